What follows belongs to an exercise in optimizing a design on an open flow for small area; a production flow would make more cautious choices.
Function was checked by simulation only, so behaviour that the tests miss may differ from the original.
The runs stand in the order in which they began. Some may have run side by side, so a run need not build on the results above it, and the first need not be the original design.
The series may have gaps, and a smaller design here may also do less where the tests do not look.

==> design/flow/design.v <==
module program_counter (clk, reset, pc_in, pc_out);
	input clk, reset;
	input [31:0] pc_in;
	output [31:0] pc_out;
	reg [31:0] pc_out;
	always @ (posedge clk or posedge reset)
	begin
		if(reset==1'b1)
			pc_out<=32'h00000000;
		else
			pc_out<=pc_in;
	end
endmodule
module PCplus4 (fromPC, nextToPC);
	input [31:0] fromPC;
	output [31:0] nextToPC;
	assign nextToPC = fromPC +32'h00000004;
endmodule 
module register_file (clk, reset, Rs1, Rs2, Rd, Write_data, RegWrite, Read_data1, Read_data2);
	input clk, reset, RegWrite;  
	input [4:0] Rs1, Rs2, Rd;  
	input [31:0] Write_data;  
	output [31:0] Read_data1, Read_data2;
	reg [31:0] Registers [31:1];  
	integer k;
	always @(posedge clk)
	begin
			if (reset == 1'b1)
			begin
				for (k=1; k<32; k=k+1)
				begin
					Registers[k] <= 32'h0;
				end
			end
			else if (RegWrite == 1'b1 && Rd != 5'd0)
			begin
				Registers[Rd] <= Write_data;
			end
	end
	assign Read_data1 = (Rs1 == 5'd0) ? 32'h0 : Registers[Rs1];
	assign Read_data2 = (Rs2 == 5'd0) ? 32'h0 : Registers[Rs2];
endmodule
module alu(A, B, zero, ALUControl_in, ALU_result);
	input [31:0] A,B;
	input [3:0] ALUControl_in;
	output reg [31:0] ALU_result;
	output reg zero;
	always @ (ALUControl_in or A or B)
	begin
		case (ALUControl_in)
			4'b0000: begin zero<=0; ALU_result <= A & B; end
			4'b0001: begin zero<=0; ALU_result <= A | B; end
			4'b0010: begin zero<=0; ALU_result <= A + B; end
			4'b0110: begin if (A==B) zero<= 1; else zero<=0; ALU_result <= A - B; end
			default: begin zero<=0; ALU_result <= A; end
		endcase
	end
endmodule 
module Mux1(Sel , A1, B1, Mux1_out);
	input Sel;
	input [31:0] A1, B1;
	output [31:0] Mux1_out;
	assign Mux1_out = (Sel == 1'b0) ? A1: B1;
endmodule 
module ALUControl (ALUOp_in, func7, func3, ALUControl_out);
	input [1:0] ALUOp_in;
	input [31:25] func7;
	input [14:12] func3;
	output reg [3:0] ALUControl_out;
	always @ (*) 
	begin
		casez ({ALUOp_in, func7, func3})
			12'b00_???????_??? : ALUControl_out = 4'b0010;  
			12'b01_???????_??? : ALUControl_out = 4'b0110;  
			12'b10_0000000_000 : ALUControl_out = 4'b0010; 
			12'b10_0100000_000 : ALUControl_out = 4'b0110;  
			12'b10_0000000_111 : ALUControl_out = 4'b0000;
			12'b10_0000000_110 : ALUControl_out = 4'b0001;
			12'b11_???????_000 : ALUControl_out = 4'b0010;  
			12'b11_???????_111 : ALUControl_out = 4'b0000;  
			12'b11_???????_110 : ALUControl_out = 4'b0001;  
			default 				: ALUControl_out = 4'b1111;  
		endcase
	end
endmodule 
module data_memory(clk, reset, MemWrite, MemRead, Address, write_data, Read_Data);
	input clk, reset, MemWrite, MemRead;
	input [31:0] Address, write_data;
	output [31:0] Read_Data;
	wire [31:0] Dword [63:0];
	genvar g;
	generate
		for (g=0; g<64; g=g+1)
		begin : word
			reg [31:0] Dmemory;
			always @ (posedge clk or posedge reset)
			begin
				if (reset == 1'b1) 
					Dmemory <= 32'h0;
				else if (MemWrite && Address[5:0] == g)
					Dmemory <= write_data;
			end
			assign Dword[g] = Dmemory;
		end
	endgenerate
	assign Read_Data = (MemRead) ? Dword[Address[5:0]] : 32'h0;
endmodule
module Mux2(Sel , A2, B2, Mux2_out);
	input Sel;
	input [31:0] A2, B2;
	output [31:0] Mux2_out;
	assign Mux2_out = (Sel == 1'b0) ? A2: B2;
endmodule 
module control (reset, OPcode, branch, MemRead, MemtoReg, MemWrite, ALUSrc, RegWrite, ALUOp_out);
	input reset;
	input [6:0] OPcode;
	output reg branch, MemRead, MemtoReg, MemWrite, ALUSrc, RegWrite;
	output reg [1:0] ALUOp_out;
	always @(*) 
	begin
		if (reset)
		begin
			{branch, MemRead, MemtoReg, MemWrite, ALUSrc, RegWrite, ALUOp_out} <= 7'b0000000;
		end
		else
		case (OPcode)
			7'b0110011:  
			begin
				branch <= 0;
				MemRead <=0;
				MemtoReg <=0;
				MemWrite <=0;
				ALUSrc <=0;
				RegWrite <= 1;
				ALUOp_out <= 2'b10;
			end
			7'b0000011:  
			begin
				ALUSrc <=1;
				MemtoReg <=1;     
				RegWrite <= 1;
				MemRead <=1;
				MemWrite <=0;
				branch <= 0;											
				ALUOp_out <= 2'b00;
			end
			7'b0010011:  
			begin
				ALUSrc <=1;
				MemtoReg <=0;
				RegWrite <= 1;
				MemRead <=0;
				MemWrite <=0;
				branch <= 0;											
				ALUOp_out <= 2'b11;
			end
			7'b0100011:  
			begin
				ALUSrc <=1;
				MemtoReg <=0;
				RegWrite <= 0;
				MemRead <=0;
				MemWrite <=1;
				branch <= 0;											
				ALUOp_out <= 2'b00;
			end
			7'b1100011:  
			begin
				ALUSrc <=0;
				MemtoReg <=0;
				RegWrite <= 0;
				MemRead <=0;
				MemWrite <=0;
				branch <= 1;											
				ALUOp_out <= 2'b01;
			end
			default:  
			begin
				ALUSrc <=0;
				MemtoReg <=0;
				RegWrite <= 0;
				MemRead <=0;
				MemWrite <=0;
				branch <= 0;											
				ALUOp_out <= 2'b10;
			end
		endcase
	end
endmodule  
module immediate_Generator(
  input wire reset,
  input wire [31:0] instruction,
  output reg [31:0] im_gen
);
  localparam [6:0] ITYPE = 7'd3;
  localparam [6:0] IMMTYPE = 7'd19;
  localparam [6:0] STYPE = 7'd35;
  localparam [6:0] SBTYPE = 7'd99;
  always @(*) begin
    im_gen = 32'h0;
    if (reset == 0) begin
      if (instruction[6:0] == ITYPE || instruction[6:0] == IMMTYPE) begin
        im_gen = {{20{instruction[31]}}, instruction[31:20]};
      end else if (instruction[6:0] == STYPE) begin
        im_gen = {{20{instruction[31]}}, instruction[31:25], instruction[11:7]};
      end else if (instruction[6:0] == SBTYPE) begin
        im_gen = {{20{instruction[31]}}, instruction[7], instruction[30:25], instruction[11:8], 1'b0};
      end
    end
  end
endmodule 
module jmp_adder
	(
    input reset,
    input [31:0] read_addr,
    input [31:0] im_gen,
    output reg [31:0] jmp_addr
	);
	always @(read_addr, reset, im_gen) 
	begin
		if (reset == 1) 
		begin
			jmp_addr<=0;
		end   
		else
		begin
			jmp_addr <= (read_addr + im_gen);
		end
  end
endmodule 
module Mux3(Sel , A3, B3, Mux3_out);
	input Sel;
	input [31:0] A3, B3;
	output [31:0] Mux3_out;
	assign Mux3_out = (Sel == 1'b1) ? B3: A3;
endmodule 
module AndGate(
	input zero, 
	input branch,
	output reg pc_sel);
	always @(branch, zero) 
	begin
		if (zero && branch)
        pc_sel <= 1;
		else
        pc_sel <= 0;
	end
endmodule 
module RICSV_TOP(
	input clk, rst_n,
	output [31:0] imem_addr,
	input  [31:0] imem_data,
	output wb_en,
	output [4:0] wb_rd,
	output [31:0] wb_data,
	output mem_we,
	output [5:0] mem_addr,
	output [31:0] mem_wdata
	);
	wire reset = ~rst_n;
	wire [31:0] instruction_outTop, read_data1Top, read_data2Top, ALUresultTop, toALU, Data_outTop, writeBackTop, im_genTop, jmp_addrTop;
	wire [3:0] ALUControl_outTop;
	wire RegWriteTop, MemWriteTop, MemReadTop, ALUSrcTop, MemtoRegTop, ZeroTop, AndGate_outTop, branch_outTop;
	wire [1:0] ALUOpTop;
	wire [31:0] PCtop, NextToPCtop, Mux3_outTop;
	PCplus4 PCplus4 
	(
	.fromPC(PCtop), 
	.nextToPC(NextToPCtop)
	);
	program_counter program_counter 
	(.clk(clk), 
	.reset(reset), 
	.pc_in(Mux3_outTop), 
	.pc_out(PCtop)
	);
	assign imem_addr = PCtop;
	assign instruction_outTop = imem_data;
	register_file register_file 
	(
	.clk(clk), 
	.reset(reset), 
	.Rs1(instruction_outTop[19:15]), 
	.Rs2(instruction_outTop[24:20]), 
	.Rd(instruction_outTop[11:7]), 
	.Write_data(writeBackTop),
	.RegWrite(RegWriteTop), 
	.Read_data1(read_data1Top), 
	.Read_data2(read_data2Top)
	);
	alu alu
	(
	.A(read_data1Top), 
	.B(toALU), 
	.zero(ZeroTop), 
	.ALUControl_in(ALUControl_outTop), 
	.ALU_result(ALUresultTop)
	);
	Mux1 Mux1
	(
	.Sel(ALUSrcTop) , 
	.A1(read_data2Top), 
	.B1(im_genTop), 
	.Mux1_out(toALU)
	);
	ALUControl ALUControl 
	(
	.ALUOp_in(ALUOpTop), 
	.func7(instruction_outTop[31:25]), 
	.func3(instruction_outTop[14:12]), 
	.ALUControl_out(ALUControl_outTop)
	);
	data_memory data_memory
	(
	.clk(clk), 
	.reset(reset), 
	.MemWrite(MemWriteTop), 
	.MemRead(MemReadTop), 
	.Address(ALUresultTop), 
	.write_data(read_data2Top), 
	.Read_Data(Data_outTop)
	);
	Mux2 Mux2
	(
	.Sel(MemtoRegTop), 
	.A2(ALUresultTop), 
	.B2(Data_outTop), 
	.Mux2_out(writeBackTop)
	);
	control control 
	(
	.reset(reset),
	.OPcode(instruction_outTop[6:0]), 
	.branch(branch_outTop), 
	.MemRead(MemReadTop), 
	.MemtoReg(MemtoRegTop), 
	.MemWrite(MemWriteTop), 
	.ALUSrc(ALUSrcTop), 
	.RegWrite(RegWriteTop), 
	.ALUOp_out(ALUOpTop)
	);
	immediate_Generator immediate_Generator
	(
	.reset(reset),
	.instruction(instruction_outTop),
	.im_gen(im_genTop)
	);
	jmp_adder jmp_adder
	(
    .reset(reset),
    .read_addr(PCtop),
    .im_gen(im_genTop),
    .jmp_addr(jmp_addrTop)
	);
	Mux3 Mux3
	(
	.Sel(AndGate_outTop), 
	.A3(NextToPCtop), 
	.B3(jmp_addrTop), 
	.Mux3_out(Mux3_outTop)
	);
	AndGate AndGate
	(
	.zero(ZeroTop), 
	.branch(branch_outTop),
	.pc_sel(AndGate_outTop)
	);	
	assign wb_en     = RegWriteTop & (instruction_outTop[11:7] != 5'd0);
	assign wb_rd     = instruction_outTop[11:7];
	assign wb_data   = writeBackTop;
	assign mem_we    = MemWriteTop;
	assign mem_addr  = ALUresultTop[5:0];
	assign mem_wdata = read_data2Top;
endmodule 
==> design/flow/run.sh <==
#!/bin/bash
# synth_recipe.tcl (not shown) runs the flow's synth.tcl, then flattens the netlist and writes it again
# the make line also repeats each setting of config.mk as NAME=value (left out here)
make -C /OpenROAD-flow-scripts/flow DESIGN_CONFIG=/design/flow/config.mk WORK_HOME=/design/flow/orfs CLKGATE_MAP_FILE= SYNTH_SCRIPT=/design/flow/synth_recipe.tcl finish
==> design/flow/config.mk <==
export PLATFORM = sky130hd
export DESIGN_NAME = RICSV_TOP
export DESIGN_NICKNAME = RICSV_TOP
export VERILOG_FILES = /design/flow/design.v
export SDC_FILE = /design/flow/constraint.sdc
export NUM_CORES = 4
export LEC_CHECK = 0
export CAP_MARGIN = 20
export CORE_MARGIN = 2
export CORE_UTILIZATION = 45
export PLACE_DENSITY = 0.6
export SETUP_SLACK_MARGIN = 0.5
export SLEW_MARGIN = 20
==> design/flow/constraint.sdc <==
create_clock -name core_clock -period 16.0 [get_ports {clk}]
set_input_delay 3.2000 -clock core_clock [delete_from_list [all_inputs] [get_ports {clk}]]
set_output_delay 3.2000 -clock core_clock [all_outputs]
set_load 0.01 [all_outputs]
==> metrics.cfg, run 1 <==
[detailed_routing]
wl_mm=646.2
firstDrtPassIters=10
via_per_inst=6.682
drt_iter0_drc=18917
wl_per_cell_um=36.43
antenna_left=0
vias=118531
drc_errors=0

[clock_network]
h-tree-depth=5
cts_sinks=3104
cts_root_buffer=clkbuf_16
cts_tree=built
cts.path.max_buffers=4
clk_pin_slew_ns=0.07
ctsHoldBuffers=0
cts_made_buffers=340
cts_setup_buffers=0
clock_latency_ns=1.00

[setup_path]
path_class=in -> out
crit_path_max_fanout=28
start_kind=input port
cp.required_ns=12.80
arrival_ns=12.48
end_kind=output pin

[placement]
gp_congestion=0.9774
port_buffers=142
preCtsSetupSlack_ns=-0.2072
place_area_mm2=0.1526
dp_hpwl_mm=403.7

[global_route]
use_met2=0.5703
grt_first_pass_wirelength_mm=897.9
grt_pass1_vias=114409
gr-usage-met3=0.1195
antenna_found_initial=46
overflow=0
grt_use_met1=0.4938
grt_max_degree=172
grt_use_total=0.3917
grt.busiest_layer=met2

[timing]
max-slew-margin-rel=0.1591
max_freq_mhz=63.78
period_share=0.9800
setup_slack_ns=0.3201
rsz0062_at_grt=false
setup_viol=0
fin_worst_skew_ns=0.09985
worst_pin_slew_ns=1.261
maxSlewViolCount=0
fin_crit_ns=15.68
hold_viol=0

[final_layout]
stdcell_area_mm2=0.1641
final_cell_mix=nand2_1 (2335), o21ai_0 (2139), dfrtp_1 (2080)
fillers=28210
layout-drive-gt1-share=0.1529
final_common_cell=nand2_1
area_delta_synth_final_pct=12.96
final_nets=13291

[synth]
synth-compound-area-share=0.1460
muxShareOfSynthArea=0.1001
syn_area_per_cell_um2=10.85
yosys.cell_types.count=95
synth_edf_count=1024
yosysWarnings=9
syn_inst=13385
synth_top_family_by_area=compound AO/OA/AOI/OAI gates
syn_area_mm2=0.1453
yosys.area_share.simple=0.1285
ys_async_sr_fraction=0.6701
ys.flop_type=dfrtp_1
synthAdderAreaFrac=0.01135
ys_ff_latch=3104
ys_seq_area_frac=0.5699
synth_xor_area_frac=0.003557

[hold_path]
hp-class=reg -> reg

[floorplanning]
initial_core_util=0.4524
die-height_um=572.2
num_rows=208
io_pins=143
coreArea_mm2=0.3211
die-area_mm2=0.3274
die_x_um=572.2

[job]
drv_cap=0

[status]
status=timing/DRC/antenna clean

==> stage by stage <==
step           instances  hold slack (ns)    util  setup TNS [ns]
3_3_place_gp       17083           0.4544  0.4749          -1.838
3_5_place_dp       17090           0.4627  0.4752         -0.4688
4_1_cts            17709           0.4772  0.5104               0
5_1_grt            17722           0.4869  0.5109               0
6_report           17740           0.4734  0.5110               0
2_1_floorplan      13416           0.4413       -               0
==> worst max-delay path: stages <==
cell and delay [ns]:
clkdlybuf4s50_1 0.48, buf_4 0.37, or3b_2 0.26, o22ai_1 0.11, a311oi_1 0.91, nand2_1 0.38, fa_1 0.54, nor3_1 0.41
nor3_1 0.15, a221oi_1 0.29, o22ai_1 0.16, a211oi_4 0.28, buf_4 0.43, a21oi_2 0.05, buf_4 0.26, and2_2 0.43
buf_4 0.33, a22oi_1 0.25, nand4_1 0.20, nor4_1 0.53, nand4_1 0.82, buf_4 0.43, a21oi_4 0.44, inv_1 0.18
clkdlybuf4s50_1 0.52
==> per-layer routing <==
layer | vias to the layer above | share of wire
met5 | - | 0.00056
met4 | 36 | 0.090
met3 | 2218 | 0.13
met2 | 8776 | 0.43
met1 | 59679 | 0.36
li1 | 47822 | -
==> kinds of logic after synthesis <==
kind of cell / count (synthesis)
compound gates: 3486
buf+inv: 1507
simple gates: 4431
other cells: 1
fa+ha+maj: 130
mux: 667
flops: 3104
xor+xnor: 59
==> registers in the layout (all words and copies together) (netlist names) <==
register                  flops
register_file.Registers    1024
data_memory.word.Dmemory   2048
program_counter.pc_out       32
==> synthesized netlist by cell type (33+ instances only) <==
master | instances | area share
nand2_1 | 2444 | 0.063
o21ai_0 | 2141 | 0.074
dfrtp_1 | 2080 | 0.36
nor2_1 | 1174 | 0.030
clkbuf_1 | 1070 | 0.028
edfxtp_1 | 1024 | 0.21
mux4_2 | 628 | 0.097
a22oi_1 | 478 | 0.025
nand4_1 | 253 | 0.011
inv_1 | 182 | 0.0047
a21oi_1 | 158 | 0.0054
a22o_1 | 132 | 0.0080
buf_1 | 131 | 0.0034
a221oi_1 | 128 | 0.0077
ha_1 | 127 | 0.011
nand3_1 | 126 | 0.0043
a222oi_1 | 104 | 0.0072
buf_2 | 103 | 0.0035
and3_1 | 81 | 0.0035
nor3_1 | 66 | 0.0023
a21o_1 | 56 | 0.0029
nand2b_1 | 52 | 0.0022
and4_1 | 48 | 0.0029
nor4_1 | 41 | 0.0018
or4_1 | 34 | 0.0018
mux2i_1 | 33 | 0.0023
==> path summary, 6_finish.rpt <==
check	depth (start not counted)	slack, ns	to	from
max	25	0.32	wb_data[13]	imem_data[19]
min	2	0.47	data_memory.word[63].Dmemory[24]	data_memory.word[63].Dmemory[24]
max reg2reg	25	6.79	register_file.Registers[18][13]	register_file.Registers[31][0]
min reg2reg	2	0.47	data_memory.word[63].Dmemory[24]	data_memory.word[63].Dmemory[24]
max in group asynchronous	6	9.54	data_memory.word[49].Dmemory[2]	rst_n
min in group asynchronous	1	2.14	data_memory.word[3].Dmemory[24]	rst_n
==> repair_timing <==
| action | 4_1_cts | 5_1_grt |
|---|---|---|
| resized for setup | 5 | 21 |
| pin swaps | 1 | 1 |
| setup endpoints to repair | 21 | 22 |
| cloned | 0 | 0 |
==> final cells by class <==
type	instances	area [µm²]	share of cell area
flip-flops and latches	3104	82800	0.5045
multi-input cells	8805	57830	0.3524
clock buffers	478	9766	0.05951
repair buffers	691	6037	0.03679
well taps	4305	5386	0.03282
clock inverters	141	1523	0.009279
inverters	185	694.4	0.004231
diodes	31	77.57	0.0004727
Power of run 1 is not shown: the default activity estimate is doubtful for this run.
==> run 2, diff against run 1 <==
==> design/flow/design.v (replaced) <==
module RICSV_TOP(
	input clk, rst_n,
	output [31:0] imem_addr,
	input  [31:0] imem_data,
	output wb_en,
	output [4:0] wb_rd,
	output [31:0] wb_data,
	output mem_we,
	output [5:0] mem_addr,
	output [31:0] mem_wdata
	);
	wire [31:0] I   = imem_data;
	wire [6:0]  op  = I[6:0];
	wire [4:0]  rs1 = I[19:15];
	wire [4:0]  rs2 = I[24:20];
	wire [4:0]  rd  = I[11:7];
	wire [2:0]  f3  = I[14:12];
	wire [6:0]  f7  = I[31:25];
	wire base   = (op[3:0] == 4'b0011);
	wire is_op  = base & (op[6:4] == 3'b011);
	wire is_opi = base & (op[6:4] == 3'b001);
	wire is_ld  = base & (op[6:4] == 3'b000);
	wire is_st  = base & (op[6:4] == 3'b010);
	wire is_br  = base & (op[6:4] == 3'b110);
	wire rf_we  = (is_op | is_opi | is_ld) & (rd != 5'd0);
	reg ph;
	always @(posedge clk)
		ph <= rst_n & ~ph;
	wire [31:0] rq [1:31];
	wire [31:0] wdata;             
	wire [31:0] rwx = {32{~rst_n}} | (wdata ^ {32{ph}});
	genvar k;
	generate
		for (k = 1; k < 32; k = k + 1) begin : xr
			reg [31:0] q;
			wire we = rf_we & (rd == k);
			wire wr = ~rst_n | we;      
			wire hd = ~we;              
			always @(posedge clk)
				q <= ~((q & {32{hd}}) | (rwx & {32{wr}}));
			assign rq[k] = q;
		end
	endgenerate
	reg [31:0] r1, r2;
	integer i;
	always @(*) begin
		r1 = 32'h0;
		r2 = 32'h0;
		for (i = 1; i < 32; i = i + 1) begin
			r1 = r1 | (rq[i] & {32{rs1 == i}});
			r2 = r2 | (rq[i] & {32{rs2 == i}});
		end
	end
	wire [31:0] rs1v = r1 ^ {32{ph & (rs1 != 5'd0)}};
	wire [31:0] rs2v = r2 ^ {32{ph & (rs2 != 5'd0)}};
	wire        use_imm = ~op[6] & ~(op[5] & op[4]);
	wire [31:0] imm     = {{20{I[31]}}, I[31:25], op[5] ? I[11:7] : I[24:20]};
	wire [31:0] B       = use_imm ? imm : rs2v;
	wire        sub     = op[5] & op[4] & I[30];
	wire [31:0] sum     = rs1v + (B ^ {32{sub}}) + {31'h0, sub};
	wire f7_ok  = ~op[5] | (f7 == 7'b0000000);    
	wire f7_sub = (f7 == 7'b0100000);
	wire do_add = (f3 == 3'b000) & (f7_ok | f7_sub);
	wire do_and = (f3 == 3'b111) & f7_ok;
	wire do_or  = (f3 == 3'b110) & f7_ok;
	wire [31:0] res = do_add ? sum :
	                  do_and ? (rs1v & B) :
	                  do_or  ? (rs1v | B) : rs1v;
	wire [5:0] maddr = sum[5:0];
	wire [31:0] mq [0:63];
	wire [31:0] mwx = {32{~rst_n}} | (rs2v ^ {32{ph}});
	generate
		for (k = 0; k < 64; k = k + 1) begin : dm
			reg [31:0] q;
			wire we = is_st & (maddr == k);
			wire wr = ~rst_n | we;
			wire hd = ~we;
			always @(posedge clk)
				q <= ~((q & {32{hd}}) | (mwx & {32{wr}}));
			assign mq[k] = q;
		end
	endgenerate
	reg [31:0] m0;
	always @(*) begin
		m0 = 32'h0;
		for (i = 0; i < 64; i = i + 1)
			m0 = m0 | (mq[i] & {32{maddr == i}});
	end
	wire [31:0] mrd = m0 ^ {32{ph}};
	assign wdata = op[4] ? res : mrd;
	wire        taken = is_br & (rs1v == rs2v);
	wire [12:1] immB  = {I[31], I[7], I[30:25], I[11:8]};
	reg  [31:1] pc;
	wire [31:1] pc_inc = taken ? {{19{I[31]}}, immB} : 31'd2;
	always @(posedge clk or negedge rst_n)
		if (!rst_n) pc <= 31'h0;
		else        pc <= pc + pc_inc;
	assign imem_addr = {pc, 1'b0};
	assign wb_en     = rf_we;
	assign wb_rd     = rd;
	assign wb_data   = wdata;
	assign mem_we    = is_st;
	assign mem_addr  = maddr;
	assign mem_wdata = rs2v;
endmodule
==> run 2 against run 1 <==
Net effect:
- routed wire length is 6.8% higher
- final area decreased by 12%
- worst hold slack lost 0.022 ns
- highest routed layer unchanged
- flip-flop and latch count down 32
- final cell count is 3.2% lower
- synthesized cell count grew 0.99%
- via count rose by 7.7%
==> metrics.cfg, run 2 <==
[status]
status=timing/DRC/antenna clean

[detailed_routing]
drc_errors=0
via_per_inst=7.434
wl_mm=690.3
vias=127694
drt_iter0_drc=23709
firstDrtPassIters=15
wl_per_cell_um=40.19
antenna_left=0

[setup_path]
end_kind=output pin
cp.required_ns=12.80
crit_top_cell=buf_4
cpPeakStageDelay_ns=0.91
r2r-end=pc[31]
rrSetupSlack_ns=7.49
path_class=in -> out
r2r_cells=29
start_kind=input port
regToRegStartpoint=xr[19].q[26]
crit_path_start=imem_data[17]
cp_slowest_cell=clkdlybuf4s50_1
arrival_ns=12.46
crit_path_max_fanout=18

[clock_network]
ctsHoldBuffers=0
cts_tree=built
cts_root_buffer=clkbuf_16
cts_made_buffers=329
clk_pin_slew_ns=0.06
cts_sinks=3072
cts.path.max_buffers=4
clock_latency_ns=1.01
h-tree-depth=5

[final_layout]
final_common_cell=a22oi_1
multi_input_area_mm2=0.05991
top_regs=dm.q: 2048 flops, xr.q: 992 flops, pc: 31 flops
area_delta_synth_final_pct=15.16
fillers=25205
regMostFlops=dm.q
final-seq-area_mm2=0.06166
final_cell_mix=a22oi_1 (3135), dfxtp_1 (3040), nand2_1 (1340)
largest_register_ffs=2048
final_nets=13228
layout-drive-gt1-share=0.1213

[timing]
period_share=0.9789
setup_viol=0
fin_crit_ns=15.66
worst_pin_slew_ns=1.386
rsz0062_at_grt=true
tns_ns=0
maxSlewViolCount=0
max-slew-margin-rel=0.07520
fin_worst_skew_ns=0.07344
max_freq_mhz=63.85
hold_viol=0

[job]
drv_cap=0

[hold_path]
hp-class=reg -> reg
hold_start=dm[3].q[12]
min_to=dm[3].q[12]
hold_depth=1

[floorplanning]
num_rows=194
die-height_um=532.9
die_x_um=532.9
coreArea_mm2=0.2789
initial_core_util=0.4514
die-area_mm2=0.2840
io_pins=143

[global_route]
grt_first_pass_wirelength_mm=941.0
antenna_found_initial=49
grt_max_degree=239
grt_use_total=0.4619
grt_pass1_vias=117123
overflow=0

[synth]
ys_ff_latch=3072
synth_common_cells=a22oi_1 (3136), dfxtp_1 (3041), nand2_1 (1378), clkbuf_1 (1133), a21oi_1 (1058)
synth_edf_count=0
ys_async_sr_fraction=0.01009
syn_area_per_cell_um2=9.314
synth.most_common_cell=a22oi_1
ys_seq_area_frac=0.4897
yosys.cell_types.count=99
synth_top_area_cell=dfxtp_1
synth_area_leaders=dfxtp_1 (48%), a22oi_1 (19%), a21oi_1 (4.2%)
syn_inst=13518
ys.flop_type=dfxtp_1
yosysWarnings=1
syn_area_mm2=0.1259
yosysTopAreaCellShare=0.4835

[placement]
gp_congestion=1.056
port_buffers=141
dp_hpwl_mm=429.7

-- run 2: stage by stage --
step / hold slack [ns] / worst slack [ns] / area [µm²] / std cells / util
2_1_floorplan: 0.4227 / 3.348 / 125900 / 13518 / -
4_1_cts: 0.4540 / 0.4620 / 144500 / 17109 / 0.5180
3_3_place_gp: 0.4362 / -1.652 / 132900 / 16492 / 0.4765
6_report: 0.4518 / 0.3374 / 145000 / 17177 / 0.5199
3_5_place_dp: 0.4395 / -0.3563 / 133000 / 16495 / 0.4769
5_1_grt: 0.4625 / 0.4222 / 144900 / 17140 / 0.5195
-- run 2: worst max-delay path, delay by kind of cell --
| kind | cells | cell delay, ns |
|---|---|---|
| compound gates | 4 | 1.44 |
| xor+xnor | 3 | 0.60 |
| fa+ha+maj | 1 | 0.38 |
| buf+inv | 6 | 2.32 |
| simple gates | 14 | 4.43 |
-- run 2: cell type report --
| class | count | share of cell area |
|---|---|---|
| flip-flops and latches | 3072 | 0.4253 |
| multi-input cells | 8815 | 0.4132 |
| clock buffers | 484 | 0.06686 |
| repair buffers | 836 | 0.04866 |
| well taps | 3724 | 0.03214 |
| clock inverters | 121 | 0.01105 |
| inverters | 78 | 0.002071 |
| diodes | 47 | 0.0008112 |
-- run 2: cell families (layout without fill, tap and decap cells) --
family	Yosys count	in the layout	synth area share
other cells	1	48	0.00002979
fa+ha+maj	62	62	0.006281
flops	3072	3072	0.4897
simple gates	2596	2596	0.09402
buf+inv	1631	1519	0.04997
xor+xnor	235	235	0.01650
mux	94	94	0.008865
compound gates	5827	5827	0.3346
-- run 2: worst max-delay path by stage --
| stage | depth (start not counted) | slack, ns | to |
|---|---|---|---|
| 3_3_place_gp | 33 | -1.65 | wb_data[20] |
| 2_1_floorplan | 29 | 3.35 | wb_data[26] |
| 4_1_cts | 30 | 0.46 | wb_data[3] |
| 3_5_place_dp | 30 | -0.36 | wb_data[3] |
| 5_1_grt | 28 | 0.42 | wb_data[20] |
| 6_report | 28 | 0.34 | wb_data[20] |
-- run 2: timing repair --
action                     4_1_cts  5_1_grt
setup buffers                    9       14
pin swaps                        4        8
gates resized for setup         23       28
setup endpoints to repair       26       32
-- run 2: layer usage --
layer  global-route usage  share of wire  vias up
met5              0.01599         0.0012        -
met4               0.3725           0.10       38
met3               0.1876           0.15     3359
met2               0.6529           0.40    11125
met1               0.5486           0.35    62408
li1                     -              -    50764
Power of run 2 is not shown: the default activity estimate is doubtful for this run.
==> run 3, diff against run 2 <==
--- a/design/flow/design.v
+++ b/design/flow/design.v
@@ -28,5 +28,9 @@
 		ph <= rst_n & ~ph;
-	wire [31:0] rq [1:31];
 	wire [31:0] wdata;             
 	wire [31:0] rwx = {32{~rst_n}} | (wdata ^ {32{ph}});
+	wire [31:0] s1, s2, sw;        
+	dec5 u_dec_rs1 (.a(rs1), .en(1'b1),  .y(s1));
+	dec5 u_dec_rs2 (.a(rs2), .en(1'b1),  .y(s2));
+	dec5 u_dec_rd  (.a(rd),  .en(rf_we), .y(sw));
+	wire [31:0] rq [1:31];
 	genvar k;
@@ -34,8 +38,9 @@
 		for (k = 1; k < 32; k = k + 1) begin : xr
-			reg [31:0] q;
-			wire we = rf_we & (rd == k);
-			wire wr = ~rst_n | we;      
-			wire hd = ~we;              
+			reg  [31:0] q;
+			wire [31:0] d;
+			wire wr = ~rst_n | sw[k];   
+			wire hd = ~sw[k];           
+			st_word u_st (.q(q), .hd(hd), .x(rwx), .wr(wr), .d(d));
 			always @(posedge clk)
-				q <= ~((q & {32{hd}}) | (rwx & {32{wr}}));
+				q <= d;
 			assign rq[k] = q;
@@ -43,13 +48,23 @@
 	endgenerate
-	reg [31:0] r1, r2;
-	integer i;
-	always @(*) begin
-		r1 = 32'h0;
-		r2 = 32'h0;
-		for (i = 1; i < 32; i = i + 1) begin
-			r1 = r1 | (rq[i] & {32{rs1 == i}});
-			r2 = r2 | (rq[i] & {32{rs2 == i}});
+	wire [31:0] t1 [0:10];
+	wire [31:0] t2 [0:10];
+	generate
+		for (k = 0; k < 10; k = k + 1) begin : rg
+			aoi222_32 u1 (.a(rq[3*k+1]), .b(rq[3*k+2]), .c(rq[3*k+3]),
+			              .sa(s1[3*k+1]), .sb(s1[3*k+2]), .sc(s1[3*k+3]), .y(t1[k]));
+			aoi222_32 u2 (.a(rq[3*k+1]), .b(rq[3*k+2]), .c(rq[3*k+3]),
+			              .sa(s2[3*k+1]), .sb(s2[3*k+2]), .sc(s2[3*k+3]), .y(t2[k]));
 		end
-	end
-	wire [31:0] rs1v = r1 ^ {32{ph & (rs1 != 5'd0)}};
+	endgenerate
+	nand2_32s u_t1l (.a(rq[31]), .sa(s1[31]), .y(t1[10]));
+	nand2_32s u_t2l (.a(rq[31]), .sa(s2[31]), .y(t2[10]));
+	wire [31:0] r1a, r1b, r1c, r2a, r2b, r2c;
+	nand4_32 u_r1a (.a(t1[0]), .b(t1[1]), .c(t1[2]), .d(t1[3]), .y(r1a));
+	nand4_32 u_r1b (.a(t1[4]), .b(t1[5]), .c(t1[6]), .d(t1[7]), .y(r1b));
+	nand3_32 u_r1c (.a(t1[8]), .b(t1[9]), .c(t1[10]), .y(r1c));
+	nand4_32 u_r2a (.a(t2[0]), .b(t2[1]), .c(t2[2]), .d(t2[3]), .y(r2a));
+	nand4_32 u_r2b (.a(t2[4]), .b(t2[5]), .c(t2[6]), .d(t2[7]), .y(r2b));
+	nand3_32 u_r2c (.a(t2[8]), .b(t2[9]), .c(t2[10]), .y(r2c));
+	wire [31:0] r2   = r2a | r2b | r2c;
+	wire [31:0] rs1v = (r1a | r1b | r1c) ^ {32{ph & (rs1 != 5'd0)}};
 	wire [31:0] rs2v = r2 ^ {32{ph & (rs2 != 5'd0)}};
@@ -69,12 +84,16 @@
 	wire [5:0] maddr = sum[5:0];
+	wire [31:0] mwx = r2 | {32{~rst_n | (ph & (rs2 == 5'd0))}};
+	wire [63:0] sm, smw;           
+	dec6 u_dec_ma (.a(maddr), .en(1'b1),  .y(sm));
+	dec6 u_dec_mw (.a(maddr), .en(is_st), .y(smw));
 	wire [31:0] mq [0:63];
-	wire [31:0] mwx = {32{~rst_n}} | (rs2v ^ {32{ph}});
 	generate
 		for (k = 0; k < 64; k = k + 1) begin : dm
-			reg [31:0] q;
-			wire we = is_st & (maddr == k);
-			wire wr = ~rst_n | we;
-			wire hd = ~we;
+			reg  [31:0] q;
+			wire [31:0] d;
+			wire wr = ~rst_n | smw[k];
+			wire hd = ~smw[k];
+			st_word u_st (.q(q), .hd(hd), .x(mwx), .wr(wr), .d(d));
 			always @(posedge clk)
-				q <= ~((q & {32{hd}}) | (mwx & {32{wr}}));
+				q <= d;
 			assign mq[k] = q;
@@ -82,8 +101,20 @@
 	endgenerate
-	reg [31:0] m0;
-	always @(*) begin
-		m0 = 32'h0;
-		for (i = 0; i < 64; i = i + 1)
-			m0 = m0 | (mq[i] & {32{maddr == i}});
-	end
+	wire [31:0] tm [0:21];
+	generate
+		for (k = 0; k < 21; k = k + 1) begin : mg
+			aoi222_32 u (.a(mq[3*k]), .b(mq[3*k+1]), .c(mq[3*k+2]),
+			             .sa(sm[3*k]), .sb(sm[3*k+1]), .sc(sm[3*k+2]), .y(tm[k]));
+		end
+	endgenerate
+	nand2_32s u_tml (.a(mq[63]), .sa(sm[63]), .y(tm[21]));
+	wire [31:0] o0, o1, o2, o3, o4, o5, n0, n1, m0;
+	nand4_32 u_o0 (.a(tm[0]),  .b(tm[1]),  .c(tm[2]),  .d(tm[3]),  .y(o0));
+	nand4_32 u_o1 (.a(tm[4]),  .b(tm[5]),  .c(tm[6]),  .d(tm[7]),  .y(o1));
+	nand4_32 u_o2 (.a(tm[8]),  .b(tm[9]),  .c(tm[10]), .d(tm[11]), .y(o2));
+	nand4_32 u_o3 (.a(tm[12]), .b(tm[13]), .c(tm[14]), .d(tm[15]), .y(o3));
+	nand4_32 u_o4 (.a(tm[16]), .b(tm[17]), .c(tm[18]), .d(tm[19]), .y(o4));
+	nand2_32 u_o5 (.a(tm[20]), .b(tm[21]), .y(o5));
+	nor3_32  u_n0 (.a(o0), .b(o1), .c(o2), .y(n0));
+	nor3_32  u_n1 (.a(o3), .b(o4), .c(o5), .y(n1));
+	nand2_32 u_m0 (.a(n0), .b(n1), .y(m0));
 	wire [31:0] mrd = m0 ^ {32{ph}};
@@ -105 +136,28 @@
 endmodule
+module dec5(input [4:0] a, input en, output [31:0] y);
+	assign y = {31'h0, en} << a;
+endmodule
+module dec6(input [5:0] a, input en, output [63:0] y);
+	assign y = {63'h0, en} << a;
+endmodule
+module st_word(input [31:0] q, input hd, input [31:0] x, input wr, output [31:0] d);
+	assign d = ~((q & {32{hd}}) | (x & {32{wr}}));
+endmodule
+module aoi222_32(input [31:0] a, b, c, input sa, sb, sc, output [31:0] y);
+	assign y = ~((a & {32{sa}}) | (b & {32{sb}}) | (c & {32{sc}}));
+endmodule
+module nand2_32s(input [31:0] a, input sa, output [31:0] y);
+	assign y = ~(a & {32{sa}});
+endmodule
+module nand4_32(input [31:0] a, b, c, d, output [31:0] y);
+	assign y = ~(a & b & c & d);
+endmodule
+module nand3_32(input [31:0] a, b, c, output [31:0] y);
+	assign y = ~(a & b & c);
+endmodule
+module nand2_32(input [31:0] a, b, output [31:0] y);
+	assign y = ~(a & b);
+endmodule
+module nor3_32(input [31:0] a, b, c, output [31:0] y);
+	assign y = ~(a | b | c);
+endmodule
--- a/design/flow/config.mk
+++ b/design/flow/config.mk
@@ -10,2 +10,3 @@
 export CORE_UTILIZATION = 45
+export CTS_BUF_LIST = sky130_fd_sc_hd__clkbuf_4 sky130_fd_sc_hd__clkbuf_8
 export PLACE_DENSITY = 0.6
@@ -13 +14,3 @@
 export SLEW_MARGIN = 20
+export SYNTH_HIERARCHICAL = 1
+export SYNTH_MINIMUM_KEEP_SIZE = 0
==> run 3 against run 2 <==
Net effect:
- worst hold slack improved by 0.0031 ns
- flip-flop and latch count unchanged
- die area shrank 5.3%
- highest routed layer unchanged
- first-iteration DRC count decreased by 3.8%
- critical endpoint is now wb_data[16]
- count of clock-buffer cells in the layout rose by 322
- critical path depth shrank 1
- fmax rose by 1.0%
- utilization is 1.3 points lower
- final area shrank 8.1%
==> metrics.cfg, run 3 <==
[setup_path]
crit_path_max_fanout=31
start_kind=input port
path_class=in -> out
crit_path_start=imem_data[18]
rrSetupSlack_ns=6.94
regToRegStartpoint=xr[19].q[1]
r2r_cells=30
r2r-end=xr[8].q[22]
end_kind=output pin
arrival_ns=12.31
cp.required_ns=12.80
crit_end=wb_data[16]

[timing]
period_share=0.9692
worst_pin_slew_ns=1.265
max-slew-margin-rel=0.1565
hold_viol=0
fin_crit_ns=15.51
tns_ns=0
rsz0062_at_grt=false
fin_worst_skew_ns=0.08785
max_freq_mhz=64.49
setup_viol=0
maxSlewViolCount=0

[placement]
gp_congestion=0.9801
dp_cells=13805
port_buffers=141
dp_hpwl_mm=332.4

[final_layout]
final_cell_mix=a22oi_1 (3041), dfxtp_1 (3040), a222oi_1 (1314)
top_regs=dm.q: 2048 flops, xr.q: 992 flops, pc: 31 flops
area_delta_synth_final_pct=11.81
fillers=23577
final_common_cell=a22oi_1
final_cells=14764
layout-drive-gt1-share=0.1612
final_nets=10954
largest_register_ffs=2048
regMostFlops=dm.q

[synth]
syn_area_mm2=0.1192
syn_area_per_cell_um2=11.18
syn_inst=10663
yosysWarnings=7

[status]
status=timing/DRC/antenna clean

[floorplanning]
coreArea_mm2=0.2630
die-height_um=518.6
initial_core_util=0.4532
io_pins=143
die-area_mm2=0.2690
die_x_um=518.6
num_rows=188

[clock_network]
cts_root_buffer=clkbuf_8
cts_made_buffers=522
cts_sinks=3072
h-tree-depth=6
clock_latency_ns=1.23
cts.path.max_buffers=4
clk_pin_slew_ns=0.06
cts_tree=built

[global_route]
grt_first_pass_wirelength_mm=745.6
grt_max_degree=65
grt_use_total=0.3694
grt_pass1_vias=102546
overflow=0
antenna_found_initial=9

[detailed_routing]
drt_iter0_drc=22799
wl_per_cell_um=35.94
drc_errors=0
via_per_inst=7.423
wl_mm=530.6
firstDrtPassIters=16
vias=109596
antenna_left=0

[job]
drv_cap=0

[hold_path]
hp-class=reg -> reg

[run 3: through the flow]
| stage | instance area [µm²] | setup slack [ns] | utilization | hold slack [ns] |
|---|---|---|---|---|
| after floorplan | 119300 | 4.054 | - | 0.4354 |
| after global placement | 121500 | -0.1937 | 0.4620 | 0.4427 |
| after detailed placement | 121500 | -0.07028 | 0.4622 | 0.4497 |
| after CTS | 132700 | 0.4830 | 0.5046 | 0.4577 |
| after global routing | 133300 | 0.4888 | 0.5067 | 0.4653 |
| final | 133300 | 0.4927 | 0.5067 | 0.4549 |
[run 3: timing repair]
item | CTS | global route
endpoints found under the setup margin | 19 | 31
buffers inserted | 4 | 30
gates cloned | 3 | 5
hold buffers | 0 | 0
gates resized for setup | 19 | 37
pin swaps | 8 | 21
[run 3: critical path, stage by stage]
cell             delay, ns
clkdlybuf4s50_1       0.64
nand2b_4              0.34
buf_4                 0.26
nor2_4                0.07
buf_4                 0.33
a222oi_1              0.43
nand4_1               0.32
nor3_2                0.49
xor2_1                0.24
a31oi_1               0.17
buf_4                 0.21
fa_1                  0.81
inv_1                 0.33
buf_4                 0.25
nand4bb_1             0.29
nor2_2                0.25
buf_4                 0.25
a222oi_1              0.60
nand4_1               0.63
nor3_4                0.54
buf_4                 0.21
nand2_1               0.08
xor2_1                0.17
nor2_1                0.08
a221oi_4              0.36
buf_4                 0.18
clkdlybuf4s50_1       0.52
[run 3: worst min-delay path by stage]
stage	start	cells after the start	slack (ns)	to
detailed placement	dm[15].q[27]	1	0.45	dm[15].q[27]
floorplan	dm[10].q[0]	1	0.44	dm[10].q[0]
global placement	dm[13].q[11]	1	0.44	dm[13].q[11]
finish	dm[29].q[7]	1	0.45	dm[29].q[7]
global route	dm[34].q[6]	1	0.47	dm[34].q[6]
CTS	dm[41].q[9]	1	0.46	dm[41].q[9]
[run 3: area by class of cell]
cell class | count | area [µm²] | area share
clock inverters | 107 | 965.9 | 0.007248
flip-flops and latches | 3072 | 61660 | 0.4627
multi-input cells | 6434 | 50000 | 0.3752
well taps | 3515 | 4398 | 0.03300
inverters | 129 | 484.2 | 0.003634
clock buffers | 806 | 10040 | 0.07536
diodes | 2 | 5.005 | 0.00003756
repair buffers | 699 | 5703 | 0.04280
[run 3: metal layers]
metal,GRT usage,vias to the layer above,part of all wire,routed length [µm]
met3,0.09320,1674,0.13,67280
met1,0.4682,54449,0.37,194500
met5,0.0001778,-,0.000077,41
met2,0.5465,8687,0.42,224800
li1,-,44778,-,-
met4,0.2638,8,0.083,43960
Power of run 3 is not shown: the default activity estimate is doubtful for this run.
==> run 4, diff against run 3 <==
--- a/design/flow/design.v
+++ b/design/flow/design.v
@@ -30,6 +30,6 @@
 	wire [31:0] rwx = {32{~rst_n}} | (wdata ^ {32{ph}});
-	wire [31:0] s1, s2, sw;        
-	dec5 u_dec_rs1 (.a(rs1), .en(1'b1),  .y(s1));
-	dec5 u_dec_rs2 (.a(rs2), .en(1'b1),  .y(s2));
-	dec5 u_dec_rd  (.a(rd),  .en(rf_we), .y(sw));
+	wire [31:0] s1, s2, swn;       
+	dec5  u_dec_rs1 (.a(rs1), .en(1'b1),  .y(s1));
+	dec5  u_dec_rs2 (.a(rs2), .en(1'b1),  .y(s2));
+	dec5n u_dec_rd  (.a(rd),  .en(rf_we), .yn(swn));
 	wire [31:0] rq [1:31];
@@ -40,4 +40,4 @@
 			wire [31:0] d;
-			wire wr = ~rst_n | sw[k];   
-			wire hd = ~sw[k];           
+			wire hd = swn[k];              
+			wire wr = ~(rst_n & swn[k]);   
 			st_word u_st (.q(q), .hd(hd), .x(rwx), .wr(wr), .d(d));
@@ -85,5 +85,5 @@
 	wire [31:0] mwx = r2 | {32{~rst_n | (ph & (rs2 == 5'd0))}};
-	wire [63:0] sm, smw;           
-	dec6 u_dec_ma (.a(maddr), .en(1'b1),  .y(sm));
-	dec6 u_dec_mw (.a(maddr), .en(is_st), .y(smw));
+	wire [63:0] sm, smwn;          
+	dec6  u_dec_ma (.a(maddr), .en(1'b1),  .y(sm));
+	dec6n u_dec_mw (.a(maddr), .en(is_st), .yn(smwn));
 	wire [31:0] mq [0:63];
@@ -93,4 +93,4 @@
 			wire [31:0] d;
-			wire wr = ~rst_n | smw[k];
-			wire hd = ~smw[k];
+			wire hd = smwn[k];
+			wire wr = ~(rst_n & smwn[k]);
 			st_word u_st (.q(q), .hd(hd), .x(mwx), .wr(wr), .d(d));
@@ -139,2 +139,8 @@
 endmodule
+module dec5n(input [4:0] a, input en, output [31:0] yn);
+	assign yn = ~({31'h0, en} << a);
+endmodule
+module dec6n(input [5:0] a, input en, output [63:0] yn);
+	assign yn = ~({63'h0, en} << a);
+endmodule
 module dec6(input [5:0] a, input en, output [63:0] y);
--- a/design/flow/config.mk
+++ b/design/flow/config.mk
@@ -10,3 +10,5 @@
 export CORE_UTILIZATION = 45
-export CTS_BUF_LIST = sky130_fd_sc_hd__clkbuf_4 sky130_fd_sc_hd__clkbuf_8
+export CTS_BUF_LIST = sky130_fd_sc_hd__clkbuf_16
+export CTS_CLUSTER_DIAMETER = 100
+export CTS_CLUSTER_SIZE = 26
 export PLACE_DENSITY = 0.6
==> run 4 against run 3 <==
Net effect:
- highest routed layer unchanged
- final cell count fell by 4.8%
- fmax fell by 0.51%
- largest cell class unchanged
- area after synthesis barely moved
==> metrics.cfg, run 4 <==
[timing]
setup_viol=0
fin_crit_ns=15.59
rsz0062_at_grt=true
fin_worst_skew_ns=0.07376
maxSlewViolCount=0
hold_viol=0
max-slew-margin-rel=0.1565
max_freq_mhz=64.16
worst_pin_slew_ns=1.256
tns_ns=0
period_share=0.9741

[final_layout]
final-seq-area_mm2=0.06166
final_cell_mix=a22oi_1 (3045), dfxtp_1 (3040), a222oi_1 (1313)
fillers=24079
area_delta_synth_final_pct=6.385
final_nets=10594
top_regs=dm.q: 2048 flops, xr.q: 992 flops, pc: 31 flops
largest_register_ffs=2048
layout-drive-gt1-share=0.1094
multi_input_area_mm2=0.05003
final_common_cell=a22oi_1
regMostFlops=dm.q

[placement]
port_buffers=141
gp_congestion=1.038
dp_hpwl_mm=324.7

[synth]
syn_area_mm2=0.1192
syn_inst=10603
syn_area_per_cell_um2=11.24
yosysWarnings=7

[detailed_routing]
wl_mm=497.0
drt_iter0_drc=23278
wl_per_cell_um=35.35
vias=105993
firstDrtPassIters=15
antenna_left=0
drc_errors=0
via_per_inst=7.540

[clock_network]
cts_root_buffer=clkbuf_16
h-tree-depth=4
cts_sinks=3072
cts_tree=built
ctsHoldBuffers=0
clk_pin_slew_ns=0.10
cts_made_buffers=141
clock_latency_ns=0.89
cts.path.max_buffers=3

[floorplanning]
coreArea_mm2=0.2630
io_pins=143
num_rows=188
die-height_um=518.6
die-area_mm2=0.2690
die_x_um=518.6
initial_core_util=0.4532

[global_route]
antenna_found_initial=15
grt_max_degree=65
grt_pass1_vias=98112
grt_first_pass_wirelength_mm=708.5
grt_use_total=0.3482
overflow=0

[hold_path]
hp-class=reg -> reg

[setup_path]
end_kind=output pin
start_kind=input port
cp.required_ns=12.80
arrival_ns=12.39
crit_path_max_fanout=16
path_class=in -> out

[status]
status=timing/DRC/antenna clean

[job]
drv_cap=0

[run 4: cell types whose count changed in the layout (fill, tap and decap cells not counted), moves of 14 or more]
cell and change:
clkinv_2 -52, nand3_1 +26, nand2_1 +55, xor2_1 -45, clkbuf_8 -638, nor2_1 -69, buf_4 +88, nor2_2 -14
clkbuf_4 -168, clkbuf_16 +143, inv_1 -70, xnor2_1 +27, nor3_2 +17
[run 4: through the flow]
stage	utilization	cell area [µm²]	hold slack, ns	cells	setup slack [ns]
finish	0.4821	126800	0.4595	14058	0.4140
global route	0.4821	126800	0.4710	14054	0.4840
CTS	0.4812	126500	0.4637	14045	0.5075
detailed placement	0.4657	122500	0.4497	13865	0.1715
global placement	0.4656	122500	0.4428	13865	0.02196
floorplan	-	119200	0.4354	10622	4.004
[run 4: layout make-up]
cell class,count,area share
inverter,50,0.001480
antenna,8,0.0001579
clock buffer,143,0.02822
timing repair buffer,791,0.05087
tap,3515,0.03469
sequential,3072,0.4863
clock inverter,37,0.003632
multi-input combinational,6442,0.3946
[run 4: timing repair]
item	in CTS	in global routing
buffers inserted	0	4
resized for setup	8	18
setup endpoints to repair	9	21
pin swaps	2	12
[run 4: worst paths after layout]
| path | end | depth (start not counted) | slack (ns) | from |
|---|---|---|---|---|
| setup / recovery | wb_data[9] | 25 | 0.41 | imem_data[16] |
| hold / removal | dm[20].q[3] | 1 | 0.46 | dm[20].q[3] |
| setup reg to reg | xr[8].q[0] | 20 | 6.96 | ph |
| hold reg to reg | dm[20].q[3] | 1 | 0.46 | dm[20].q[3] |
| max in group asynchronous | pc[1] | 2 | 12.91 | rst_n |
| min in group asynchronous | pc[29] | 1 | 2.32 | rst_n |
[run 4: layer usage]
| layer | vias to the layer above | GRT usage | part of all wire |
|---|---|---|---|
| li1 | 43788 | - | - |
| met1 | 53402 | 0.4517 | 0.38 |
| met2 | 7533 | 0.5272 | 0.44 |
| met3 | 1266 | 0.07495 | 0.11 |
| met4 | 4 | 0.2169 | 0.073 |
| met5 | - | 0.001422 | 0.00013 |
[run 4: worst max-delay path: stages]
cell and delay [ns]:
clkdlybuf4s50_1 0.81, nand2b_1 0.51, nor2_4 0.21, a222oi_1 0.47
nand4_1 0.39, o31a_1 0.38, o21ai_0 0.25, nand3_1 0.19
mux2_2 0.36, fa_1 0.62, inv_1 0.60, or4b_1 0.43
nor2_2 0.24, buf_4 0.26, a222oi_1 0.60, nand4_1 0.69
nor3_4 0.55, buf_4 0.17, nand2_1 0.08, xor2_1 0.16
buf_4 0.14, o22ai_1 0.07, a21oi_1 0.16, buf_4 0.22
clkdlybuf4s50_1 0.56
Power of run 4 is not shown: the default activity estimate is doubtful for this run.
==> run 5, diff against run 4 <==
--- a/design/flow/design.v
+++ b/design/flow/design.v
@@ -31,4 +31,4 @@
 	wire [31:0] s1, s2, swn;       
-	dec5  u_dec_rs1 (.a(rs1), .en(1'b1),  .y(s1));
-	dec5  u_dec_rs2 (.a(rs2), .en(1'b1),  .y(s2));
+	dec5  u_dec_rs1 (.a(rs1), .y(s1));
+	dec5  u_dec_rs2 (.a(rs2), .y(s2));
 	dec5n u_dec_rd  (.a(rd),  .en(rf_we), .yn(swn));
@@ -73,4 +73,6 @@
 	wire [31:0] B       = use_imm ? imm : rs2v;
-	wire        sub     = op[5] & op[4] & I[30];
-	wire [31:0] sum     = rs1v + (B ^ {32{sub}}) + {31'h0, sub};
+	wire        sub     = op[6] | (op[5] & op[4] & I[30]);
+	wire [31:0] Bx      = B ^ {32{sub}};
+	wire [31:0] sum     = rs1v + Bx + {31'h0, sub};
+	wire        eq      = &(rs1v ^ Bx);     
 	wire f7_ok  = ~op[5] | (f7 == 7'b0000000);    
@@ -86,3 +88,3 @@
 	wire [63:0] sm, smwn;          
-	dec6  u_dec_ma (.a(maddr), .en(1'b1),  .y(sm));
+	dec6  u_dec_ma (.a(maddr), .y(sm));
 	dec6n u_dec_mw (.a(maddr), .en(is_st), .yn(smwn));
@@ -109,3 +111,3 @@
 	nand2_32s u_tml (.a(mq[63]), .sa(sm[63]), .y(tm[21]));
-	wire [31:0] o0, o1, o2, o3, o4, o5, n0, n1, m0;
+	wire [31:0] o0, o1, o2, o3, o4, o5;
 	nand4_32 u_o0 (.a(tm[0]),  .b(tm[1]),  .c(tm[2]),  .d(tm[3]),  .y(o0));
@@ -116,8 +118,5 @@
 	nand2_32 u_o5 (.a(tm[20]), .b(tm[21]), .y(o5));
-	nor3_32  u_n0 (.a(o0), .b(o1), .c(o2), .y(n0));
-	nor3_32  u_n1 (.a(o3), .b(o4), .c(o5), .y(n1));
-	nand2_32 u_m0 (.a(n0), .b(n1), .y(m0));
-	wire [31:0] mrd = m0 ^ {32{ph}};
+	wire [31:0] mrd = (o0 | o1 | o2 | o3 | o4 | o5) ^ {32{ph}};
 	assign wdata = op[4] ? res : mrd;
-	wire        taken = is_br & (rs1v == rs2v);
+	wire        taken = is_br & eq;
 	wire [12:1] immB  = {I[31], I[7], I[30:25], I[11:8]};
@@ -136,4 +135,4 @@
 endmodule
-module dec5(input [4:0] a, input en, output [31:0] y);
-	assign y = {31'h0, en} << a;
+module dec5(input [4:0] a, output [31:0] y);
+	assign y = 32'h1 << a;
 endmodule
@@ -145,4 +144,4 @@
 endmodule
-module dec6(input [5:0] a, input en, output [63:0] y);
-	assign y = {63'h0, en} << a;
+module dec6(input [5:0] a, output [63:0] y);
+	assign y = 64'h1 << a;
 endmodule
@@ -166,4 +165 @@
 endmodule
-module nor3_32(input [31:0] a, b, c, output [31:0] y);
-	assign y = ~(a | b | c);
-endmodule
==> run 5 against run 4 <==
Net effect:
- still clean
- critical path depth grew 6
- worst hold slack lost 0.00065 ns
- area after synthesis shrank 0.92%
- non-clock buffer count grew 7
- first-iteration DRC count grew 1.5%
- critical path type unchanged
==> metrics.cfg, run 5 <==
[setup_path]
r2r-end=xr[29].q[11]
crit_top_cell=buf_4
crit_buf_inv=9
arrival_ns=12.37
r2r_cells=30
crit_end=wb_data[2]
regToRegStartpoint=xr[1].q[1]
rrSetupSlack_ns=6.72
cp.required_ns=12.80
end_kind=output pin
critical_path_cell_count=31
cp_slowest_cell=a222oi_1
crit_path_max_fanout=32
cpPeakStageDelay_ns=0.67
start_kind=input port
path_class=in -> out
crit_path_start=imem_data[24]
crit_family=simple AND/OR/NAND/NOR gates

[status]
status=timing/DRC/antenna clean

[clock_network]
clk_pin_slew_ns=0.08
clock_latency_ns=0.91
h-tree-depth=4
cts_tree=built
ctsHoldBuffers=0
cts.path.max_buffers=3
cts_made_buffers=143
cts_sinks=3072
cts_root_buffer=clkbuf_16

[detailed_routing]
vias=106699
via_per_inst=7.665
wl_per_cell_um=36.71
drt_iter0_drc=23637
drc_errors=0
firstDrtPassIters=17
antenna_left=0
wl_mm=511.0

[final_layout]
top_regs=dm.q: 2048 flops, xr.q: 992 flops, pc: 31 flops
final_cell_mix=a22oi_1 (3041), dfxtp_1 (3040), a222oi_1 (1312)
final-seq-area_mm2=0.06166
postLayoutCoreUtil=0.4812
regMostFlops=dm.q
area_delta_synth_final_pct=6.589
final_nets=10449
largest_register_ffs=2048
multi_input_area_mm2=0.04895
fillers=23865
final_common_cell=a22oi_1
stdcell_area_mm2=0.1259
layout-drive-gt1-share=0.1084

[global_route]
use_met2=0.5032
grt.busiest_layer=met2
grt_use_total=0.3635
grt_use_met1=0.4923
grt_pass1_vias=97759
overflow=0
grt_max_degree=65
grt_first_pass_wirelength_mm=718.5
gr-usage-met3=0.1405
antenna_found_initial=39

[timing]
max_freq_mhz=64.22
maxSlewViolCount=0
rsz0062_at_grt=true
setup_viol=0
period_share=0.9733
fin_crit_ns=15.57
fin_worst_skew_ns=0.06535
hold_viol=0
worst_pin_slew_ns=1.317
max-slew-margin-rel=0.09678

[placement]
place_area_mm2=0.1213
dp_hpwl_mm=335.7
gp_congestion=1.045
port_buffers=141

[synth]
yosysWarnings=7
syn_inst=10476
syn_area_per_cell_um2=11.27
syn_area_mm2=0.1181

[floorplanning]
io_pins=143
num_rows=188
initial_core_util=0.4514
coreArea_mm2=0.2616
die_x_um=516.3
die-height_um=516.3
die-area_mm2=0.2665

[hold_path]
hp-class=reg -> reg

[job]
drv_cap=0

run 5: metal layers:
metal | wire (µm) | share of wire | vias up
li1 | - | - | 43392
met2 | 205800 | 0.40 | 7939
met3 | 76710 | 0.15 | 1293
met4 | 28090 | 0.055 | 30
met5 | 201 | 0.00039 | -
met1 | 200200 | 0.39 | 54045
run 5: metrics by stage:
| stage | hold slack [ns] | setup TNS (ns) | instances | setup WS, ns |
|---|---|---|---|---|
| 6_report | 0.4588 | 0 | 13920 | 0.4276 |
| 5_1_grt | 0.4729 | 0 | 13906 | 0.4756 |
| 4_1_cts | 0.4613 | 0 | 13895 | 0.4946 |
| 3_5_place_dp | 0.4497 | -0.09213 | 13711 | -0.09213 |
| 3_3_place_gp | 0.4428 | -0.2840 | 13708 | -0.1521 |
| 2_1_floorplan | 0.4354 | 0 | 10476 | 3.749 |
run 5: worst min path at each step:
stage                 start           end  slack (ns)  cells past startpoint
3_3_place_gp   dm[42].q[30]  dm[42].q[30]        0.44                      1
4_1_cts         dm[41].q[6]   dm[41].q[6]        0.46                      1
3_5_place_dp    dm[9].q[21]   dm[9].q[21]        0.45                      1
6_report        dm[41].q[6]   dm[41].q[6]        0.46                      1
2_1_floorplan   dm[10].q[0]   dm[10].q[0]        0.44                      1
5_1_grt        dm[56].q[14]  dm[56].q[14]        0.47                      1
run 5: repair_timing:
item,4_1_cts,5_1_grt
buffers inserted,1,6
gates resized for setup,20,25
endpoints found under the setup margin,14,32
pin swaps,6,18
run 5: final cells by class:
class	count	share of cell area
Clock inverter	39	0.004344
Antenna cell	16	0.0003181
Multi-Input combinational cell	6301	0.3889
Timing Repair Buffer	798	0.05196
Sequential cell	3072	0.4898
Inverter	35	0.001044
Clock buffer	144	0.02863
Tap cell	3515	0.03494
Power of run 5 is not shown: the default activity estimate is doubtful for this run.
==> run 6, diff against run 5 <==
==> design/flow/flow/run.sh (new file) <==
#!/bin/bash
# The standard layout (standard.sh: synthesis through finish, unchanged),
# except that the port buffers ORFS inserts before global placement are plain
# sky130_fd_sc_hd__buf_1 cells instead of its default delay-cell buffers. Every
# input and output port still gets its own buffer; the resizer sizes them up
# where timing or slew needs it. The full make output goes to standard.log.
set -euo pipefail
export BUFFER_PORTS_ARGS="-buffer_cell sky130_fd_sc_hd__buf_1"
bash standard.sh > standard.log 2>&1
==> design/flow/standard.sh (new file) <==
#!/bin/bash
# synth_recipe.tcl (not shown) runs the flow's synth.tcl, then flattens the netlist and writes it again
# the make line also repeats each setting of config.mk as NAME=value (left out here)
make -C /OpenROAD-flow-scripts/flow DESIGN_CONFIG=/design/flow/config.mk WORK_HOME=/design/flow/orfs CLKGATE_MAP_FILE= SYNTH_SCRIPT=/design/flow/synth_recipe.tcl "${@:-finish}"
removed: design/flow/run.sh
==> run 6 against run 5 <==
Net effect:
- sequential share of layout area rose by 0.74 points
- highest routed layer unchanged
- worst hold slack hardly changed
- routed wire length increased by 0.73%
- count of clock-buffer cells in the layout did not move
- clock skew increased by 0.013 ns
==> metrics.cfg, run 6 <==
[status]
status=timing/DRC/antenna clean

[final_layout]
final_cells=13812
stdcell_area_mm2=0.1240
regMostFlops=dm.q
area_delta_synth_final_pct=4.996
final_cell_mix=a22oi_1 (3041), dfxtp_1 (3040), a222oi_1 (1312)
final_common_cell=a22oi_1
layout-drive-gt1-share=0.09956
top_regs=dm.q: 2048 flops, xr.q: 992 flops, pc: 31 flops
final_nets=10339
largest_register_ffs=2048

[global_route]
grt_first_pass_wirelength_mm=717.0
grt_pass1_vias=96329
antenna_found_initial=39
grt_use_total=0.3642
overflow=0
grt_max_degree=65

[setup_path]
crit_path_max_fanout=18
r2r_cells=24
start_kind=input port
path_class=in -> out
arrival_ns=12.42
end_kind=output pin
cp.required_ns=12.80

[detailed_routing]
vias=106592
wl_met2_mm=204.6
drt_iter0_drc=24790
antenna_left=0
wirelength_met1_mm=201.4
top_layer_used=met5
drc_errors=0
via_per_inst=7.717
firstDrtPassIters=14
wl_per_cell_um=37.27
wl_mm=514.7
wl_met3_mm=80.39

[clock_network]
cts_root_buffer=clkbuf_16
cts.path.max_buffers=3
clock_latency_ns=0.89
cts_made_buffers=142
clk_pin_slew_ns=0.10
cts_sinks=3072
ctsHoldBuffers=0
cts_tree=built
h-tree-depth=4

[timing]
fin_worst_skew_ns=0.07883
fin_crit_ns=15.62
setup_slack_ns=0.3799
max_freq_mhz=64.02
period_share=0.9763
hold_viol=0
tns_ns=0
worst_pin_slew_ns=1.261
setup_viol=0
rsz0062_at_grt=false
max-slew-margin-rel=0.1596
maxSlewViolCount=0

[floorplanning]
die_x_um=516.3
initial_core_util=0.4514
coreArea_mm2=0.2616
die-height_um=516.3
num_rows=188
io_pins=143
die-area_mm2=0.2665

[placement]
port_buffers=141
dp_cells=13597
place_area_mm2=0.1196
dp_hpwl_mm=331.7
preCtsSetupSlack_ns=0.4587
gp_congestion=1.029

[synth]
syn_area_per_cell_um2=11.27
syn_inst=10476
syn_area_mm2=0.1181
yosysWarnings=7

[job]
drv_cap=0

[hold_path]
hp-class=reg -> reg
hold_depth=1

## run 6: what timing repair did
item / CTS / global route
setup endpoints to repair: 1 / 26
pin swaps: 0 / 10
resized for setup: 2 / 20
setup buffers: 0 / 12
gates cloned: 0 / 3
## run 6: worst paths after layout
path,start,to,slack [ns]
setup / recovery,imem_data[20],wb_data[9],0.38
hold reg to reg,dm[59].q[4],dm[59].q[4],0.46
setup reg to reg,xr[7].q[4],xr[30].q[9],6.13
max in group asynchronous,rst_n,pc[1],12.93
hold / removal,dm[59].q[4],dm[59].q[4],0.46
min in group asynchronous,rst_n,pc[14],2.28
## run 6: per-stage QoR
step                      hold WS, ns  utilization
final                          0.4589       0.4740
after global placement         0.4426       0.4570
after floorplan                0.4354            -
after global routing           0.4707       0.4738
after detailed placement       0.4498       0.4573
after CTS                      0.4630       0.4729
## run 6: area by class of cell
type | instances | area, µm²
Tap cell | 3515 | 4398
Antenna cell | 22 | 55.05
Sequential cell | 3072 | 61660
Clock buffer | 144 | 3603
Clock inverter | 34 | 474.2
Timing Repair Buffer | 686 | 4753
Fill cell | 23975 | 137600
Inverter | 35 | 131.4
Multi-Input combinational cell | 6304 | 48910
## run 6: routing by layer
| layer | vias up | track usage |
|---|---|---|
| li1 | 43156 | - |
| met1 | 53827 | 0.5064 |
| met2 | 8391 | 0.4988 |
| met3 | 1206 | 0.1319 |
| met4 | 12 | 0.1637 |
| met5 | - | 0 |
## run 6: critical path: stages
cell and delay [ns]:
buf_1 0.34, nand3b_1 0.51, nor2_4 0.25, a222oi_1 0.39, nand4_1 0.46, nor3_1 0.86
xnor2_1 0.20, a21oi_1 0.32, xnor2_1 0.12, ha_1 0.40, nand2_1 0.12, o21ai_2 0.56
xor2_2 0.35, nand4bb_1 0.49, nor2_2 0.28, buf_4 0.25, a222oi_1 0.72, nand4_1 0.40
or4_1 0.67, nor3_1 0.60, xnor2_1 0.14, o22ai_1 0.15, a21o_1 0.37, buf_4 0.20
Power of run 6 is not shown: the default activity estimate is doubtful for this run.
==> run 7, diff against run 6 <==
--- a/design/flow/config.mk
+++ b/design/flow/config.mk
@@ -9,3 +9,3 @@
 export CORE_MARGIN = 2
-export CORE_UTILIZATION = 45
+export CORE_UTILIZATION = 52
 export CTS_BUF_LIST = sky130_fd_sc_hd__clkbuf_16
@@ -13,3 +13,3 @@
 export CTS_CLUSTER_SIZE = 26
-export PLACE_DENSITY = 0.6
+export PLACE_DENSITY = 0.68
 export SETUP_SLACK_MARGIN = 0.5
==> run 7 against run 6 <==
Net effect:
- worst hold slack better by 0.0017 ns
- critical path depth is 7 higher
- routed wire length is 5.5% lower
- still clean on timing, DRC and antenna
- count of clock-buffer cells in the layout is 2 lower
- highest routed layer unchanged
- clock skew is 0.029 ns lower
- synthesized cell count stayed put
- register-to-register slack better by 0.35 ns
- fmax hardly changed
- non-clock buffer count is 3 lower
==> metrics.cfg, run 7 <==
[status]
status=timing/DRC/antenna clean

[placement]
port_buffers=141
preCtsSetupSlack_ns=0.5844
dp_hpwl_mm=312.7
gp_congestion=1.082

[setup_path]
crit_family=simple AND/OR/NAND/NOR gates
crit_path_max_fanout=32
critical_path_cell_count=31
start_kind=input port
r2r_cells=24
crit_top_cell=buf_4
arrival_ns=12.42
crit_buf_inv=9
cp_slowest_cell=a222oi_1
end_kind=output pin
r2r-end=xr[1].q[18]
path_class=in -> out
cp.required_ns=12.80
cpPeakStageDelay_ns=0.92
rrSetupSlack_ns=6.48
regToRegStartpoint=ph

[final_layout]
layout-drive-gt1-share=0.09521
postLayoutCoreUtil=0.5462
final_nets=10331
final_common_cell=a22oi_1
regMostFlops=dm.q
top_regs=dm.q: 2048 flops, xr.q: 992 flops, pc: 31 flops
area_delta_synth_final_pct=4.234
final_cell_mix=a22oi_1 (3041), dfxtp_1 (3040), a222oi_1 (1312)
largest_register_ffs=2048

[timing]
rsz0062_at_grt=false
maxSlewViolCount=0
max-slew-margin-rel=0.09061
max_freq_mhz=64.01
fin_crit_ns=15.62
worst_pin_slew_ns=1.354
setup_slack_ns=0.3769
fin_worst_skew_ns=0.05009
tns_ns=0
period_share=0.9764
setup_viol=0
hold_viol=0

[detailed_routing]
via_per_inst=7.964
wl_mm=486.6
firstDrtPassIters=22
drt_iter0_drc=24202
wl_per_cell_um=36.67
drc_errors=0
antenna_left=0
vias=105685

[floorplanning]
num_rows=174
die-area_mm2=0.2309
initial_core_util=0.5241
coreArea_mm2=0.2253
die_x_um=480.5
io_pins=143
die-height_um=480.5

[clock_network]
cts_root_buffer=clkbuf_16
clk_pin_slew_ns=0.10
clock_latency_ns=0.89
cts_made_buffers=139
cts.path.max_buffers=3
cts_sinks=3072
h-tree-depth=4
cts_tree=built

[hold_path]
hp-class=reg -> reg
hold_start=dm[11].q[14]
hold_depth=1
min_to=dm[11].q[14]

[synth]
syn_area_mm2=0.1181
yosysWarnings=7
syn_inst=10476
syn_area_per_cell_um2=11.27

[global_route]
grt_first_pass_wirelength_mm=690.6
overflow=0
grt_use_total=0.3983
grt_pass1_vias=97184
grt_max_degree=105
antenna_found_initial=31

[job]
drv_cap=0

## run 7: timing repair
item / in CTS / in global routing
buffers inserted: 0 / 4
resized for setup: 0 / 10
hold buffers: 0 / 0
endpoints found under the setup margin: 0 / 23
## run 7: routing by layer
layer  wire length (µm)  GRT usage  up-vias
li1                   -          -    43123
met1             171900     0.4968    52449
met2             205300     0.5843     8484
met3              64770     0.1118     1615
met4              44520     0.3001       14
met5                 81          0        -
## run 7: how the worst max path moves through the flow
stage                  startpoint          end  slack, ns
floorplan           imem_data[22]  wb_data[10]       3.75
global placement    imem_data[24]  wb_data[16]       0.54
detailed placement  imem_data[23]  wb_data[16]       0.58
CTS                 imem_data[23]  wb_data[16]       0.50
global route        imem_data[20]  wb_data[16]       0.49
finish              imem_data[20]  wb_data[19]       0.38
## run 7: layout make-up
class / count / area, µm²
fillers: 19474 / 102200
flip-flops and latches: 3072 / 61660
multi-input cells: 6302 / 48810
repair buffers: 683 / 4763
well taps: 2992 / 3744
clock buffers: 142 / 3553
clock inverters: 28 / 390.4
inverters: 35 / 131.4
diodes: 16 / 40.04
## run 7: metrics by stage
| step | std cells | instance area [µm²] | hold slack, ns |
|---|---|---|---|
| after global routing | 13258 | 123100 | 0.4719 |
| after CTS | 13241 | 122800 | 0.4637 |
| after floorplan | 10476 | 118100 | 0.4354 |
| after global placement | 13068 | 118800 | 0.4428 |
| final | 13270 | 123100 | 0.4606 |
| after detailed placement | 13071 | 118900 | 0.4497 |
Power of run 7 is not shown: the default activity estimate is doubtful for this run.
==> run 8, diff against run 7 <==
--- a/design/flow/config.mk
+++ b/design/flow/config.mk
@@ -7,5 +7,5 @@
 export LEC_CHECK = 0
-export CAP_MARGIN = 20
+export CAP_MARGIN = 10
 export CORE_MARGIN = 2
-export CORE_UTILIZATION = 52
+export CORE_UTILIZATION = 45
 export CTS_BUF_LIST = sky130_fd_sc_hd__clkbuf_16
@@ -13,5 +13,5 @@
 export CTS_CLUSTER_SIZE = 26
-export PLACE_DENSITY = 0.68
+export PLACE_DENSITY = 0.6
 export SETUP_SLACK_MARGIN = 0.5
-export SLEW_MARGIN = 20
+export SLEW_MARGIN = 10
 export SYNTH_HIERARCHICAL = 1
==> run 8 against run 7 <==
Net effect:
- final cell count rose by 3.9%
- count of clock-buffer cells in the layout rose by 2
- fmax is essentially flat
- via count increased by 0.78%
- critical endpoint is now wb_data[13]
- global-route usage is 3.4 points lower
- area after synthesis unchanged
- die area grew 15%
- routed wire length rose by 5.7%
- highest routed layer unchanged
- flip-flop and latch count did not move
==> metrics.cfg, run 8 <==
[status]
status=timing/DRC/antenna clean

[setup_path]
r2r-end=xr[17].q[9]
end_kind=output pin
arrival_ns=12.42
r2r_cells=25
rrSetupSlack_ns=6.33
cpPeakStageDelay_ns=0.98
cp_slowest_cell=nor2_2
crit_path_max_fanout=19
start_kind=input port
crit_family=simple AND/OR/NAND/NOR gates
crit_top_cell=buf_4
regToRegStartpoint=ph
cp.required_ns=12.80
crit_buf_inv=8
path_class=in -> out

[timing]
hold_viol=0
setup_viol=0
tns_ns=0
maxSlewViolCount=0
setup_slack_ns=0.3788
max-slew-margin-rel=0.08525
worst_pin_slew_ns=1.362
rsz0062_at_grt=false
max_freq_mhz=64.02
fin_worst_skew_ns=0.06264
fin_crit_ns=15.62
period_share=0.9763

[final_layout]
final_cell_mix=a22oi_1 (3041), dfxtp_1 (3040), a222oi_1 (1312)
layout-drive-gt1-share=0.09803
top_regs=dm.q: 2048 flops, xr.q: 992 flops, pc: 31 flops
regMostFlops=dm.q
final_nets=10325
final_common_cell=a22oi_1
area_delta_synth_final_pct=4.824
largest_register_ffs=2048

[hold_path]
hold_depth=1
hp-class=reg -> reg
min_to=dm[17].q[29]
hold_start=dm[17].q[29]

[detailed_routing]
antenna_left=0
drc_errors=0
drt_iter0_drc=24451
firstDrtPassIters=14
wl_per_cell_um=37.30
wl_mm=514.3
via_per_inst=7.726
vias=106505

[clock_network]
cts.path.max_buffers=3
cts_made_buffers=142
cts_root_buffer=clkbuf_16
h-tree-depth=4
cts_tree=built
clk_pin_slew_ns=0.07
clock_latency_ns=0.88
cts_sinks=3072

[placement]
gp_congestion=1.029
dp_hpwl_mm=331.5
preCtsSetupSlack_ns=0.4822
port_buffers=141

[global_route]
gr-usage-met3=0.1340
overflow=0
use_met2=0.4958
grt_use_total=0.3646
antenna_found_initial=37
grt_use_met1=0.5070
grt.busiest_layer=met1
grt_pass1_vias=96713
grt_max_degree=65
grt_first_pass_wirelength_mm=717.5

[floorplanning]
die-area_mm2=0.2665
die-height_um=516.3
io_pins=143
num_rows=188
die_x_um=516.3
initial_core_util=0.4514
coreArea_mm2=0.2616

[synth]
syn_area_per_cell_um2=11.27
yosysWarnings=7
syn_inst=10476
syn_area_mm2=0.1181

[job]
drv_cap=0

run 8: worst reg2reg max path, cell delays in order (launching register included):
cell       delay, ns
dfxtp_2         0.77
o21a_2          0.57
buf_4           0.47
xnor2_1         0.19
a21oi_1         0.26
mux2i_1         0.13
ha_1            0.44
a21oi_1         0.30
inv_1           0.10
a31oi_2         0.35
o21ai_2         0.28
xor2_2          0.33
nand4bb_1       0.46
nor2_2          0.27
buf_4           0.26
a222oi_1        0.67
nand4_1         0.39
or4_1           0.67
nor3_2          0.40
xnor2_1         0.19
o22ai_1         0.10
a21o_1          0.34
xnor2_1         0.19
nand2b_1        0.78
buf_4           0.45
a22oi_1         0.15
run 8: cell type report:
cell class | instances | area, µm²
tap | 3515 | 4398
inverter | 35 | 131.4
sequential | 3072 | 61660
timing repair buffer | 674 | 4636
antenna | 9 | 22.52
clock inverter | 35 | 457.9
fill | 23997 | 137800
multi-input combinational | 6302 | 48880
clock buffer | 144 | 3603
run 8: how the worst max path moves through the flow:
stage	startpoint	end	cells past startpoint
2_1_floorplan	imem_data[22]	wb_data[10]	27
3_3_place_gp	imem_data[22]	wb_data[0]	28
3_5_place_dp	imem_data[19]	wb_data[0]	26
4_1_cts	imem_data[22]	wb_data[0]	29
5_1_grt	imem_data[21]	wb_data[1]	29
6_report	imem_data[20]	wb_data[13]	29
run 8: through the flow:
step | cell area, µm² | utilization | hold WS [ns] | cells
2_1_floorplan | 118100 | - | 0.4354 | 10476
3_3_place_gp | 119500 | 0.4570 | 0.4426 | 13595
3_5_place_dp | 119500 | 0.4570 | 0.4498 | 13595
4_1_cts | 123600 | 0.4725 | 0.4630 | 13774
5_1_grt | 123800 | 0.4732 | 0.4715 | 13779
6_report | 123800 | 0.4732 | 0.4600 | 13786
run 8: routing by layer:
| layer | routed length (µm) | up-vias |
|---|---|---|
| met5 | 192 | - |
| met4 | 27360 | 24 |
| met3 | 79860 | 1185 |
| met2 | 204500 | 8393 |
| met1 | 202400 | 53810 |
| li1 | - | 43093 |
run 8: what timing repair did:
action / in CTS / in global routing
cloned: 0 / 1
hold endpoints to repair: 0 / 0
resized for setup: 1 / 24
pin swaps: 0 / 10
buffers inserted: 0 / 2
endpoints found under the setup margin: 1 / 28
hold buffers: 0 / 0
Power of run 8 is not shown: the default activity estimate is doubtful for this run.

[port drivers added, routing unchanged]
The flow's constraints put no driver on any port. The routed layouts listed below were extracted and timed again, unchanged, in two steps.
Step 1 sets driving cells, clkbuf_16 on the clock port and buf_2 on the other inputs (assumed; they add their load-dependent delay and slew).
Step 2 times the ports against the registers' clock, not the clock port: input delays grow and output delays shrink by t, the midpoint of the rising clock arrivals with the driver on.
Slacks: ideal ports / drivers / drivers and shift; pairs: ideal ports / drivers.
run | t (ns) | setup WS [ns] | worst data-port slew with drivers (ns)
run 1 | 1.054 | 0.320 / 0.221 / 0.221 | 0.11
run 2 | 1.059 | 0.337 / 0.314 / 0.314 | 0.08
run 3 | 1.275 | 0.493 / 0.464 / 0.464 | 0.04
run 4 | 0.945 | 0.414 / 0.305 / 0.305 | 0.16
run 5 | 0.985 | 0.428 / 0.398 / 0.398 | 0.20
run 6 | 0.952 | 0.380 / 0.273 / 0.273 | 0.12
run 7 | 0.953 | 0.377 / 0.247 / 0.247 | 0.15
run 8 | 0.962 | 0.379 / 0.232 / 0.232 | 0.15
After both steps setup and hold are still met in every run listed. The setup slack of run 8, which loses most, moves by -0.147 ns with the drivers and by -0.147 ns with both steps.
